Context: an optimization exercise on an open-source flow, tuned for small area. The choices shown serve that exercise and are no tape-out recipe. At most, simulation tests tie the RTL to the original design; equivalence was not proved. Runs are listed by start time; runs that overlapped did not see each other's results, and the first one shown may already differ from the original design. Not every run is shown, and edits may drop behaviour that the tests do not exercise. For run 1, only the layout was checked, not whether the RTL still works. The clock cells of runs 7 and 8 come from the design's own scripts or RTL, not from TritonCTS. The clock port is modelled as an ideal driver, which makes a skipped or thinned clock tree look cheaper than it is; a real chip needs a root buffer or a tree. Power is estimated from default activity; no workload was simulated.

### run.sh
#!/bin/bash
# synth_recipe.tcl (not shown) runs the flow's synth.tcl, then flattens the netlist and writes it again
# the make line also repeats each setting of config.mk as NAME=value (left out here)
make -C /OpenROAD-flow-scripts/flow DESIGN_CONFIG=/design/flow/config.mk WORK_HOME=/design/flow/orfs CLKGATE_MAP_FILE= SYNTH_SCRIPT=/design/flow/synth_recipe.tcl finish
### config.mk
export PLATFORM = sky130hd
export DESIGN_NAME = oled_top
export DESIGN_NICKNAME = oled_top
export VERILOG_FILES = /design/flow/design.v
export SDC_FILE = /design/flow/constraint.sdc
export NUM_CORES = 4
export LEC_CHECK = 0
export ABC_AREA = 1
export CAP_MARGIN = 20
export CORE_MARGIN = 2
export CORE_UTILIZATION = 60
export PLACE_DENSITY = 0.8
export SLEW_MARGIN = 20
### constraint.sdc
create_clock -name core_clock -period 10.0 [get_ports {clk}]
set_input_delay 2.0000 -clock core_clock [delete_from_list [all_inputs] [get_ports {clk}]]
set_output_delay 2.0000 -clock core_clock [all_outputs]
set_load 0.01 [all_outputs]
### design.v
module oled_top(
    input clk,
    input rst,
    output sck,
    output reg miso,
    output reg reset_oled,
    output dc,
    output sck_reg
    );
    localparam [2:0] INIT1 = 3'd0,   
                     INIT2 = 3'd1,   
                     CLEAR = 3'd2,
                     WRITE = 3'd3,
                     GAP   = 3'd4,   
                     DONE  = 3'd6;
    reg [5:0] dcnt;
    reg sr;
    reg [3:0] slot;
    reg [11:0] ptr;
    reg [2:0] ph;
    assign sck_reg = sr;
    wire tick = (dcnt == 6'd50);
    wire rise = tick & ~sr;
    wire fall = tick & sr;
    wire [1:0] bc = ptr[1:0];
    wire [6:0] x  = ptr[8:2];
    wire [2:0] pg = ptr[11:9];
    wire is_init = (ph == INIT1) | (ph == INIT2);
    wire is_cw   = (ph == CLEAR) | (ph == WRITE);
    wire is_wr   = (ph == WRITE);
    wire x_mod6 = (x == 7'd36) | (x == 7'd42) | (x == 7'd48) | (x == 7'd54) | (x == 7'd60) | (x == 7'd66) | (x == 7'd72) | (x == 7'd78) | (x == 7'd84);
    wire col_end   = is_cw & (bc == 2'd0);
    wire block_end = is_wr ? (col_end & x_mod6) : (ptr == 12'd0);
    wire jump = (slot == (4'd14 - {2'b00, block_end, col_end}));
    wire [6:0] font;
    assign font[0] = (x == 7'd31) | (x == 7'd35) | (x == 7'd37) | (x == 7'd38) | (x == 7'd39) | (x == 7'd40) | (x == 7'd41) | (x == 7'd43) | (x == 7'd49) | (x == 7'd56) | (x == 7'd57) | (x == 7'd58) | (x == 7'd61) | (x == 7'd62) | (x == 7'd63) | (x == 7'd64) | (x == 7'd65) | (x == 7'd67) | (x == 7'd68) | (x == 7'd69) | (x == 7'd70) | (x == 7'd74) | (x == 7'd75) | (x == 7'd76) | (x == 7'd77) | (x == 7'd81);
    assign font[1] = (x == 7'd31) | (x == 7'd35) | (x == 7'd37) | (x == 7'd43) | (x == 7'd49) | (x == 7'd55) | (x == 7'd59) | (x == 7'd61) | (x == 7'd67) | (x == 7'd71) | (x == 7'd73) | (x == 7'd80) | (x == 7'd82);
    assign font[2] = (x == 7'd31) | (x == 7'd35) | (x == 7'd37) | (x == 7'd43) | (x == 7'd49) | (x == 7'd55) | (x == 7'd59) | (x == 7'd61) | (x == 7'd67) | (x == 7'd71) | (x == 7'd73) | (x == 7'd79) | (x == 7'd83);
    assign font[3] = (x == 7'd31) | (x == 7'd32) | (x == 7'd33) | (x == 7'd34) | (x == 7'd35) | (x == 7'd37) | (x == 7'd38) | (x == 7'd39) | (x == 7'd40) | (x == 7'd41) | (x == 7'd43) | (x == 7'd49) | (x == 7'd55) | (x == 7'd59) | (x == 7'd61) | (x == 7'd62) | (x == 7'd63) | (x == 7'd64) | (x == 7'd65) | (x == 7'd67) | (x == 7'd68) | (x == 7'd69) | (x == 7'd70) | (x == 7'd73) | (x == 7'd75) | (x == 7'd76) | (x == 7'd77) | (x == 7'd79) | (x == 7'd80) | (x == 7'd81) | (x == 7'd82) | (x == 7'd83);
    assign font[4] = (x == 7'd31) | (x == 7'd35) | (x == 7'd37) | (x == 7'd43) | (x == 7'd49) | (x == 7'd55) | (x == 7'd59) | (x == 7'd61) | (x == 7'd67) | (x == 7'd73) | (x == 7'd77) | (x == 7'd79) | (x == 7'd83);
    assign font[5] = (x == 7'd31) | (x == 7'd35) | (x == 7'd37) | (x == 7'd43) | (x == 7'd49) | (x == 7'd55) | (x == 7'd59) | (x == 7'd61) | (x == 7'd67) | (x == 7'd73) | (x == 7'd77) | (x == 7'd79) | (x == 7'd83);
    assign font[6] = (x == 7'd31) | (x == 7'd35) | (x == 7'd37) | (x == 7'd38) | (x == 7'd39) | (x == 7'd40) | (x == 7'd41) | (x == 7'd43) | (x == 7'd44) | (x == 7'd45) | (x == 7'd46) | (x == 7'd47) | (x == 7'd49) | (x == 7'd50) | (x == 7'd51) | (x == 7'd52) | (x == 7'd53) | (x == 7'd56) | (x == 7'd57) | (x == 7'd58) | (x == 7'd61) | (x == 7'd67) | (x == 7'd74) | (x == 7'd75) | (x == 7'd76) | (x == 7'd79) | (x == 7'd83);
    wire [7:0] init_byte;
    assign init_byte[0] = (ptr[3:0] == 4'd6) | (ptr[3:0] == 4'd8) | (ptr[3:0] == 4'd10) | (ptr[3:0] == 4'd11) | (ptr[3:0] == 4'd12) | (ptr[3:0] == 4'd13) | (ptr[3:0] == 4'd15);
    assign init_byte[1] = (ptr[3:0] == 4'd5) | (ptr[3:0] == 4'd11) | (ptr[3:0] == 4'd15);
    assign init_byte[2] = (ptr[3:0] == 4'd5) | (ptr[3:0] == 4'd6) | (ptr[3:0] == 4'd8) | (ptr[3:0] == 4'd9) | (ptr[3:0] == 4'd11) | (ptr[3:0] == 4'd15);
    assign init_byte[3] = (ptr[3:0] == 4'd5) | (ptr[3:0] == 4'd8) | (ptr[3:0] == 4'd11) | (ptr[3:0] == 4'd12) | (ptr[3:0] == 4'd15);
    assign init_byte[4] = (ptr[3:0] == 4'd6) | (ptr[3:0] == 4'd9) | (ptr[3:0] == 4'd12) | (ptr[3:0] == 4'd13);
    assign init_byte[5] = (ptr[3:0] == 4'd5) | (ptr[3:0] == 4'd13) | (ptr[3:0] == 4'd14) | (ptr[3:0] == 4'd15);
    assign init_byte[6] = (ptr[3:0] == 4'd6) | (ptr[3:0] == 4'd11) | (ptr[3:0] == 4'd12) | (ptr[3:0] == 4'd13);
    assign init_byte[7] = (ptr[3:0] == 4'd5) | (ptr[3:0] == 4'd6) | (ptr[3:0] == 4'd7) | (ptr[3:0] == 4'd8) | (ptr[3:0] == 4'd10) | (ptr[3:0] == 4'd11) | (ptr[3:0] == 4'd12) | (ptr[3:0] == 4'd13) | (ptr[3:0] == 4'd14) | (ptr[3:0] == 4'd15);
    wire [2:0] page = is_wr ? ((x >= 7'd60) ? 3'd4 : 3'd3) : pg;
    reg [7:0] byte_out;
    always @(*)
        if (is_init) byte_out = init_byte;
        else case (bc)
            2'd0: byte_out = {5'b10110, page};
            2'd1: byte_out = {5'b00010, x[6:4]};
            2'd2: byte_out = {4'b0000, x[3:0]};
            default: byte_out = is_wr ? {1'b0, font} : 8'h00;
        endcase
    assign sck = slot[3] | sr;
    assign dc  = is_cw & (bc == 2'd3) & (~slot[3] | (slot == 4'd15));
    always @(posedge clk)
        if (rst) begin
            dcnt <= 6'd0;
            sr <= 1'b0;
        end else if (tick) begin
            dcnt <= 6'd0;
            sr <= ~sr;
        end else
            dcnt <= dcnt + 6'd1;
    always @(posedge clk)
        if (rst)
            miso <= 1'b0;
        else if (fall & ~slot[3])
            miso <= byte_out[slot[2:0]];
    always @(posedge clk)
        if (rst)
            reset_oled <= 1'b0;
        else if (ph == INIT1 && slot == 4'd14 && dcnt == 6'd10)
            reset_oled <= 1'b1;
        else if (ph == INIT1 && slot == 4'd15 && ptr[3:0] == 4'd13 && dcnt == 6'd4 && !sr)
            reset_oled <= 1'b0;
        else if (ph == GAP && ptr == 12'd95 && dcnt == 6'd8 && !sr)
            reset_oled <= 1'b1;
    always @(posedge clk)
        if (rst) begin
            slot <= 4'd14;
            ptr <= 12'd4085;
            ph <= INIT1;
        end else if (rise) begin
            if (ph == GAP) begin
                if (ptr == 12'd193) begin
                    ph <= INIT2;
                    ptr <= 12'd4085;
                    slot <= 4'd8;
                end else
                    ptr <= ptr + 12'd1;
            end else if (ph != DONE) begin
                if (slot == 4'd15)
                    ptr <= ptr + 12'd1;
                if (is_init && !reset_oled)
                    ph <= GAP;
                if (jump) begin
                    if (is_wr && x == 7'd84)
                        ph <= DONE;
                    else begin
                        slot <= 4'd8;
                        if (block_end) begin
                            if (is_init) ph <= CLEAR;
                            else if (ph == CLEAR) begin
                                ph <= WRITE;
                                ptr <= {3'd0, 7'd30, 2'd0};
                            end
                        end
                    end
                end else
                    slot <= slot - 4'd1;
            end
        end
endmodule
==> results of run 1 <==
## cells in the mapped netlist, types with 7 or more instances
cell type / number
nor3_1: 12
nor2_1: 72
a21oi_1: 34
inv_2: 13
xor2_1: 7
dfxtp_1: 28
nand2_1: 144
ha_1: 11
nand4_1: 9
o21ai_0: 28
o211ai_1: 7
inv_1: 47
nand3_1: 25
## state kept, by name (all words and copies together), names as in the netlist
| signal | cells |
|---|---|
| ptr | 12 |
| ph | 3 |
| miso | 1 |
| reset_oled | 1 |
| slot | 4 |
| dcnt | 6 |
| sr | 1 |
## worst max-delay path: stages (launching register included)
cell and delay, ns:
dfxtp_1 0.50, ha_1 0.21, nand3_1 0.18, a21oi_1 0.21, clkdlybuf4s50_1 0.56
## area by class of cell
class,instances,share of cell area [%]
Timing Repair Buffer,6,1.92
Clock inverter,1,0.960
Clock buffer,3,1.32
Sequential cell,28,17.9
Multi-Input combinational cell,406,67.3
Tap cell,67,2.68
Inverter,64,7.88
## metal layers
metal / part of all wire (%) / track usage (%)
met3: 9.8 / 7.63
met2: 45 / 51.3
met4: 3.0 / 13.7
met5: 0 / 0
met1: 42 / 43.9
## stage by stage
step           hold slack [ns]  setup slack, ns  utilization (%)
6_report                 0.455             6.06             65.4
5_1_grt                  0.474             5.92             65.4
4_1_cts                  0.458             6.05             65.4
3_5_place_dp             0.441             6.35             63.9
3_3_place_gp             0.429             6.41             63.9
2_1_floorplan            0.417             7.00                -
## worst paths after layout
path,startpoint,to,slack (ns),depth (start not counted)
setup / recovery,slot[1]$_SDFFE_PP1P_,dc,6.06,4
hold / removal,dcnt[0]$_SDFF_PP0_,dcnt[0]$_SDFF_PP0_,0.45,1
setup reg to reg,ptr[2]$_SDFFE_PP1P_,slot[3]$_SDFFE_PP1P_,6.44,15
hold reg to reg,dcnt[0]$_SDFF_PP0_,dcnt[0]$_SDFF_PP0_,0.45,1
## cells in the final DEF, fill, tap and decap left out, types with 7 or more instances in the layout
| cell type | netlist | layout |
|---|---|---|
| o211ai_1 | 7 | 7 |
| ha_1 | 11 | 11 |
| o21ai_0 | 28 | 28 |
| inv_2 | 13 | 13 |
| nand3_1 | 25 | 25 |
| xor2_1 | 7 | 7 |
| inv_1 | 47 | 47 |
| nor3_1 | 12 | 12 |
| a21oi_1 | 34 | 34 |
| dfxtp_1 | 28 | 28 |
| nand2_1 | 144 | 144 |
| nor2_1 | 72 | 72 |
| nand4_1 | 9 | 9 |
## cells by family after synthesis
family,share of synthesized area [%]
xor gates and xnor gates,3.21
adders and majority gates,4.59
AOI/OAI and AO/OA,17.0
DFF,18.7
buffers and inverters,11.1
and+or+nand+nor,45.4
==> impl_metrics.yaml, run 1 <==
status:
  status: "finished clean"
cts:
  path_clk_slew_ns: 0.10
  cts_root_buf: "clkbuf_8"
  cts_tree: "done"
  htreeDepth: 1
  cts_buffers: 3
  postCtsSetupBuffers: 0
  clk_path_buf_depth: 2
  cts-resized-gates: 0
  clock_latency_ns: 0.28
  cts-hold-fix-buffers: 0
  clock_sinks: 28
synth:
  synth.largest_area_cell: "dfxtp_1"
  syn_area_um2: 3000
  ys_types: 44
  synthesis.nets: 524
  synth_edf_count: 0
  synth.yosys.seq_area_share_pct: 18.7
  yosys.area.top_type_share_pct: 18.7
  async_reset_ff_share_pct: 0
  synth-seq-cells: 28
  yosys_warnings: 1
  synth_ff_type: "dfxtp_1"
  yosys-top-cells-area: "dfxtp_1 19%, nand2_1 18%, nor2_1 9.0%"
  synth_area_per_cell_um2: 5.87
  syn_inst: 511
detailed_routing:
  first_pass_iters: 8
  wirelength_mm: 8.60
  avgViaCountPerCell: 6.02
  antenna_left: 0
  routedWlPerCell_um: 14.9
  vias: 3464
  first_iter_violations: 337
  drc: 0
die:
  std_cell_rows: 25
  start_util_pct: 62.7
  die_w_um: 74.7
  die_y_um: 74.7
  die_area_um2: 5580
  io_pins: 7
  core_area_um2: 4790
critical_path:
  critPathCaptureType: "primary output"
  path_class: "reg -> out"
  cp_max_fo: 8
  worst_setup_path_start_kind: "flip-flop"
  required_ns: 8.00
  worstPathArrival_ns: 1.94
final_layout:
  diodes: 0
  multi_input_area_um2: 2110
  ff_latch_area_um2: 561
  finalNetCount: 522
  drive_gt1_share_pct: 8.86
  final_cell_area_um2: 3130
  final_cells: 575
  syn_to_final_growth_pct: 4.25
  fill_cells: 465
grt:
  grt_pass1_wl_mm: 14.4
  grt_pass1_vias: 3121
  grtUsageTotal_pct: 32.9
  antenna_found_initial: 0
  grt_max_degree: 19
  grt_overflow: 0
placed_design:
  port_buffers: 6
  gp_congestion: 1.01
  post_dp_cell_area_um2: 3060
  dp.cells: 571
  dp_hpwl_mm: 6.63
timing:
  slew_headroom_pct: 59.7
  grt_setup_unrepaired: "false"
  period_minus_slack_ns: 3.94
  final_max_slew_viol_count: 0
  fin_tns_setup_ns: 0
  hold_viol: 0
  finalCritPeriodShare_pct: 39.4
  fmax_mhz: 254
  setup_viol: 0
  skew_ns: 0.00228
  tightest_slew_ns: 0.604
flow_run:
  max-cap-violations: 0
min_path:
  min_path_type: "reg -> reg"
Power of run 1 is not shown: the default activity estimate is doubtful for this run.
==> run 2, diff against run 1 <==
--- a/design.v
+++ b/design.v
@@ -9,8 +9,2 @@
     );
-    localparam [2:0] INIT1 = 3'd0,   
-                     INIT2 = 3'd1,   
-                     CLEAR = 3'd2,
-                     WRITE = 3'd3,
-                     GAP   = 3'd4,   
-                     DONE  = 3'd6;
     reg [5:0] dcnt;
@@ -19,5 +13,5 @@
     reg [11:0] ptr;
-    reg [2:0] ph;
+    reg [1:0] ph;
     assign sck_reg = sr;
-    wire tick = (dcnt == 6'd50);
+    wire tick = dcnt[5] & dcnt[4] & dcnt[1];    
     wire rise = tick & ~sr;
@@ -27,9 +21,9 @@
     wire [2:0] pg = ptr[11:9];
-    wire is_init = (ph == INIT1) | (ph == INIT2);
-    wire is_cw   = (ph == CLEAR) | (ph == WRITE);
-    wire is_wr   = (ph == WRITE);
-    wire x_mod6 = (x == 7'd36) | (x == 7'd42) | (x == 7'd48) | (x == 7'd54) | (x == 7'd60) | (x == 7'd66) | (x == 7'd72) | (x == 7'd78) | (x == 7'd84);
-    wire col_end   = is_cw & (bc == 2'd0);
-    wire block_end = is_wr ? (col_end & x_mod6) : (ptr == 12'd0);
-    wire jump = (slot == (4'd14 - {2'b00, block_end, col_end}));
+    wire is_init = ~ph[1];
+    wire is_cw   = ph[1];
+    wire is_wr   = ph[1] & ph[0];
+    wire is_w1   = (ph == 2'd0);
+    wire gap  = (slot == 4'd10);
+    wire done = (slot == 4'd9);
+    wire fin  = (slot == 4'd15);
     wire [6:0] font;
@@ -51,2 +45,6 @@
     assign init_byte[7] = (ptr[3:0] == 4'd5) | (ptr[3:0] == 4'd6) | (ptr[3:0] == 4'd7) | (ptr[3:0] == 4'd8) | (ptr[3:0] == 4'd10) | (ptr[3:0] == 4'd11) | (ptr[3:0] == 4'd12) | (ptr[3:0] == 4'd13) | (ptr[3:0] == 4'd14) | (ptr[3:0] == 4'd15);
+    wire col_end   = is_cw & (bc == 2'd0);
+    wire block_end = is_wr ? (col_end & (font == 7'd0)) : (ptr == 12'd0);
+    wire jump = (slot == (4'd14 - {2'b00, block_end, col_end}));
+    wire gap_end = ~ptr[11] & ptr[7] & ptr[6] & ptr[0];   
     wire [2:0] page = is_wr ? ((x >= 7'd60) ? 3'd4 : 3'd3) : pg;
@@ -62,3 +60,3 @@
     assign sck = slot[3] | sr;
-    assign dc  = is_cw & (bc == 2'd3) & (~slot[3] | (slot == 4'd15));
+    assign dc  = is_cw & (bc == 2'd3) & (~slot[3] | fin);
     always @(posedge clk)
@@ -77,2 +75,5 @@
             miso <= byte_out[slot[2:0]];
+    wire ro_set = ((slot == 4'd14) & dcnt[3] & dcnt[1]) |
+                  (~ptr[11] & ptr[6] & ptr[4] & ptr[3] & ptr[2] & ptr[1] & ptr[0] & dcnt[3] & ~sr);
+    wire ro_clr = is_w1 & fin & ptr[3] & ptr[2] & ptr[0] & dcnt[2] & ~sr;
     always @(posedge clk)
@@ -80,8 +81,4 @@
             reset_oled <= 1'b0;
-        else if (ph == INIT1 && slot == 4'd14 && dcnt == 6'd10)
-            reset_oled <= 1'b1;
-        else if (ph == INIT1 && slot == 4'd15 && ptr[3:0] == 4'd13 && dcnt == 6'd4 && !sr)
-            reset_oled <= 1'b0;
-        else if (ph == GAP && ptr == 12'd95 && dcnt == 6'd8 && !sr)
-            reset_oled <= 1'b1;
+        else
+            reset_oled <= ro_set | (reset_oled & ~ro_clr);
     always @(posedge clk)
@@ -90,7 +87,7 @@
             ptr <= 12'd4085;
-            ph <= INIT1;
+            ph <= 2'd0;
         end else if (rise) begin
-            if (ph == GAP) begin
-                if (ptr == 12'd193) begin
-                    ph <= INIT2;
+            if (gap) begin
+                if (gap_end) begin
+                    ph <= 2'd1;
                     ptr <= 12'd4085;
@@ -99,23 +96,18 @@
                     ptr <= ptr + 12'd1;
-            end else if (ph != DONE) begin
-                if (slot == 4'd15)
-                    ptr <= ptr + 12'd1;
-                if (is_init && !reset_oled)
-                    ph <= GAP;
-                if (jump) begin
-                    if (is_wr && x == 7'd84)
-                        ph <= DONE;
-                    else begin
-                        slot <= 4'd8;
-                        if (block_end) begin
-                            if (is_init) ph <= CLEAR;
-                            else if (ph == CLEAR) begin
-                                ph <= WRITE;
-                                ptr <= {3'd0, 7'd30, 2'd0};
-                            end
-                        end
+            end else if (fin) begin
+                ptr <= ptr + 12'd1;
+                slot <= reset_oled ? 4'd14 : 4'd10;
+            end else if (jump) begin
+                if (is_wr && x[6] && x[4] && x[2])     
+                    slot <= 4'd9;
+                else begin
+                    slot <= 4'd8;
+                    if (block_end && !is_wr) begin
+                        ph <= ph + 2'd1;
+                        if (ph[1])
+                            ptr <= {3'd0, 7'd30, 2'd0};
                     end
-                end else
-                    slot <= slot - 4'd1;
-            end
+                end
+            end else if (!done)
+                slot <= slot - 4'd1;
         end
--- a/config.mk
+++ b/config.mk
@@ -10,3 +10,3 @@
 export CORE_MARGIN = 2
-export CORE_UTILIZATION = 60
+export CORE_UTILIZATION = 65
 export PLACE_DENSITY = 0.8
==> run 2 against run 1 <==
Against the previous run:
- still clean on timing, DRC and antenna
- die area fell by 22%
- first-iteration DRC count up 7.4%
- fmax fell by 2.1%
- critical path depth did not move
- setup slack worse by 0.085 ns
- critical path type unchanged
- critical endpoint unchanged
==> impl_metrics.yaml, run 2 <==
final_layout:
  finalNetCount: 439
  ff_latch_area_um2: 541
  final_common_cell: "nand2_1"
  multi_input_area_um2: 1710
  syn_to_final_growth_pct: 4.51
  fill_cells: 350
  diodes: 0
  top_register: "ptr"
  largest_register_ffs: 12
  drive_gt1_share_pct: 6.84
  layout_common_cells: "116 x nand2_1, 56 x nor2_1, 47 x nand3_1"
  top_regs: "ptr: 12 flops, dcnt: 6 flops, slot: 4 flops"
timing:
  setup_viol: 0
  slew_headroom_pct: 51.3
  fmax_mhz: 248
  skew_ns: 0.0125
  grt_setup_unrepaired: "false"
  tightest_slew_ns: 0.725
  fin_ws_ns: 5.97
  finalCritPeriodShare_pct: 40.3
  period_minus_slack_ns: 4.03
  hold_viol: 0
  fin_tns_setup_ns: 0
  final_max_slew_viol_count: 0
critical_path:
  path_class: "reg -> out"
  reg2reg_from: "ptr[3]$_SDFFE_PP0P_"
  crit_cells: 4
  r2r-end: "ptr[0]$_SDFFE_PP1P_"
  r2r_cells: 20
  worst_setup_path_start_kind: "flip-flop"
  worstPathArrival_ns: 2.03
  crit_buf_inv: 2
  slowest_delay_ns: 0.58
  critPathCaptureType: "primary output"
  cp_max_fo: 9
  critPathSlowestCell: "clkdlybuf4s50_1"
  crit_family: "buffers and inverters"
  required_ns: 8.00
  worst-r2r-setup-slack_ns: 6.33
  cp_cell_sequence: "ha_1, inv_1, a211oi_1, clkdlybuf4s50_1"
synth:
  syn_area_um2: 2490
  synth_area_per_cell_um2: 5.87
  ys_types: 40
  yosys-top-cells-area: "dfxtp_1 22%, nand2_1 17%, nand3_1 9.4%"
  synth.largest_area_cell: "dfxtp_1"
  synth_ff_type: "dfxtp_1"
  synth_commonest_cells: "116 x nand2_1, 56 x nor2_1, 47 x nand3_1"
  synthesis.nets: 439
  yosysMostFrequentCell: "nand2_1"
  syn_inst: 425
  yosys_warnings: 1
  yosys.area.top_type_share_pct: 21.7
  synth-seq-cells: 27
  synth.yosys.seq_area_share_pct: 21.7
  synth_edf_count: 0
  async_reset_ff_share_pct: 0
grt:
  grt_pass1_vias: 2503
  grtUsageTotal_pct: 33.0
  antenna_found_initial: 0
  grt_overflow: 0
  grt_max_degree: 17
  grt_pass1_wl_mm: 11.3
min_path:
  min_path_type: "reg -> reg"
  whs_path_depth: 1
  hold_path_end: "dcnt[0]$_SDFF_PP0_"
  min-delay-start: "dcnt[0]$_SDFF_PP0_"
detailed_routing:
  drc: 0
  wirelength_mm: 6.63
  first_pass_iters: 5
  vias: 2848
  avgViaCountPerCell: 6.03
  routedWlPerCell_um: 14.0
  first_iter_violations: 362
  antenna_left: 0
cts:
  path_clk_slew_ns: 0.10
  htreeDepth: 1
  clk_path_buf_depth: 2
  clock_sinks: 27
  cts-hold-fix-buffers: 0
  cts-resized-gates: 0
  cts_buffers: 3
  cts_root_buf: "clkbuf_8"
  clock_latency_ns: 0.28
  cts_tree: "done"
  postCtsSetupBuffers: 0
die:
  die_y_um: 66.0
  std_cell_rows: 22
  start_util_pct: 67.6
  core_area_um2: 3690
  io_pins: 7
  die_area_um2: 4350
  die_w_um: 66.0
placed_design:
  dp_hpwl_mm: 5.29
  port_buffers: 6
  post-place-ws_ns: 6.29
  gp_congestion: 1.01
status:
  status: "finished clean"
flow_run:
  max-cap-violations: 0
## run 2: cell count changes after synthesis, moves of 5 or more
cell,previous run,this run
nor3_1,12,6
nand3_1,25,47
o21ai_0,28,22
inv_1,47,42
nor2_1,72,56
a21oi_1,34,23
inv_2,13,7
nand2_1,144,116
## run 2: logic make-up after synthesis
group / count (synthesis) / synth area share (%)
flip-flops: 27 / 21.7
AND/OR/NAND/NOR: 249 / 43.3
AO/OA/AOI/OAI: 71 / 17.4
buffers and inverters: 61 / 9.83
XOR/XNOR: 5 / 1.76
adder cells (fa/ha/maj): 12 / 6.02
## run 2: metrics by stage
stage          cell area [um2]  util (%)  hold WS (ns)  cells
3_3_place_gp              2560      69.4         0.431    468
5_1_grt                   2610      70.7         0.487    472
4_1_cts                   2610      70.7         0.473    472
2_1_floorplan             2490         -         0.418    425
6_report                  2610      70.7         0.469    472
3_5_place_dp              2560      69.4         0.456    468
## run 2: layout make-up
class | count | area share [%]
multi-input cells | 337 | 65.5
flip-flops and latches | 27 | 20.7
inverters | 50 | 7.25
repair buffers | 6 | 2.30
well taps | 48 | 2.30
clock buffers | 3 | 1.58
clock inverters | 1 | 0.288
## run 2: how the worst max path moves through the flow
stage / end / startpoint / slack, ns
floorplan: dc / ptr[0]$_SDFFE_PP1P_ / 6.77
global placement: dc / ptr[0]$_SDFFE_PP1P_ / 6.33
detailed placement: dc / ptr[0]$_SDFFE_PP1P_ / 6.29
CTS: dc / slot[0]$_SDFFE_PP0P_ / 5.98
global route: dc / slot[0]$_SDFFE_PP0P_ / 5.85
finish: dc / ptr[0]$_SDFFE_PP1P_ / 5.97
## run 2: per-layer routing
layer,wire [um],global-route usage (%),part of all wire (%),vias to the layer above
met4,135,8.93,2.0,0
met5,0,0,0,-
met2,2990,53.7,45,145
li1,-,-,-,1405
met1,2930,46.0,44,1280
met3,567,4.09,8.6,18
Power of run 2 is not shown: the default activity estimate is doubtful for this run.
==> run 3, diff against run 2 <==
--- a/design.v
+++ b/design.v
@@ -15,3 +15,15 @@
     assign sck_reg = sr;
-    wire tick = dcnt[5] & dcnt[4] & dcnt[1];    
+    wire tick = ~dcnt[0] & ~dcnt[1] & ~dcnt[2] & ~dcnt[4];    
+    wire d4  = dcnt[4];                
+    wire d8  = ~dcnt[0] & ~dcnt[2];    
+    wire d10 = ~dcnt[0] & ~dcnt[4];    
+    always @(posedge clk)
+        if (rst) begin
+            dcnt <= 6'd1;
+            sr <= 1'b0;
+        end else if (tick) begin
+            dcnt <= 6'd1;
+            sr <= ~sr;
+        end else
+            dcnt <= {dcnt[4:0], dcnt[5] ^ dcnt[0]};
     wire rise = tick & ~sr;
@@ -25,5 +37,6 @@
     wire is_w1   = (ph == 2'd0);
-    wire gap  = (slot == 4'd10);
-    wire done = (slot == 4'd9);
-    wire fin  = (slot == 4'd15);
+    wire fin   = (slot == 4'd15);
+    wire idle1 = (slot == 4'd14);
+    wire gap   = (slot == 4'd12);
+    wire done  = (slot == 4'd13);
     wire [6:0] font;
@@ -47,4 +60,3 @@
     wire block_end = is_wr ? (col_end & (font == 7'd0)) : (ptr == 12'd0);
-    wire jump = (slot == (4'd14 - {2'b00, block_end, col_end}));
-    wire gap_end = ~ptr[11] & ptr[7] & ptr[6] & ptr[0];   
+    wire gap_end = ~ptr[11] & ptr[7] & ptr[6];   
     wire [2:0] page = is_wr ? ((x >= 7'd60) ? 3'd4 : 3'd3) : pg;
@@ -62,11 +74,2 @@
     always @(posedge clk)
-        if (rst) begin
-            dcnt <= 6'd0;
-            sr <= 1'b0;
-        end else if (tick) begin
-            dcnt <= 6'd0;
-            sr <= ~sr;
-        end else
-            dcnt <= dcnt + 6'd1;
-    always @(posedge clk)
         if (rst)
@@ -75,5 +78,5 @@
             miso <= byte_out[slot[2:0]];
-    wire ro_set = ((slot == 4'd14) & dcnt[3] & dcnt[1]) |
-                  (~ptr[11] & ptr[6] & ptr[4] & ptr[3] & ptr[2] & ptr[1] & ptr[0] & dcnt[3] & ~sr);
-    wire ro_clr = is_w1 & fin & ptr[3] & ptr[2] & ptr[0] & dcnt[2] & ~sr;
+    wire ro_set = (idle1 & ptr[0] & d10) |
+                  (~ptr[11] & ptr[6] & ptr[4] & ptr[3] & ptr[2] & ptr[1] & d8 & ~sr);
+    wire ro_clr = is_w1 & fin & ptr[3] & ptr[2] & ptr[0] & d4 & ~sr;
     always @(posedge clk)
@@ -83,29 +86,29 @@
             reset_oled <= ro_set | (reset_oled & ~ro_clr);
+    wire adv = rise & (fin | (gap & ~gap_end));
     always @(posedge clk)
-        if (rst) begin
+        if (rst | (rise & gap & gap_end))
+            ptr <= 12'd4085;
+        else if (rise & idle1 & reset_oled & block_end & (ph == 2'd2))
+            ptr <= {3'd0, 7'd30, 2'd0};
+        else
+            ptr <= ptr + {11'd0, adv};
+    always @(posedge clk)
+        if (rst)
+            ph <= 2'd0;
+        else if (rise & ((gap & gap_end) | (idle1 & reset_oled & block_end & ~is_wr)))
+            ph <= ph + 2'd1;
+    always @(posedge clk)
+        if (rst)
             slot <= 4'd14;
-            ptr <= 12'd4085;
-            ph <= 2'd0;
-        end else if (rise) begin
-            if (gap) begin
-                if (gap_end) begin
-                    ph <= 2'd1;
-                    ptr <= 12'd4085;
+        else if (rise) begin
+            if (idle1) begin
+                if (!reset_oled)
+                    slot <= 4'd12;
+                else if (is_wr && x[6] && x[4] && x[2])    
+                    slot <= 4'd13;
+                else
+                    slot <= {2'b10, block_end, col_end};
+            end else if (gap) begin
+                if (gap_end)
                     slot <= 4'd8;
-                end else
-                    ptr <= ptr + 12'd1;
-            end else if (fin) begin
-                ptr <= ptr + 12'd1;
-                slot <= reset_oled ? 4'd14 : 4'd10;
-            end else if (jump) begin
-                if (is_wr && x[6] && x[4] && x[2])     
-                    slot <= 4'd9;
-                else begin
-                    slot <= 4'd8;
-                    if (block_end && !is_wr) begin
-                        ph <= ph + 2'd1;
-                        if (ph[1])
-                            ptr <= {3'd0, 7'd30, 2'd0};
-                    end
-                end
             end else if (!done)
==> flow/run.sh (new file) <==
#!/bin/bash
# Own flow: the standard layout, with the synthesis's final ABC mapping
# done by an area-oriented script (flow/area.abc) instead of ORFS's,
# adders left to ABC instead of the half-adder cell map, and the port
# buffers (still one per port) made with the smallest buffer cell.
# Everything else (synthesis passes, register names, floorplan, place,
# CTS, route) is the standard flow, run through standard.sh.
set -euo pipefail
W=$(pwd)
{
  echo 'proc abc {args} {'
  echo '  set i [lsearch -exact $args -script]'
  echo "  if {\$i >= 0} { lset args [expr {\$i + 1}] $W/flow/area.abc }"
  echo '  yosys abc {*}$args'
  echo '}'
  cat "$W/synth_recipe.tcl"
} > "$W/own_synth.tcl"
bash "$W/standard.sh" SYNTH_SCRIPT="$W/own_synth.tcl" ADDER_MAP_FILE= BUFFER_PORTS_ARGS="-buffer_cell sky130_fd_sc_hd__buf_1" synth > "$W/synth.log" 2>&1
bash "$W/standard.sh" SYNTH_SCRIPT="$W/own_synth.tcl" ADDER_MAP_FILE= BUFFER_PORTS_ARGS="-buffer_cell sky130_fd_sc_hd__buf_1" finish > "$W/layout.log" 2>&1
==> flow/area.abc (new file) <==
strash
&get -n
&deepsyn -T 60
&put
dch -f
amap
strash
dch -f
amap
topo
==> standard.sh (new file) <==
#!/bin/bash
# synth_recipe.tcl (not shown) runs the flow's synth.tcl, then flattens the netlist and writes it again
# the make line also repeats each setting of config.mk as NAME=value (left out here)
make -C /OpenROAD-flow-scripts/flow DESIGN_CONFIG=/design/flow/config.mk WORK_HOME=/design/flow/orfs CLKGATE_MAP_FILE= SYNTH_SCRIPT=/design/flow/synth_recipe.tcl "${@:-finish}"
--- a/config.mk
+++ b/config.mk
@@ -10,4 +10,6 @@
 export CORE_MARGIN = 2
-export CORE_UTILIZATION = 65
-export PLACE_DENSITY = 0.8
+export CORE_UTILIZATION = 80
+export CTS_BUF_LIST = sky130_fd_sc_hd__clkbuf_8
+export CTS_CLUSTER_SIZE = 30
+export PLACE_DENSITY = 0.9
 export SLEW_MARGIN = 20
removed: run.sh
==> run 3 against run 2 <==
Against the previous run:
- the flow now stops in global placement without I/O
- synthesized area fell by 29%
- synthesized cell count fell by 34%
==> impl_metrics.yaml, run 3 <==
status:
  status: "stopped before the end"
  lastStage: "global placement without I/O"
  stop_error: "[ERROR GPL-0301] Utilization 104.661 % exceeds 100%."
synth:
  yosys_warnings: 1
  synth_ff_type: "dfxtp_1"
  syn_area_um2: 1760
  yosys.area.top_type_share_pct: 30.7
  synth_commonest_cells: "73 x nor2_1, 49 x clkinv_1, 27 x dfxtp_1"
  synth-seq-cells: 27
  synth_area_per_cell_um2: 6.31
  synthesis.nets: 281
  synth.largest_area_cell: "dfxtp_1"
  ys_types: 33
  syn_inst: 279
  synth_edf_count: 0
  async_reset_ff_share_pct: 0
  yosysMostFrequentCell: "nor2_1"
  synth.yosys.seq_area_share_pct: 30.7
  yosys-top-cells-area: "dfxtp_1 31%, nor2_1 16%, clkinv_1 10%"
die:
  std_cell_rows: 16
  die_w_um: 50.9
  start_util_pct: 87.1
  die_y_um: 50.9
## run 3: cell families after synthesis
logic type / share of synthesized area [%]
buf+inv: 10.4
compound gates: 27.0
flops: 30.7
simple gates: 31.8
==> run 4, diff against run 3 <==
--- a/config.mk
+++ b/config.mk
@@ -9,4 +9,6 @@
 export CAP_MARGIN = 20
+export CELL_PAD_IN_SITES_DETAIL_PLACEMENT = 0
+export CELL_PAD_IN_SITES_GLOBAL_PLACEMENT = 0
 export CORE_MARGIN = 2
-export CORE_UTILIZATION = 80
+export CORE_UTILIZATION = 75
 export CTS_BUF_LIST = sky130_fd_sc_hd__clkbuf_8
==> run 4 against run 3 <==
Against the previous run:
- synthesized area stayed put
- the run now finishes clean
- synthesized cell count stayed put
==> impl_metrics.yaml, run 4 <==
status:
  status: "finished clean"
synth:
  yosys-top-cells-area: "dfxtp_1 31%, nor2_1 16%, clkinv_1 10%"
  synth_area_per_cell_um2: 6.31
  syn_inst: 279
  synth.largest_area_cell: "dfxtp_1"
  synth_edf_count: 0
  synth.yosys.seq_area_share_pct: 30.7
  ys_types: 33
  yosys.area.top_type_share_pct: 30.7
  synth-seq-cells: 27
  synth_ff_type: "dfxtp_1"
  yosysMostFrequentCell: "nor2_1"
  async_reset_ff_share_pct: 0
  yosys_warnings: 1
  syn_area_um2: 1760
  synth_commonest_cells: "73 x nor2_1, 49 x clkinv_1, 27 x dfxtp_1"
  synthesis.nets: 281
final_layout:
  final_cell_area_um2: 1860
  drive_gt1_share_pct: 1.04
  layout_common_cells: "73 x nor2_1, 49 x clkinv_1, 27 x dfxtp_1"
  final_common_cell: "nor2_1"
  utilization_pct: 84.2
  final_cells: 317
  top_register: "ptr"
  largest_register_ffs: 12
  top_regs: "ptr: 12 flops, dcnt: 6 flops, slot: 4 flops"
  syn_to_final_growth_pct: 5.83
  finalNetCount: 292
  diodes: 0
placed_design:
  post-place-ws_ns: 6.44
  post_dp_cell_area_um2: 1820
  dp_hpwl_mm: 4.09
  dp.cells: 313
  port_buffers: 6
  gp_congestion: 1.08
detailed_routing:
  antenna_left: 0
  vias: 2215
  avgViaCountPerCell: 6.99
  routedWlPerCell_um: 17.4
  first_pass_iters: 6
  first_iter_violations: 241
  wirelength_mm: 5.51
  drc: 0
cts:
  clk_path_buf_depth: 2
  clock_latency_ns: 0.28
  cts-hold-fix-buffers: 0
  cts_buffers: 3
  htreeDepth: 1
  cts-resized-gates: 0
  cts_tree: "done"
  clock_sinks: 27
  path_clk_slew_ns: 0.10
  cts_root_buf: "clkbuf_8"
  postCtsSetupBuffers: 0
min_path:
  hold_path_end: "dcnt[2]$_SDFF_PP0_"
  whs_path_depth: 1
  min-delay-start: "dcnt[1]$_SDFF_PP0_"
  min_path_type: "reg -> reg"
die:
  core_area_um2: 2210
  io_pins: 7
  die_y_um: 52.5
  die_w_um: 52.5
  std_cell_rows: 17
  die_area_um2: 2750
  start_util_pct: 79.6
timing:
  fmax_mhz: 253
  period_minus_slack_ns: 3.95
  slew_headroom_pct: 54.1
  setup_viol: 0
  hold_viol: 0
  fin_tns_setup_ns: 0
  final_max_slew_viol_count: 0
  tightest_slew_ns: 0.671
  fin_ws_ns: 6.05
  grt_setup_unrepaired: "false"
  skew_ns: 0.00632
  finalCritPeriodShare_pct: 39.5
critical_path:
  critPathCaptureType: "primary output"
  slowest_delay_ns: 0.40
  required_ns: 8.00
  crit_top_cell: "clkinv_1"
  r2r_cells: 17
  critPathSlowestCell: "dfxtp_1"
  cp_max_fo: 4
  cp_cell_sequence: "clkinv_1, nor2_1, clkinv_1, nor2_1, clkinv_1, a211oi_1, buf_1"
  worst-r2r-setup-slack_ns: 6.26
  r2r-end: "ptr[10]$_SDFF_PP1_"
  path_class: "reg -> out"
  worstPathArrival_ns: 1.95
  reg2reg_from: "dcnt[4]$_SDFF_PP0_"
  worst_setup_path_start_kind: "flip-flop"
pwr:
  p_int_mw: 0.137
  clkPwrFrac_pct: 35.2
  p_leak_nw: 0.639
  swShare_pct: 22.2
  combPwrFrac_pct: 2.8
  switchingPower_mw: 0.0391
  ir_drop_mv: 0.129
  seqPwrFrac_pct: 62.0
  powerDensity_nw_per_um2: 94.8
grt:
  grt_pass1_vias: 1933
  grtUsageTotal_pct: 44.2
  grt_max_degree: 15
  antenna_found_initial: 0
  grt_overflow: 0
  grt_pass1_wl_mm: 8.95
flow_run:
  max-cap-violations: 0
[run 4: cell counts after synthesis]
Identical to the previous run, type by type.
[run 4: power by group through the flow]
| stage | combinational, mW | clock (mW) | sequential [mW] |
|---|---|---|---|
| finish | 0.00491 | 0.0622 | 0.109 |
| global route | 0.00540 | 0.0630 | 0.110 |
| CTS | 0.00475 | 0.0606 | 0.109 |
| detailed placement | 0.00461 | 0 | 0.112 |
| global placement | 0.00430 | 0 | 0.112 |
| floorplan | 0.00266 | 0 | 0.112 |
[run 4: layout make-up]
class	count	area (um2)
inverter	49	184
fill	156	349
clock buffer	3	41.3
sequential	27	541
timing repair buffer	6	22.5
tap	28	35.0
clock inverter	1	3.75
multi-input combinational	203	1040
[run 4: per-stage QoR]
step | power [mW] | hold WS (ns)
global route | 0.178 | 0.511
global placement | 0.116 | 0.451
CTS | 0.175 | 0.490
finish | 0.177 | 0.505
floorplan | 0.114 | 0.428
detailed placement | 0.117 | 0.471
[run 4: worst max-delay path by stage]
stage / start / endpoint / slack [ns] / cells past startpoint
2_1_floorplan: slot[3]$_SDFFE_PP1P_ / dc / 6.65 / 6
3_3_place_gp: slot[3]$_SDFFE_PP1P_ / dc / 6.47 / 7
3_5_place_dp: slot[3]$_SDFFE_PP1P_ / dc / 6.44 / 7
4_1_cts: slot[3]$_SDFFE_PP1P_ / dc / 6.11 / 7
5_1_grt: slot[3]$_SDFFE_PP1P_ / dc / 5.89 / 7
6_report: slot[3]$_SDFFE_PP1P_ / dc / 6.05 / 7
[run 4: cell families after synthesis]
kind of cell	count (synthesis)	synth area share, %
flip-flops	27	30.7
buffers and inverters	49	10.4
AO/OA/AOI/OAI	72	27.0
AND/OR/NAND/NOR	131	31.8
[run 4: critical path, delay by kind of cell, from the launching register on]
family	cells	cell delay [ns]
buf+inv	4	0.61
simple gates	2	0.42
flops	1	0.40
compound gates	1	0.24
[run 4: layer usage]
layer / track usage (%) / routed length, um / vias up
li1: - / - / 1000
met1: 57.7 / 2050 / 937
met2: 66.7 / 2370 / 223
met3: 11.7 / 809 / 55
met4: 22.2 / 279 / 0
met5: 0 / 0 / -
==> run 5, diff against run 4 <==
==> flow/run.sh (replaced) <==
#!/bin/bash
# Own flow: the standard layout (standard.sh) with three changes:
# - the synthesis's final ABC mapping is replaced (flow/abc_best.tcl) by an
#   area-oriented script run for several seeds, keeping the smallest netlist;
# - adders are left to ABC instead of the half-adder cell map;
# - the port buffers (still one per port) use the smallest buffer cell.
# Synthesis passes, register names, floorplan, place, CTS and route are the
# standard flow's.
set -euo pipefail
W=$(pwd)
cat "$W/flow/abc_best.tcl" "$W/synth_recipe.tcl" > "$W/own_synth.tcl"
export OWN_ABC_SEEDS="1 2 3"
export OWN_ABC_T=150
V=(SYNTH_SCRIPT="$W/own_synth.tcl" ADDER_MAP_FILE= BUFFER_PORTS_ARGS="-buffer_cell sky130_fd_sc_hd__buf_1")
bash "$W/standard.sh" "${V[@]}" synth > "$W/synth.log" 2>&1
bash "$W/standard.sh" "${V[@]}" finish > "$W/layout.log" 2>&1
==> flow/abc_best.tcl (new file) <==
# Replaces the abc command of ORFS's synthesis: maps the logic with an
# area-oriented ABC script (deepsyn, then area mapping) for several random
# seeds and keeps the smallest result. Flip-flops are not touched.
proc abc {args} {
  set i [lsearch -exact $args -script]
  set li [lsearch -exact $args -liberty]
  set lib [lindex $args [expr {$li + 1}]]
  set dir $::env(OBJECTS_DIR)
  yosys design -save pre_abc
  set best -1
  foreach seed $::env(OWN_ABC_SEEDS) {
    set f [open $dir/own_abc_$seed.script w]
    puts $f "strash"
    puts $f "&get -n"
    puts $f "&deepsyn -T $::env(OWN_ABC_T) -S $seed"
    puts $f "&put"
    puts $f "dch -f"
    puts $f "amap -F 50 -A 50"
    puts $f "strash"
    puts $f "dch -f"
    puts $f "amap -F 50 -A 50"
    puts $f "topo"
    close $f
    yosys design -load pre_abc
    set a $args
    lset a [expr {$i + 1}] $dir/own_abc_$seed.script
    yosys abc {*}$a
    yosys tee -q -o $dir/own_abc_$seed.stat stat -liberty $lib
    set f [open $dir/own_abc_$seed.stat r]
    set txt [read $f]
    close $f
    regexp {Chip area for module '[^']*': ([0-9.]+)} $txt -> area
    puts "own abc: seed $seed area $area"
    if {$best < 0 || $area < $best} {
      set best $area
      yosys design -save best_abc
    }
  }
  puts "own abc: kept area $best"
  yosys design -load best_abc
}
==> config.mk (replaced) <==
export PLATFORM = sky130hd
export DESIGN_NAME = oled_top
export DESIGN_NICKNAME = oled_top
export VERILOG_FILES = /design/flow/design.v
export SDC_FILE = /design/flow/constraint.sdc
export NUM_CORES = 4
export LEC_CHECK = 0
export ABC_AREA = 1
export CAP_MARGIN = 20
export CORE_AREA = 2 2 63 63
export CTS_BUF_LIST = sky130_fd_sc_hd__clkbuf_8
export DIE_AREA = 0 0 65 65
export PLACE_DENSITY = 0.6
export SLEW_MARGIN = 20
removed: flow/area.abc
==> run 5 against run 4 <==
Against the previous run:
- die area grew 54%
- clock skew shrank 0.0026 ns
- first-iteration DRC count grew 11%
- global-route usage shrank 20 points
- sequential share of layout area grew 0.76 points
- final cell count shrank 2.8%
- critical path depth shrank 2
- sequential power is essentially flat
- wire length shrank 11%
==> impl_metrics.yaml, run 5 <==
detailed_routing:
  antenna_left: 0
  first_iter_violations: 268
  routedWlPerCell_um: 15.9
  drc: 0
  vias: 1897
  avgViaCountPerCell: 6.16
  wirelength_mm: 4.90
  first_pass_iters: 6
synth:
  synth_ff_type: "dfxtp_1"
  yosys.area.top_type_share_pct: 32.1
  synth-seq-cells: 27
  syn_area_um2: 1680
  yosys-top-cells-area: "dfxtp_1 32%, nor2_1 13%, clkinv_1 8.0%"
  synth_area_per_cell_um2: 6.73
  yosysMostFrequentCell: "nor2_1"
  synthesis.nets: 252
  async_reset_ff_share_pct: 0
  syn_inst: 250
  synth.largest_area_cell: "dfxtp_1"
  synth.yosys.seq_area_share_pct: 32.1
  ys_types: 34
  yosys_warnings: 1
  synth_commonest_cells: "57 x nor2_1, 36 x clkinv_1, 27 x dfxtp_1"
  synth_edf_count: 0
status:
  status: "finished clean"
placed_design:
  post_dp_cell_area_um2: 1770
  dp_hpwl_mm: 3.77
  post-place-ws_ns: 6.42
  port_buffers: 6
  dp.cells: 304
  gp_congestion: 0.943
die:
  core_area_um2: 3610
  die_y_um: 65
  die_area_um2: 4230
  die_w_um: 65
  start_util_pct: 46.7
  std_cell_rows: 22
  io_pins: 7
cts:
  path_clk_slew_ns: 0.10
  cts-hold-fix-buffers: 0
  cts-resized-gates: 0
  cts_tree: "done"
  clock_sinks: 27
  cts_root_buf: "clkbuf_8"
  clock_latency_ns: 0.28
  htreeDepth: 1
  clk_path_buf_depth: 2
  cts_buffers: 3
  postCtsSetupBuffers: 0
critical_path:
  crit_family: "compound AO/OA/AOI/OAI gates"
  worst_setup_path_start_kind: "flip-flop"
  critPathCaptureType: "primary output"
  reg2reg_from: "ptr[3]$_SDFF_PP0_"
  worst-r2r-setup-slack_ns: 6.29
  crit_cells: 5
  cp_cell_sequence: "clkinv_1, nor2_1, nand3_1, a2111oi_0, buf_1"
  worstPathArrival_ns: 1.89
  worstSetupStartpoint: "slot[3]$_SDFFE_PP1P_"
  slowest_delay_ns: 0.45
  crit_buf_inv: 2
  cp_max_fo: 5
  cp-endpoint: "dc"
  critPathSlowestCell: "a2111oi_0"
  required_ns: 8.00
  path_class: "reg -> out"
  r2r-end: "miso$_SDFFE_PP0P_"
  r2r_cells: 16
timing:
  grt_setup_unrepaired: "false"
  fmax_mhz: 257
  hold_viol: 0
  finalCritPeriodShare_pct: 38.9
  fin_ws_ns: 6.11
  skew_ns: 0.00376
  fin_tns_setup_ns: 0
  final_max_slew_viol_count: 0
  slew_headroom_pct: 59.8
  tightest_slew_ns: 0.596
  fin_hold_ws_ns: 0.468
  setup_viol: 0
  period_minus_slack_ns: 3.89
final_layout:
  final_common_cell: "nor2_1"
  layout_common_cells: "57 x nor2_1, 36 x clkinv_1, 27 x dfxtp_1"
  final_cell_area_um2: 1820
  top_regs: "ptr: 12 flops, dcnt: 6 flops, slot: 4 flops"
  finalNetCount: 263
  syn_to_final_growth_pct: 7.88
  final_cells: 308
  diodes: 0
  largest_register_ffs: 12
  top_register: "ptr"
  drive_gt1_share_pct: 1.54
grt:
  grtUsageTotal_pct: 24.5
  grt_pass1_vias: 1695
  grt_overflow: 0
  grt_pass1_wl_mm: 8.00
  grt_max_degree: 18
  antenna_found_initial: 0
pwr:
  p_leak_nw: 0.593
  powerDensity_nw_per_um2: 100
  ir_drop_mv: 0.0971
min_path:
  min_path_type: "reg -> reg"
flow_run:
  max-cap-violations: 0
run 5: cell count changes in the layout (fill, tap and decap cells not counted), sizes merged, moves of 3 or more:
| cell | change |
|---|---|
| nand2 | -6 |
| or4 | +3 |
| nor4 | -3 |
| a21oi | +6 |
| nand4 | +3 |
| nor3 | -4 |
| nor2 | -16 |
| nand3 | -3 |
| o221ai | +3 |
| clkinv | -13 |
run 5: logic make-up (layout without fill, tap and decap cells):
family / count (synthesis) / in the layout / synth area share (%)
buffers and inverters: 36 / 46 / 8.03
flip-flops: 27 / 27 / 32.1
AND/OR/NAND/NOR: 111 / 111 / 29.9
AO/OA/AOI/OAI: 76 / 76 / 30.0
run 5: worst reg2reg max path, cell delays in order, from the launching register on:
cell and delay (ns):
dfxtp_1 0.44, clkinv_1 0.33, o21ai_0 0.45, nor2_1 0.11, o32a_1 0.40, a21oi_1 0.20
o211ai_1 0.15, nor2b_1 0.17, o21ai_0 0.22, nor2_1 0.22, nor2_1 0.06, nor2_1 0.09
a41oi_1 0.06, a222oi_1 0.37, o21ai_0 0.13, o22ai_1 0.17, nor2_1 0.05
run 5: cell type report:
cell class	instances	area (um2)
clock inverters	1	8.76
multi-input cells	187	1010
inverters	36	135
repair buffers	6	22.5
flip-flops and latches	27	541
well taps	48	60.1
fillers	378	1790
clock buffers	3	41.3
run 5: worst min path at each step:
| stage | from | end | slack, ns | cells after the start |
|---|---|---|---|---|
| after floorplan | dcnt[2]$_SDFF_PP0_ | dcnt[3]$_SDFF_PP0_ | 0.41 | 2 |
| final | dcnt[2]$_SDFF_PP0_ | dcnt[3]$_SDFF_PP0_ | 0.47 | 2 |
| after detailed placement | dcnt[3]$_SDFF_PP0_ | dcnt[4]$_SDFF_PP0_ | 0.46 | 1 |
| after CTS | dcnt[1]$_SDFF_PP0_ | dcnt[2]$_SDFF_PP0_ | 0.48 | 1 |
| after global placement | dcnt[3]$_SDFF_PP0_ | dcnt[4]$_SDFF_PP0_ | 0.45 | 1 |
| after global routing | dcnt[2]$_SDFF_PP0_ | dcnt[3]$_SDFF_PP0_ | 0.49 | 2 |
run 5: layer usage:
layer  global-route usage (%)  up-vias  part of all wire [%]
met5                        0        -                     0
met4                     11.4        0                   3.5
met3                     4.51       19                   7.4
met2                     35.7      100                    42
met1                     34.6      833                    47
li1                         -      945                     -
run 5: through the flow:
step / util (%) / total power [mW]
4_1_cts: 50.3 / 0.184
5_1_grt: 50.3 / 0.188
6_report: 50.3 / 0.182
2_1_floorplan: - / 0.114
3_5_place_dp: 49.0 / 0.116
3_3_place_gp: 49.0 / 0.116
run 5: where the power goes:
part           switching [mW]  leakage, nW  internal, mW  total (mW)
combinational         0.00286        0.348       0.00136     0.00423
sequential           0.000877        0.219         0.109       0.109
clock                  0.0386       0.0261        0.0294      0.0680
==> run 6, diff against run 5 <==
==> flow/run.sh (replaced) <==
#!/bin/bash
# Own flow: the standard layout (standard.sh) with three changes:
# - the synthesis's final ABC mapping is replaced (flow/abc_best.tcl) by an
#   area-oriented script (deepsyn, then area mapping); the whole standard
#   synthesis is run once per random seed, in parallel, each in its own
#   folder, and the run with the smallest netlist is kept as the synthesis;
# - adders are left to ABC instead of the half-adder cell map;
# - the port buffers (still one per port) use the smallest buffer cell.
# Synthesis passes, register names, floorplan, place, CTS and route are the
# standard flow's.
set -euo pipefail
W=$(pwd)
cat "$W/flow/abc_best.tcl" "$W/synth_recipe.tcl" > "$W/own_synth.tcl"
export OWN_ABC_T=300
V=(SYNTH_SCRIPT="$W/own_synth.tcl" ADDER_MAP_FILE= BUFFER_PORTS_ARGS="-buffer_cell sky130_fd_sc_hd__buf_1")
SEEDS="1 2 3 4"
for s in $SEEDS; do
  OWN_ABC_SEEDS=$s bash "$W/standard.sh" "${V[@]}" WORK_HOME="$W/try$s" synth > "$W/synth_try$s.log" 2>&1 &
done
wait
best=""; barea=""
for s in $SEEDS; do
  f="$W/try$s/reports/sky130hd/oled_top/base/synth_stat.txt"
  [[ -f "$W/try$s/results/sky130hd/oled_top/base/1_synth.odb" && -f "$f" ]] || continue
  a=$(sed -n "s/.*Chip area for module '[^']*': \([0-9.]*\).*/\1/p" "$f" | head -1)
  echo "seed $s: synthesis area $a"
  if [[ -z "$best" ]] || awk -v a="$a" -v b="$barea" 'BEGIN{exit !(a < b)}'; then best=$s; barea=$a; fi
done
echo "kept seed $best (area $barea)"
rm -rf "$W/orfs"
cp -a "$W/try$best" "$W/orfs"
bash "$W/standard.sh" "${V[@]}" finish > "$W/layout.log" 2>&1
==> run 6 against run 5 <==
Against the previous run:
- still clean
- die area unchanged
- sequential power hardly changed
- non-clock buffer count stayed put
- via count down 3.7%
- setup slack got worse by 0.30 ns
- critical path type is now reg -> reg
==> impl_metrics.yaml, run 6 <==
timing:
  finalCritPeriodShare_pct: 41.9
  fin_ws_ns: 5.81
  hold_viol: 0
  setup_viol: 0
  slew_headroom_pct: 65.2
  fin_tns_setup_ns: 0
  tightest_slew_ns: 0.522
  grt_setup_unrepaired: "false"
  skew_ns: 0.00674
  final_max_slew_viol_count: 0
  period_minus_slack_ns: 4.19
  fmax_mhz: 238
detailed_routing:
  first_iter_violations: 182
  first_pass_iters: 5
  routedWlPerCell_um: 15.7
  wirelength_mm: 4.67
  drc: 0
  avgViaCountPerCell: 6.15
  antenna_left: 0
  vias: 1827
synth:
  muxShareOfSynthArea_pct: 0
  yosys.area_share.simple_pct: 25.6
  synth_area_per_cell_um2: 6.86
  synth_commonest_cells: "44 x nor2_1, 32 x clkinv_1, 31 x o21ai_0"
  synth_compound_area_share_pct: 34.1
  synthesis.nets: 241
  yosys.area.top_type_share_pct: 33.0
  synth-xor-area-share_pct: 0
  syn_inst: 239
  synth_top_family_by_area: "compound AO/OA/AOI/OAI gates"
  synth.yosys.seq_area_share_pct: 33.0
  yosysMostFrequentCell: "nor2_1"
  synth.largest_area_cell: "dfxtp_1"
  async_reset_ff_share_pct: 0
  yosys_warnings: 1
  synth_ff_type: "dfxtp_1"
  synth_edf_count: 0
  ys_types: 34
  syn_area_um2: 1640
  yosys-top-cells-area: "dfxtp_1 33%, nor2_1 10%, o21ai_0 9.5%"
  synth-seq-cells: 27
  synth_fa_ha_area_share_pct: 0
final_layout:
  syn_to_final_growth_pct: 7.86
  drive_gt1_share_pct: 1.61
  layout_common_cells: "44 x nor2_1, 32 x clkinv_1, 31 x o21ai_0"
  largest_register_ffs: 12
  top_register: "ptr"
  top_regs: "ptr: 12 flops, dcnt: 6 flops, slot: 4 flops"
  final_cell_area_um2: 1770
  diodes: 0
  utilization_pct: 49.1
  finalNetCount: 252
  final_common_cell: "nor2_1"
cts:
  clock_latency_ns: 0.27
  postCtsSetupBuffers: 0
  clock_sinks: 27
  path_clk_slew_ns: 0.09
  cts_tree: "done"
  cts_root_buf: "clkbuf_8"
  clk_path_buf_depth: 2
  htreeDepth: 1
  cts-resized-gates: 0
  cts_buffers: 3
  cts-hold-fix-buffers: 0
critical_path:
  cp_max_fo: 12
  critPathCaptureType: "flip-flop"
  worstPathArrival_ns: 4.37
  worst_setup_path_start_kind: "flip-flop"
  slowest_delay_ns: 0.58
  crit_buf_inv: 1
  critPathSlowestCell: "dfxtp_1"
  required_ns: 10.17
  path_class: "reg -> reg"
  crit_family: "simple AND/OR/NAND/NOR gates"
  cp_cell_sequence: "clkinv_1, nor3_1, o32ai_1, nor3_1, a2111o_1, o21ai_0, o21ai_0, o211a_1, a31oi_1, nor3b_1, o21ai_0, or4_1, nor3_1, nor2_1, nor2_1, nor2_1, o21ai_0, nor2_1"
die:
  die_area_um2: 4230
  die_w_um: 65
  start_util_pct: 45.5
  std_cell_rows: 22
  io_pins: 7
  die_y_um: 65
  core_area_um2: 3610
placed_design:
  gp_congestion: 0.948
  port_buffers: 6
  dp_hpwl_mm: 3.52
  post_dp_cell_area_um2: 1720
  post-place-ws_ns: 5.94
grt:
  grtUsageTotal_pct: 23.9
  antenna_found_initial: 0
  grt_pass1_wl_mm: 7.94
  grt_overflow: 0
  grt_pass1_vias: 1658
  grt_max_degree: 16
flow_run:
  max-cap-violations: 0
pwr:
  powerDensity_nw_per_um2: 98.9
  p_leak_nw: 0.592
  p_total_mw: 0.175
  ir_drop_mv: 0.0966
min_path:
  min_path_type: "reg -> reg"
status:
  status: "finished clean"
run 6: cell count changes after synthesis, moves of 3 or more:
| cell | delta |
|---|---|
| nand4_1 | -3 |
| o21ai_0 | +8 |
| clkinv_1 | -4 |
| nor2_1 | -13 |
run 6: path summary, 6_finish.rpt:
kind / cells past startpoint / start / slack, ns / end
min reg2reg: 1 / dcnt[1]$_SDFF_PP0_ / 0.47 / dcnt[2]$_SDFF_PP0_
max: 18 / ptr[5]$_SDFF_PP1_ / 5.81 / ptr[1]$_SDFF_PP0_
max reg2reg: 18 / ptr[5]$_SDFF_PP1_ / 5.81 / ptr[1]$_SDFF_PP0_
min: 1 / dcnt[1]$_SDFF_PP0_ / 0.47 / dcnt[2]$_SDFF_PP0_
run 6: stage by stage:
stage          hold slack [ns]  cells
2_1_floorplan            0.428    239
3_3_place_gp             0.449    293
3_5_place_dp             0.458    293
4_1_cts                  0.477    297
5_1_grt                  0.491    297
6_report                 0.474    297
run 6: cell families after synthesis:
| logic type | Yosys count |
|---|---|
| flops | 27 |
| compound gates | 87 |
| buf+inv | 32 |
| simple gates | 93 |
run 6: per-layer routing:
| layer | track usage [%] | routed length [um] | vias up |
|---|---|---|---|
| met3 | 2.78 | 333 | 7 |
| met5 | 0 | 0 | - |
| li1 | - | - | 902 |
| met1 | 35.3 | 2270 | 826 |
| met2 | 36.5 | 2010 | 92 |
| met4 | 6.91 | 63 | 0 |
run 6: worst reg2reg max path, cell delays in order (launching register included):
cell      delay [ns]
dfxtp_1         0.58
clkinv_1        0.32
nor3_1          0.37
o32ai_1         0.15
nor3_1          0.29
a2111o_1        0.18
o21ai_0         0.11
o21ai_0         0.12
o211a_1         0.21
a31oi_1         0.08
nor3b_1         0.40
o21ai_0         0.15
or4_1           0.51
nor3_1          0.16
nor2_1          0.09
nor2_1          0.17
nor2_1          0.08
o21ai_0         0.08
nor2_1          0.05
run 6: cell type report:
| type | instances | area [um2] |
|---|---|---|
| Fill cell | 374 | 1840 |
| Multi-Input combinational cell | 180 | 980 |
| Sequential cell | 27 | 541 |
| Inverter | 32 | 120 |
| Tap cell | 48 | 60.1 |
| Clock buffer | 3 | 41.3 |
| Timing Repair Buffer | 6 | 22.5 |
| Clock inverter | 1 | 5.00 |
run 6: power by group:
part | switching (mW) | total [mW] | internal [mW]
logic | 0.00288 | 0.00433 | 0.00145
registers | 0.000858 | 0.109 | 0.109
clock network | 0.0334 | 0.0613 | 0.0279
==> run 7, diff against run 6 <==
--- a/flow/run.sh
+++ b/flow/run.sh
@@ -1,3 +1,3 @@
 #!/bin/bash
-# Own flow: the standard layout (standard.sh) with three changes:
+# Own flow: the standard layout (standard.sh) with four changes:
 # - the synthesis's final ABC mapping is replaced (flow/abc_best.tcl) by an
@@ -7,4 +7,5 @@
 # - adders are left to ABC instead of the half-adder cell map;
-# - the port buffers (still one per port) use the smallest buffer cell.
-# Synthesis passes, register names, floorplan, place, CTS and route are the
+# - the port buffers (still one per port) use the smallest buffer cell;
+# - the clock tree is one clkbuf_8 (flow/one_clkbuf.tcl) instead of three.
+# Synthesis passes, register names, floorplan, place and route are the
 # standard flow's.
@@ -13,5 +14,5 @@
 cat "$W/flow/abc_best.tcl" "$W/synth_recipe.tcl" > "$W/own_synth.tcl"
-export OWN_ABC_T=300
-V=(SYNTH_SCRIPT="$W/own_synth.tcl" ADDER_MAP_FILE= BUFFER_PORTS_ARGS="-buffer_cell sky130_fd_sc_hd__buf_1")
-SEEDS="1 2 3 4"
+export OWN_ABC_T=5
+V=(PRE_CTS_TCL="$W/flow/one_clkbuf.tcl" SYNTH_SCRIPT="$W/own_synth.tcl" ADDER_MAP_FILE= BUFFER_PORTS_ARGS="-buffer_cell sky130_fd_sc_hd__buf_1")
+SEEDS="1"
 for s in $SEEDS; do
==> flow/one_clkbuf.tcl (new file) <==
# PRE_CTS hook: the clock port drives one clkbuf_16, placed at the centre of
# the flip-flops, which drives every flip-flop clock pin. The tree is this one
# buffer, so TritonCTS (which would build a root and two leaf buffers for
# this small design) is not run; the rest of the CTS step (legalization,
# timing repair) runs as usual.
set block [ord::get_db_block]
set clk_net [$block findNet clk]
set master [[ord::get_db] findMaster sky130_fd_sc_hd__clkbuf_16]
set buf [odb::dbInst_create $block $master clkbuf_0_clk]
set leaf [odb::dbNet_create $block clknet_0_clk]
$leaf setSigType CLOCK
set n 0; set sx 0; set sy 0
foreach it [$clk_net getITerms] {
  set inst [$it getInst]
  lassign [$inst getLocation] x y
  set sx [expr {$sx + $x}]; set sy [expr {$sy + $y}]; incr n
  $it disconnect
  $it connect $leaf
}
[$buf findITerm A] connect $clk_net
[$buf findITerm X] connect $leaf
$buf setLocation [expr {$sx / $n}] [expr {$sy / $n}]
$buf setPlacementStatus PLACED
puts "one_clkbuf: $n clock pins on clknet_0_clk"
proc clock_tree_synthesis {args} { puts "one_clkbuf: clock_tree_synthesis not run" }
==> run 7 against run 6 <==
Against the previous run:
- final cell count up 10%
- die area is the same
- power shrank 4.4%
- first-iteration DRC count up 57%
- core utilization rose by 1.8 points
==> impl_metrics.yaml, run 7 <==
status:
  status: "finished clean"
cts:
  path_clk_slew_ns: 0.10
  cts-resized-gates: 0
  cts-hold-fix-buffers: 0
  postCtsSetupBuffers: 0
  clock_latency_ns: 0.16
final_layout:
  fill_cells: 391
  drive_gt1_share_pct: 0.357
  final_cells: 328
  utilization_pct: 50.9
  syn_to_final_growth_pct: 6.23
  layout_common_cells: "61 x nor2_1, 46 x clkinv_1, 31 x o21ai_0"
  largest_register_ffs: 12
  top_regs: "ptr: 12 flops, dcnt: 6 flops, slot: 4 flops"
  diodes: 0
  final_common_cell: "nor2_1"
  finalNetCount: 284
  final_cell_area_um2: 1840
  top_register: "ptr"
critical_path:
  reg2reg_from: "ptr[3]$_SDFF_PP0_"
  required_ns: 8.00
  worst-r2r-setup-slack_ns: 6.59
  path_class: "reg -> out"
  r2r_cells: 11
  worst_setup_path_start_kind: "flip-flop"
  worstSetupStartpoint: "slot[3]$_SDFFE_PP1P_"
  cp_max_fo: 4
  critPathCaptureType: "primary output"
  r2r-end: "miso$_SDFFE_PP0P_"
  worstPathArrival_ns: 1.80
placed_design:
  port_buffers: 6
  dp.cells: 327
  gp_congestion: 0.913
  dp_hpwl_mm: 3.77
  post_dp_cell_area_um2: 1810
pwr:
  p_leak_nw: 0.583
  clkPwrFrac_pct: 27.3
  ir_drop_mv: 0.106
  switchingPower_mw: 0.0364
  seqPwrFrac_pct: 66.0
  p_int_mw: 0.131
  swShare_pct: 21.7
  combPwrFrac_pct: 6.7
  powerDensity_nw_per_um2: 91.2
die:
  io_pins: 7
  die_y_um: 65
  die_w_um: 65
  core_area_um2: 3610
  start_util_pct: 47.9
  std_cell_rows: 22
  die_area_um2: 4230
detailed_routing:
  avgViaCountPerCell: 5.98
  antenna_left: 0
  first_iter_violations: 286
  routedWlPerCell_um: 14.3
  wirelength_mm: 4.68
  drc: 0
  first_pass_iters: 6
  vias: 1963
synth:
  yosysMostFrequentCell: "nor2_1"
  synth_ff_type: "dfxtp_1"
  synthesis.nets: 275
  synth-seq-cells: 27
  yosys-top-cells-area: "dfxtp_1 31%, nor2_1 13%, clkinv_1 10%"
  yosys_warnings: 1
  syn_inst: 273
  ys_types: 30
  synth_commonest_cells: "61 x nor2_1, 46 x clkinv_1, 31 x o21ai_0"
  synth.yosys.seq_area_share_pct: 31.3
  synth_edf_count: 0
  yosys.area.top_type_share_pct: 31.3
  async_reset_ff_share_pct: 0
  synth.largest_area_cell: "dfxtp_1"
  synth_area_per_cell_um2: 6.33
  syn_area_um2: 1730
min_path:
  min_path_type: "reg -> reg"
  whs_path_depth: 2
  hold_path_end: "dcnt[3]$_SDFF_PP0_"
  min-delay-start: "dcnt[2]$_SDFF_PP0_"
grt:
  grt_pass1_vias: 1795
  grtUsageTotal_pct: 24.1
  antenna_found_initial: 0
  grt_overflow: 0
  grt_pass1_wl_mm: 8.36
  grt_max_degree: 28
timing:
  period_minus_slack_ns: 3.80
  final_max_slew_viol_count: 0
  skew_ns: 0.00572
  hold_viol: 0
  setup_viol: 0
  finalCritPeriodShare_pct: 38.0
  tightest_slew_ns: 0.696
  slew_headroom_pct: 53.1
  fmax_mhz: 263
  grt_setup_unrepaired: "false"
  fin_tns_setup_ns: 0
flow_run:
  max-cap-violations: 0
-- run 7: worst max-delay path, cell delays in order (launching register included) --
cell      delay [ns]
dfxtp_1         0.39
clkinv_1        0.13
nor2_1          0.19
clkinv_1        0.15
nor3_1          0.23
clkinv_1        0.12
a211oi_1        0.25
buf_1           0.17
-- run 7: layout make-up --
type	count	area (um2)	area share, %
Tap cell	48	60.1	3.27
Sequential cell	27	541	29.4
Multi-Input combinational cell	200	1010	55.3
Timing Repair Buffer	6	22.5	1.23
Buffer	1	25.0	1.36
Inverter	46	173	9.41
-- run 7: routing by layer --
metal	wire [um]	track usage [%]
met5	0	0
met4	106	5.05
met3	332	0.868
met2	1960	38.3
met1	2280	36.2
-- run 7: worst max-delay path by stage --
stage | to | slack, ns | cells past startpoint
3_3_place_gp | dc | 6.50 | 7
2_1_floorplan | dc | 6.62 | 6
4_1_cts | dc | 6.42 | 7
3_5_place_dp | dc | 6.44 | 7
5_1_grt | dc | 5.90 | 7
6_report | dc | 6.20 | 7
-- run 7: per-stage QoR --
step / hold WS, ns / setup slack [ns] / total power [mW]
floorplan: 0.411 / 6.62 / 0.121
global route: 0.492 / 5.90 / 0.175
detailed placement: 0.453 / 6.44 / 0.124
CTS: 0.453 / 6.42 / 0.158
global placement: 0.444 / 6.50 / 0.124
finish: 0.460 / 6.20 / 0.167
-- run 7: kinds of logic (layout without fill, tap and decap cells) --
kind of cell,count (synthesis),in the layout,share of synthesized area [%]
AND/OR/NAND/NOR,121,121,30.5
AO/OA/AOI/OAI,79,79,28.2
flip-flops,27,27,31.3
buffers and inverters,46,53,9.99
-- run 7: power by group through the flow --
stage,Sequential (mW),Clock (mW),Combinational (mW)
2_1_floorplan,0.113,0,0.00813
3_3_place_gp,0.113,0,0.0114
3_5_place_dp,0.113,0,0.0111
4_1_cts,0.113,0.0344,0.0112
5_1_grt,0.111,0.0516,0.0129
6_report,0.110,0.0457,0.0112
==> run 8, diff against run 7 <==
--- a/flow/run.sh
+++ b/flow/run.sh
@@ -8,3 +8,3 @@
 # - the port buffers (still one per port) use the smallest buffer cell;
-# - the clock tree is one clkbuf_8 (flow/one_clkbuf.tcl) instead of three.
+# - the clock tree is one clkbuf_16 (flow/one_clkbuf.tcl) instead of three.
 # Synthesis passes, register names, floorplan, place and route are the
@@ -14,5 +14,5 @@
 cat "$W/flow/abc_best.tcl" "$W/synth_recipe.tcl" > "$W/own_synth.tcl"
-export OWN_ABC_T=5
+export OWN_ABC_T=300
 V=(PRE_CTS_TCL="$W/flow/one_clkbuf.tcl" SYNTH_SCRIPT="$W/own_synth.tcl" ADDER_MAP_FILE= BUFFER_PORTS_ARGS="-buffer_cell sky130_fd_sc_hd__buf_1")
-SEEDS="1"
+SEEDS="1 2 3 4"
 for s in $SEEDS; do
==> run 8 against run 7 <==
Against the previous run:
- design area shrank 4.8%
- wire length shrank 1.2%
- core utilization shrank 2.4 points
- largest cell class unchanged
- fmax shrank 10%
- critical endpoint is now ph[1]$_SDFFE_PP0P_
- via count shrank 8.3%
==> impl_metrics.yaml, run 8 <==
pwr:
  clkPwrFrac_pct: 28.7
  p_leak_nw: 0.579
  seqPwrFrac_pct: 68.6
  swShare_pct: 19.4
  p_total_mw: 0.159
  switchingPower_mw: 0.0310
  powerDensity_nw_per_um2: 91.2
  combPwrFrac_pct: 2.7
  ir_drop_mv: 0.136
  p_int_mw: 0.129
timing:
  period_minus_slack_ns: 4.24
  slew_headroom_pct: 65.1
  final_max_slew_viol_count: 0
  finalCritPeriodShare_pct: 42.4
  hold_viol: 0
  fin_hold_ws_ns: 0.477
  tightest_slew_ns: 0.523
  skew_ns: 0.00431
  setup_viol: 0
  fin_tns_setup_ns: 0
  grt_setup_unrepaired: "false"
  fmax_mhz: 236
critical_path:
  crit_top_cell: "o21ai_0"
  crit_family: "simple AND/OR/NAND/NOR gates"
  r2r_cells: 17
  path_class: "reg -> reg"
  crit_cells: 17
  worstPathArrival_ns: 4.34
  cp_max_fo: 12
  worst_setup_path_start_kind: "flip-flop"
  required_ns: 10.10
  slowest_delay_ns: 0.59
  critPathCaptureType: "flip-flop"
  critPathSlowestCell: "dfxtp_1"
  cp_cell_sequence: "clkinv_1, nor3_1, o32ai_1, nor3_1, a2111o_1, o21ai_0, o21ai_0, o211a_1, a31oi_1, nor3b_1, o21ai_0, or4_1, nor3_1, nor2_1, nor2_1, o21ai_0, a21oi_1"
  crit_buf_inv: 1
synth:
  ys_types: 34
  synthesis.nets: 241
  syn_area_um2: 1640
  synth_area_per_cell_um2: 6.86
  synth_edf_count: 0
  yosysMostFrequentCell: "nor2_1"
  yosys-top-cells-area: "dfxtp_1 33%, nor2_1 10%, o21ai_0 9.5%"
  synth_commonest_cells: "44 x nor2_1, 32 x clkinv_1, 31 x o21ai_0"
  synth.largest_area_cell: "dfxtp_1"
  syn_inst: 239
  synth-seq-cells: 27
  yosys.area.top_type_share_pct: 33.0
  yosys_warnings: 1
  async_reset_ff_share_pct: 0
  synth_ff_type: "dfxtp_1"
  synth.yosys.seq_area_share_pct: 33.0
min_path:
  min_path_type: "reg -> reg"
  whs_path_depth: 1
die:
  start_util_pct: 45.5
  die_area_um2: 4230
  die_w_um: 65
  die_y_um: 65
  std_cell_rows: 22
  core_area_um2: 3610
  io_pins: 7
grt:
  antenna_found_initial: 0
  grtUsageTotal_pct: 23.0
  grt_pass1_vias: 1658
  grt_max_degree: 28
  grt_overflow: 0
  grt_pass1_wl_mm: 7.90
placed_design:
  port_buffers: 6
  gp_congestion: 0.948
  dp_hpwl_mm: 3.52
final_layout:
  finalNetCount: 250
  drive_gt1_share_pct: 0.407
  diodes: 0
  top_regs: "ptr: 12 flops, dcnt: 6 flops, slot: 4 flops"
  largest_register_ffs: 12
  top_register: "ptr"
  layout_common_cells: "44 x nor2_1, 32 x clkinv_1, 31 x o21ai_0"
  syn_to_final_growth_pct: 6.56
  utilization_pct: 48.5
  final_common_cell: "nor2_1"
cts:
  postCtsSetupBuffers: 0
  cts-resized-gates: 0
  clock_latency_ns: 0.16
  path_clk_slew_ns: 0.10
  cts-hold-fix-buffers: 0
detailed_routing:
  avgViaCountPerCell: 6.12
  antenna_left: 0
  drc: 0
  first_pass_iters: 5
  routedWlPerCell_um: 15.7
  vias: 1800
  wirelength_mm: 4.62
  first_iter_violations: 205
flow_run:
  max-cap-violations: 0
status:
  status: "finished clean"
==> run 8: layout make-up <==
cell class | instances | area, um2
Fill cell | 380 | 1860
Multi-Input combinational cell | 180 | 980
Sequential cell | 27 | 541
Inverter | 32 | 120
Tap cell | 48 | 60.1
Buffer | 1 | 25.0
Timing Repair Buffer | 6 | 22.5
==> run 8: power groups by stage <==
stage	Clock (mW)	Combinational [mW]	Sequential, mW
floorplan	0	0.00266	0.112
global placement	0	0.00435	0.112
detailed placement	0	0.00429	0.112
CTS	0.0344	0.00432	0.112
global route	0.0503	0.00499	0.110
finish	0.0458	0.00431	0.109
==> run 8: layer usage <==
metal / share of wire (%) / global-route usage (%) / up-vias
met5: 0 / 0 / -
met3: 5.1 / 0.521 / 6
met1: 49 / 34.7 / 832
met2: 44 / 37.1 / 66
met4: 0.97 / 3.99 / 0
li1: - / - / 896
==> run 8: cell families (layout without fill, tap and decap cells) <==
family	count (synthesis)	after routing	synth area share, %
simple gates	93	93	25.6
compound gates	87	87	34.1
buf+inv	32	39	7.32
flops	27	27	33.0
==> run 8: final timing paths <==
path | startpoint | end | slack [ns]
setup reg to reg | ptr[5]$_SDFF_PP1_ | ph[1]$_SDFFE_PP0P_ | 5.76
setup / recovery | ptr[5]$_SDFF_PP1_ | ph[1]$_SDFFE_PP0P_ | 5.76
hold reg to reg | dcnt[1]$_SDFF_PP0_ | dcnt[2]$_SDFF_PP0_ | 0.48
hold / removal | dcnt[1]$_SDFF_PP0_ | dcnt[2]$_SDFF_PP0_ | 0.48
==> run 8: worst reg2reg max path: cells and delay by family (launching register included) <==
family	cells	cell delay [ns]
AOI/OAI and AO/OA	9	1.24
and+or+nand+nor	7	2.02
buffers and inverters	1	0.32
DFF	1	0.59
==> run 8: through the flow <==
stage	setup slack (ns)	std cells	cell area [um2]
after global routing	5.50	294	1750
after detailed placement	5.94	293	1720
after floorplan	6.60	239	1640
after global placement	5.97	293	1720
after CTS	5.93	294	1750
final	5.76	294	1750

[re-timing with driven ports]
How much do the figures lean on ideal ports? The routed layouts below were timed once more, with nothing changed but the port constraints.
Step 1, drivers: a clkbuf_16 drives clk and a buf_2 each remaining input, both assumed.
Step 2, shift: input delay + t, output delay - t, t = (earliest + latest rising clock arrival at the registers) / 2. This alone moves slack from input paths to output paths.
a / b / c = no drivers / after step 1 / after step 2; a / b = the first two.
run | shift t [ns] | slack for setup (ns) | worst data-port slew with drivers (ns)
run 1 | 0.311 | 6.059 / 6.029 / 6.313 | 0.03
run 2 | 0.302 | 5.974 / 5.947 / 6.249 | 0.03
run 4 | 0.295 | 6.052 / 6.029 / 6.256 | 0.03
run 5 | 0.307 | 6.111 / 6.085 / 6.292 | 0.03
run 6 | 0.292 | 5.807 / 5.807 / 5.807 | 0.03
run 7 | 0.188 | 6.199 / 6.172 / 6.359 | 0.03
run 8 | 0.188 | 5.761 / 5.761 / 5.761 | 0.03
After both steps every run listed still meets setup and hold.
